Context: an optimization exercise on an open-source flow, tuned for small area and a short achievable clock period. The choices shown serve that exercise and are no tape-out recipe.
At most, simulation tests tie the RTL to the original design; equivalence was not proved.
The runs stand in the order in which they began. Some may have run side by side, so a run need not build on the results above it, and the first need not be the original design.
The series may have gaps, and a smaller design here may also do less where the tests do not look.
The RTL of runs 2 to 4 was laid out without a check of its function.

===== flow/design.v =====
`timescale 1ns / 1ps
module Lorenz_axi (
    input clk,
    input rst,
    input key_valid,          
    input [7:0] key_in,       
    output reg [7:0] tdata,   
    output reg tvalid,        
    input tready              
);
    reg signed [43:0] x, y, z;
    reg signed [43:0] x_next, y_next, z_next;
    reg signed [43:0] a, b, c;
    localparam signed [43:0] T = 44'sd10486;  
    reg [1:0] key_select;
    always @(posedge clk or posedge rst) begin
        if (rst) begin
            x <= 44'sd1048576;   
            y <= 44'sd2097152;
            z <= 44'sd3145728;
            a <= 44'sd10485760;
            b <= 44'sd29360128;
            c <= 44'sd87381;
            key_select <= 2'b00;
            tvalid <= 0;
        end 
        else begin
            if (key_valid) begin
                a <= 44'sd10485760 + (key_in[7:0] << 12);
                b <= 44'sd29360128 + (key_in[7:0] << 12);
                c <= 44'sd87381 + (key_in[7:0] << 12);
            end
            x_next = x + ((T * (a * (y - x) >> 20)) >> 20);
            y_next = y + ((T * ((b * x >> 20) - (x * z >> 20) - y) >> 20));
            z_next = z + ((T * ((x * y >> 20) - (c * z >> 20)) >> 20));
            x <= x_next;
            y <= y_next;
            z <= z_next;
            case (key_select)
                2'b00: tdata <= x_next[7:0];
                2'b01: tdata <= y_next[7:0];
                2'b10: tdata <= z_next[7:0];
            endcase
            key_select <= key_select + 1;
            tvalid <= 1'b1;   
            if (tready)
                tvalid <= 1'b1;
        end
    end
endmodule
`timescale 1ns / 1ps
module Encryptor_axi (
    input clk,
    input rst,
    input [7:0] pixel_in,      
    input pixel_valid,         
    input [7:0] tdata,         
    input tvalid,              
    output reg tready,         
    output reg [7:0] pixel_out,  
    output reg done
);
    reg [31:0] count;
    always @(posedge clk or posedge rst) begin
        if (rst) begin
            count <= 0;
            done <= 0;
            pixel_out <= 0;
            tready <= 1'b1;   
        end 
        else if (pixel_valid && tvalid) begin
            pixel_out <= pixel_in ^ tdata;  
            count <= count + 1;
            if (count == (512*512*3)) 
                done <= 1;
        end
    end
endmodule
`timescale 1ns / 1ps
module Lorenz_Encryptor_Top (
    input wire clk,
    input wire rst,
    input wire [7:0]  s_axis_key_tdata,    
    input wire        s_axis_key_tvalid,   
    output wire       s_axis_key_tready,   
    output wire [7:0] m_axis_key_tdata,    
    output wire       m_axis_key_tvalid,   
    input wire        m_axis_key_tready,   
    input wire [7:0]  s_axis_pixel_tdata,   
    input wire        s_axis_pixel_tvalid,  
    output wire       s_axis_pixel_tready,  
    output wire [7:0] m_axis_pixel_tdata,   
    output wire       m_axis_pixel_tvalid,  
    input wire        m_axis_pixel_tready,  
    output wire done
);
    wire [7:0] key_data_out;
    wire key_valid_out;
    wire key_ready_in;
    Lorenz_axi lorenz_inst (
        .clk(clk),
        .rst(rst),
        .key_valid(s_axis_key_tvalid),    
        .key_in(s_axis_key_tdata),        
        .tdata(key_data_out),             
        .tvalid(key_valid_out),           
        .tready(key_ready_in)             
    );
    Encryptor_axi encryptor_inst (
        .clk(clk),
        .rst(rst),
        .pixel_in(s_axis_pixel_tdata),    
        .pixel_valid(s_axis_pixel_tvalid),
        .tdata(key_data_out),             
        .tvalid(key_valid_out),           
        .tready(key_ready_in),            
        .pixel_out(m_axis_pixel_tdata),   
        .done(done)
    );
    assign s_axis_key_tready  = key_ready_in;   
    assign m_axis_key_tdata   = key_data_out;   
    assign m_axis_key_tvalid  = key_valid_out;  
    assign s_axis_pixel_tready = m_axis_pixel_tready;   
    assign m_axis_pixel_tvalid = s_axis_pixel_tvalid;   
endmodule

===== flow/run.sh =====
#!/bin/bash
# synth_recipe.tcl (not shown) runs the flow's synth.tcl, then flattens the netlist and writes it again
# the make line also repeats each setting of config.mk as NAME=value (left out here)
make -C /OpenROAD-flow-scripts/flow DESIGN_CONFIG=/design/flow/config.mk WORK_HOME=/design/flow/orfs CLKGATE_MAP_FILE= SYNTH_SCRIPT=/design/flow/synth_recipe.tcl finish

===== flow/config.mk =====
export PLATFORM = sky130hd
export DESIGN_NAME = Lorenz_Encryptor_Top
export DESIGN_NICKNAME = Lorenz_Encryptor_Top
export VERILOG_FILES = /design/flow/design.v
export SDC_FILE = /design/flow/constraint.sdc
export NUM_CORES = 4
export LEC_CHECK = 0
export CAP_MARGIN = 20
export CORE_MARGIN = 2
export CORE_UTILIZATION = 40
export SLEW_MARGIN = 20

===== flow/constraint.sdc =====
create_clock -name core_clock -period 22.0 [get_ports {clk}]
set_input_delay 4.4000 -clock core_clock [delete_from_list [all_inputs] [get_ports {clk}]]
set_output_delay 4.4000 -clock core_clock [all_outputs]
set_load 0.01 [all_outputs]

==> qor.csv, run 1 <==
stage;metric;value;unit
worst_hold_path;hold_path_class;register to register;
job;max-cap-violations;0;
critical_path;reg2reg_depth;79;
layout;num-nets-final;18800;
layout;synthToLayoutAreaGrowth;5.39;%
timing;drv_slew;0;
timing;relSlewSlack;0.199;
timing;finalHoldViolCount;0;
cts;cts_buffers;27;
detailed_routing;wirelength;396;mm
placement;pre_cts_slack;0.886;ns
timing;rsz0062_at_grt;no;
synth;synth.distinct_cells;93;
detailed_routing;routedWlPerCell;21.5;µm
timing;fin_ws;0.947;ns
critical_path;setup.worst_path.end_class;register;
global_routing;grt_pass1_vias;98900;
placement;io_buffer_count;38;
timing;fmax;47.5;MHz
synth;yosysSeqAreaShare;0.0393;
synth;yosysTopAreaCellShare;0.445;
detailed_routing;detail_route.drc_violations;0;
placement;dp_hpwl;326;mm
detailed_routing;drt_iter0_drc;6841;
synth;async_flop_share;0.960;
cts;hold_buffers;0;
layout;layout_commonest_cell;inv_1;
floorplanning;dieArea;328000;µm²
timing;finalSetupViolations;0;
layout;layout_common_cells;inv_1, fa_1, ha_1;
layout;fill_cells;31600;
detailed_routing;first_pass_iters;9;
synth;synth-edff-count;8;
critical_path;reg2reg_to;lorenz_inst.y[38]$_DFF_PP0_;
synth;synth_ff_type;dfrtp_1;
floorplanning;die_y;573;µm
synth;ys_seq_elements;201;
cts;cts_buffer_depth;3;
global_routing;grt_pass1_wl;613;mm
critical_path;setup.worst_path.class;register to register;
layout;drive_gt1_frac;0.0319;
synth;synth_area_leader_cell;fa_1;
timing;finClkSkew;0.0857;ns
timing;tightest_slew;1.19;ns
critical_path;crit_fanout;15;
critical_path;cp.required;22.63;ns
detailed_routing;num_vias;93200;
cts;clk_pin_slew;0.07;ns
detailed_routing;via_per_inst;5.06;
global_routing;antenna_found_initial;29;
global_routing;gr-total-overflow;0;
global_routing;grt_usage;0.250;
worst_hold_path;holdPathStages;1;
floorplanning;design.portCount;43;
timing;finalCritPeriodShare;0.957;
critical_path;r2r_setup_slack;0.95;ns
detailed_routing;ant_nets;0;
cts;clock-root-buffer;clkbuf_16;
critical_path;r2r-start;lorenz_inst.x[1]$_DFF_PP0_;
cts;cts_tree;done;
critical_path;worstPathArrival;21.68;ns
cts;clkSinkCount;201;
synth;netlist_area;129000;µm²
run_status;status;no timing/DRC/antenna violations;
floorplanning;num_rows;208;
timing;totalNegativeSetupSlack;0;ns
placement;place_congestion;0.979;
floorplanning;initial_core_util;0.402;
synth;synthTopCellsByArea;fa_1, ha_1, inv_1, nand2_1, xnor2_1;
global_routing;grt_max_degree;85;
critical_path;critPathSlowestCell;dfrtp_2;
cts;clk_latency;0.71;ns
worst_hold_path;hold_start;encryptor_inst.count[31]$_DFFE_PP0P_;
worst_hold_path;hold_end;encryptor_inst.count[31]$_DFFE_PP0P_;
floorplanning;die_w;573;µm
timing;period_minus_slack;21.05;ns
critical_path;cpPeakStageDelay;1.04;ns
synth;ys_warn_count;2;
cts;cts_max_level;1;
synth;synth.avg_cell_area;9.07;µm²
layout;final_core_util;0.424;
critical_path;critPathLaunchType;register;
critical_path;cpMostUsedCell;fa_1;
floorplanning;core_area;321000;µm²
synth;synthCells;14300;
## metrics by stage
step | cells | instance area [µm²] | hold WS (ns)
6_report | 18400 | 136000 | 0.472
5_1_grt | 18400 | 136000 | 0.493
2_1_floorplan | 14300 | 129000 | 0.443
4_1_cts | 18400 | 136000 | 0.475
3_5_place_dp | 18300 | 135000 | 0.462
3_3_place_gp | 18300 | 135000 | 0.459
## how the worst max path moves through the flow
stage / start / end / slack (ns)
global route: lorenz_inst.x[8]$_DFF_PP0_ / lorenz_inst.y[38]$_DFF_PP0_ / 0.003
global placement: lorenz_inst.x[8]$_DFF_PP0_ / lorenz_inst.y[32]$_DFF_PP0_ / 0.97
CTS: lorenz_inst.x[1]$_DFF_PP0_ / lorenz_inst.y[38]$_DFF_PP0_ / 0.92
finish: lorenz_inst.x[1]$_DFF_PP0_ / lorenz_inst.y[38]$_DFF_PP0_ / 0.95
floorplan: lorenz_inst.x[18]$_DFF_PP0_ / lorenz_inst.y[38]$_DFF_PP0_ / 3.38
detailed placement: lorenz_inst.z[3]$_DFF_PP0_ / lorenz_inst.y[32]$_DFF_PP0_ / 0.89
## cells in the mapped netlist (8+ instances only)
library cell / instances
o21ai_0: 146
nand2_1: 1412
nor3_1: 71
nand4_1: 36
nand2b_1: 38
a21o_1: 133
a21boi_0: 13
buf_1: 25
or3_1: 22
and3_1: 42
o21bai_1: 46
dfrtp_1: 186
nor4_1: 22
and2_1: 715
ha_1: 1847
nor2_1: 940
or2_2: 12
inv_1: 3782
a31oi_1: 23
nor2b_1: 65
xor2_1: 163
a21oi_1: 242
o211ai_1: 15
clkinv_1: 33
mux2_2: 9
xnor2_1: 533
clkbuf_1: 489
o21a_1: 63
nand3_1: 67
a211oi_1: 15
o21ai_1: 9
and4_1: 9
edfxtp_1: 8
fa_1: 2871
## critical path, delay by kind of cell, from the launching register on
kind	cells	cell delay (ns)
AOI/OAI and AO/OA	27	5.52
xor gates and xnor gates	4	1.40
adders and majority gates	19	8.27
buffers and inverters	10	0.98
DFF	1	1.04
and+or+nand+nor	19	3.68
## sequential cells by signal, indices dropped and copies added (netlist names)
register and cells:
lorenz_inst.x 44, lorenz_inst.y 44, lorenz_inst.z 44, encryptor_inst.count 32
lorenz_inst.c 9, encryptor_inst.pixel_out 8, lorenz_inst.b 8, lorenz_inst.tdata 8
lorenz_inst.key_select 2, encryptor_inst.done 1, lorenz_inst.tvalid 1
## logic make-up after synthesis
logic type	synth area share
AND/OR/NAND/NOR	0.122
buffers and inverters	0.126
multiplexers	0.00102
flip-flops	0.0393
AO/OA/AOI/OAI	0.0407
other	0.0000290
XOR/XNOR	0.0479
adder cells (fa/ha/maj)	0.623
## repair_timing
item / 4_1_cts / 5_1_grt
setup endpoints to repair: 0 / 15
resized for setup: 0 / 8
setup buffers: 0 / 2
## routing by layer
| layer | part of all wire | up-vias | routed length (µm) | global-route usage |
|---|---|---|---|---|
| li1 | - | 41500 | - | - |
| met1 | 0.42 | 47600 | 165000 | 0.339 |
| met2 | 0.44 | 3463 | 174000 | 0.391 |
| met3 | 0.091 | 689 | 36200 | 0.0495 |
| met4 | 0.053 | 24 | 21000 | 0.105 |
| met5 | 0.00041 | - | 164 | 0 |
## area by class of cell
cell class	count	area, µm²	area share
Timing Repair Buffer	312	2490	0.0183
Clock inverter	14	113	0.000826
Sequential cell	201	5160	0.0379
Multi-Input combinational cell	9711	108000	0.792
Tap cell	4305	5390	0.0395
Clock buffer	36	802	0.00589
Antenna cell	14	35.0	0.000257
Inverter	3820	14300	0.105
Power of run 1 is not shown: the default activity estimate is doubtful for this run.
==> run 2: too many edits to list; what changed since run 1 <==
flow/design.v: 125 -> 14741 lines; modules unchanged: 1
  Lorenz_axi: edited, 49 -> 14666 lines, shown in part
  Encryptor_axi: edited, 27 -> 28 lines
  code outside the modules changed too, not shown
==> module Lorenz_axi, changes in run 2, first 99 of 14697 lines <==
@@ -1,37 +1,14655 @@
 module Lorenz_axi (
     input clk,
     input rst,
-    input key_valid,          
-    input [7:0] key_in,       
-    output reg [7:0] tdata,   
-    output reg tvalid,        
-    input tready              
+    input key_valid,
+    input [7:0] key_in,
+    output reg [7:0] tdata,
+    output reg tvalid,
+    input tready
 );
-    reg signed [43:0] x, y, z;
-    reg signed [43:0] x_next, y_next, z_next;
-    reg signed [43:0] a, b, c;
-    localparam signed [43:0] T = 44'sd10486;  
+    reg [43:0] x, y, z;
+    reg [7:0] k;
     reg [1:0] key_select;
+    wire [43:0] x_next, y_next, z_next;
+    wire [8:0] kc = {1'b0, k} + 9'd21;
+    wire [31:0] d;
+    wire n1;
+    wire n2;
+    wire n3;
+    wire n4;
+    wire n5;
+    wire n6;
+    wire n7;
+    wire n8;
+    wire n9;
+    wire n10;
+    wire n11;
+    wire n12;
+    wire n13;
+    wire n14;
+    wire n15;
+    wire n16;
+    wire n17;
+    wire n18;
+    wire n19;
+    wire n20;
+    wire n21;
+    wire n22;
+    wire n23;
+    wire n24;
+    wire n25;
+    wire n26;
+    wire n27;
+    wire n28;
+    wire n29;
+    wire n30;
+    wire n31;
+    wire n32;
+    wire n33;
+    wire n34;
+    wire n35;
+    wire n36;
+    wire n37;
+    wire n38;
+    wire n39;
+    wire n40;
+    wire n41;
+    wire n42;
+    wire n43;
+    wire n44;
+    wire n45;
+    wire n46;
+    wire n47;
+    wire n48;
+    wire n49;
+    wire n50;
+    wire n51;
+    wire n52;
+    wire n53;
+    wire n54;
+    wire n55;
+    wire n56;
+    wire n57;
+    wire n58;
+    wire n59;
+    wire n60;
+    wire n61;
+    wire n62;
+    wire n63;
+    wire n64;
+    wire n65;
+    wire n66;
+    wire n67;
+    wire n68;
+    wire n69;
+    wire n70;
+    wire n71;
+    wire n72;
+    wire n73;
+    wire n74;
==> module Encryptor_axi as of run 2 <==
module Encryptor_axi (
    input clk,
    input rst,
    input [7:0] pixel_in,
    input pixel_valid,
    input [7:0] tdata,
    input tvalid,
    output reg tready,
    output reg [7:0] pixel_out,
    output reg done
);
    reg [19:0] count;
    wire fire = pixel_valid & tvalid;
    always @(posedge clk or posedge rst) begin
        if (rst) begin
            count <= 20'd0;
            done <= 1'b0;
            pixel_out <= 8'd0;
            tready <= 1'b1;
        end else if (fire) begin
            pixel_out <= pixel_in ^ tdata;
            if (!done)
                count <= count + 20'd1;
            if (count[19] & count[18])
                done <= 1'b1;
        end
    end
endmodule
--- a/flow/config.mk
+++ b/flow/config.mk
@@ -5,7 +5,8 @@
 export SDC_FILE = /design/flow/constraint.sdc
 export NUM_CORES = 4
 export LEC_CHECK = 0
+export ABC_AREA = 1
 export CAP_MARGIN = 20
 export CORE_MARGIN = 2
-export CORE_UTILIZATION = 40
+export CORE_UTILIZATION = 60
 export SLEW_MARGIN = 20
==> run 2 against run 1 <==
Final cell count shrank 19%. Global-route usage is 24 points higher. Area after synthesis decreased by 19%. Hold slack gained 0.025 ns. Fmax increased by 37%. Register-to-register slack better by 5.6 ns. Design area shrank 20%. Setup slack better by 5.6 ns.
==> qor.csv, run 2 <==
stage;metric;value;unit
run_status;status;no timing/DRC/antenna violations;
floorplanning;num_rows;153;
placement;io_buffer_count;38;
critical_path;crit_fanout;36;
critical_path;setup.worst_path.class;register to register;
synth;synth.distinct_cells;69;
synth;synth.avg_cell_area;8.18;µm²
detailed_routing;num_vias;95000;
timing;period_minus_slack;15.42;ns
critical_path;critPathTopFamily;adder cells;
global_routing;antenna_found_initial;21;
global_routing;grt_max_degree;66;
layout;layout_commonest_cell;inv_1;
detailed_routing;via_per_inst;6.39;
critical_path;startpoint;lorenz_inst.x[7]$_DFF_PP0_;
detailed_routing;detail_route.drc_violations;0;
synth;yosysSeqAreaShare;0.0434;
critical_path;cp.required;22.53;ns
synth;synthTopCellsByCount;inv_1, fa_1, nand2_1, xor2_1, o22ai_1;
cts;cts_buffers;17;
worst_hold_path;hold_path_class;register to register;
critical_path;worstPathArrival;15.95;ns
detailed_routing;first_pass_iters;14;
timing;tightest_slew;1.17;ns
floorplanning;die_y;422;µm
synth;yosysTopAreaCellShare;0.409;
layout;final_cells;14900;
timing;relSlewSlack;0.200;
timing;finalSetupViolations;0;
cts;cts_buffer_depth;2;
synth;ys_warn_count;2;
timing;finalHoldViolCount;0;
critical_path;cpMostUsedCell;fa_1;
global_routing;gr-total-overflow;0;
synth;synth-edff-count;8;
synth;synth_area_leader_cell;fa_1;
cts;postCtsSetupBuffers;0;
cts;clkSinkCount;180;
global_routing;grt_pass1_wl;638;mm
cts;clk_latency;0.63;ns
timing;rsz0062_at_grt;no;
floorplanning;design.portCount;43;
cts;cts_max_level;4;
timing;drv_slew;0;
synth;synthTopCellsByArea;fa_1, inv_1, xor2_1, ha_1, o22ai_1;
placement;place_congestion;1.10;
synth;synth_ff_type;dfrtp_1;
layout;final_core_util;0.624;
cts;clock-root-buffer;clkbuf_16;
job;max-cap-violations;0;
critical_path;critPathSlowestCell;nand2_1;
synth;ys_seq_elements;180;
detailed_routing;routedWlPerCell;29.4;µm
worst_hold_path;hold_start;lorenz_inst.key_select[0]$_DFF_PP0_;
timing;totalNegativeSetupSlack;0;ns
layout;layout_common_cells;inv_1, fa_1, nand2_1;
detailed_routing;ant_nets;0;
detailed_routing;drt_iter0_drc;13800;
synth;netlist_area;105000;µm²
global_routing;grt_usage;0.491;
timing;finalCritPeriodShare;0.701;
floorplanning;core_area;174000;µm²
layout;drive_gt1_frac;0.0365;
critical_path;critPathLaunchType;register;
layout;fin_area;108000;µm²
layout;reg_top3;lorenz_inst.x: 44 flops, lorenz_inst.y: 44 flops, lorenz_inst.z: 44 flops;
critical_path;r2r-start;lorenz_inst.x[7]$_DFF_PP0_;
placement;dp_hpwl;333;mm
cts;hold_buffers;0;
layout;synthToLayoutAreaGrowth;3.37;%
synth;async_flop_share;0.956;
critical_path;cpPeakStageDelay;0.85;ns
critical_path;crit_buf_inv;12;
cts;cts_resized;0;
cts;clk_pin_slew;0.10;ns
placement;placedInstanceArea;108000;µm²
placement;dp_cells;14800;
timing;finClkSkew;0.0341;ns
detailed_routing;wirelength;437;mm
floorplanning;initial_core_util;0.604;
floorplanning;dieArea;178000;µm²
synth;synth_most_common_cell;inv_1;
layout;num-nets-final;15400;
synth;synthCells;12800;
timing;fmax;64.9;MHz
floorplanning;die_w;422;µm
global_routing;grt_pass1_vias;97900;
critical_path;setup.worst_path.end_class;register;
cts;cts_tree;done;
run 2: cell count changes after synthesis, sizes merged, moves of 80 or more:
cell,before,now
inv,3787,3190
a21oi,245,427
fa,2871,2142
ha,1847,686
xnor2,535,127
nor2,941,711
a21o,135,20
o22ai,5,965
nand2,1412,1616
and2,718,17
buf,34,214
xor2,164,1223
clkbuf,489,409
nand3,67,228
run 2: per-layer routing:
layer / share of wire / vias to the layer above / global-route usage
li1: - / 38300 / -
met1: 0.35 / 46600 / 0.606
met2: 0.40 / 7657 / 0.680
met3: 0.17 / 2329 / 0.245
met4: 0.085 / 38 / 0.305
met5: 0.0023 / - / 0.0371
run 2: kinds of logic after synthesis:
group,share of synthesized area
buf+inv,0.139
fa+ha+maj,0.491
simple gates,0.107
compound gates,0.106
xor+xnor,0.113
flops,0.0434
other cells,0.0000358
mux,0.0000955
run 2: worst register-to-register path: cells and delay by family (launching register included):
family | cells | cell delay [ns]
fa+ha+maj | 14 | 6.07
flops | 1 | 0.45
simple gates | 10 | 2.40
compound gates | 7 | 1.80
buf+inv | 12 | 3.34
xor+xnor | 6 | 1.26
run 2: path summary, 6_finish.rpt:
path	slack, ns	cells after the start	end
setup / recovery	6.58	49	lorenz_inst.z[40]$_DFFE_PP0P_
hold / removal	0.50	1	lorenz_inst.key_select[0]$_DFF_PP0_
setup reg to reg	6.58	49	lorenz_inst.z[40]$_DFFE_PP0P_
hold reg to reg	0.50	1	lorenz_inst.key_select[0]$_DFF_PP0_
max in group asynchronous	16.29	3	lorenz_inst.k[0]$_DFFE_PP0P_
min in group asynchronous	4.28	2	lorenz_inst.key_select[1]$_DFF_PP0_
run 2: stage by stage:
step / setup WS [ns] / hold slack, ns
3_3_place_gp: 7.29 / 0.469
6_report: 6.58 / 0.498
3_5_place_dp: 7.28 / 0.476
4_1_cts: 7.21 / 0.489
2_1_floorplan: 10.27 / 0.448
5_1_grt: 5.96 / 0.519
run 2: layout make-up:
type	instances	area (µm²)
repair buffers	294	2330
clock buffers	18	429
clock inverters	14	156
flip-flops and latches	180	4570
diodes	11	27.5
well taps	2325	2910
inverters	3219	12100
multi-input cells	8794	85800
fillers	15500	65300
Power of run 2 is not shown: the default activity estimate is doubtful for this run.
==> inputs of run 3 (changes only) <==
--- a/flow/config.mk
+++ b/flow/config.mk
@@ -8,5 +8,5 @@
 export ABC_AREA = 1
 export CAP_MARGIN = 20
 export CORE_MARGIN = 2
-export CORE_UTILIZATION = 60
+export CORE_UTILIZATION = 40
 export SLEW_MARGIN = 20
==> run 3 against run 2 <==
Sequential share of layout area is essentially flat. Still clean. Hold slack lost 0.010 ns. Fmax grew 0.91%. Die area grew 49%. Utilization shrank 20 points. Setup slack gained 0.14 ns.
==> qor.csv, run 3 <==
stage;metric;value;unit
cts;clk_latency;0.58;ns
floorplanning;num_rows;187;
placement;place_congestion;1.00;
placement;io_buffer_count;38;
layout;synthToLayoutAreaGrowth;4.34;%
critical_path;setup.worst_path.class;register to register;
critical_path;worstPathArrival;15.77;ns
synth;synthTopCellsByCount;inv_1, fa_1, nand2_1, xor2_1, o22ai_1;
synth;synth_most_common_cell;inv_1;
worst_hold_path;hold_path_class;register to register;
detailed_routing;wl_met3;50.5;mm
detailed_routing;m1WireLength;156;mm
timing;period_minus_slack;15.28;ns
run_status;status;no timing/DRC/antenna violations;
global_routing;antenna_found_initial;17;
cts;clk_pin_slew;0.08;ns
cts;clock-root-buffer;clkbuf_16;
floorplanning;core_area;260000;µm²
critical_path;cpPeakStageDelay;0.80;ns
layout;num-nets-final;15300;
cts;cts_buffer_depth;2;
layout;drive_gt1_frac;0.0322;
timing;totalNegativeSetupSlack;0;ns
synth;yosysSeqAreaShare;0.0434;
critical_path;critPathTopFamily;adder cells;
global_routing;grt_pass1_wl;599;mm
floorplanning;dieArea;266000;µm²
critical_path;crit_buf_inv;13;
synth;synth.avg_cell_area;8.18;µm²
cts;postCtsSetupBuffers;0;
timing;relSlewSlack;0.239;
timing;finalCritPeriodShare;0.694;
detailed_routing;drt_iter0_drc;11300;
detailed_routing;first_pass_iters;10;
critical_path;cpMostUsedCell;nand2_1;
timing;tightest_slew;1.14;ns
cts;cts_buffers;17;
detailed_routing;top_layer;met5;
cts;cts_resized;0;
critical_path;r2r-start;lorenz_inst.k[2]$_DFFE_PP0P_;
critical_path;reg2reg_depth;57;
synth;synthTopCellsByArea;fa_1, inv_1, xor2_1, ha_1, o22ai_1;
cts;hold_buffers;0;
timing;finalSetupViolations;0;
floorplanning;design.portCount;43;
layout;reg_top3;lorenz_inst.x: 44 flops, lorenz_inst.y: 44 flops, lorenz_inst.z: 44 flops;
synth;yosysTopAreaCellShare;0.409;
timing;fmax;65.5;MHz
detailed_routing;ant_nets;0;
global_routing;gr-total-overflow;0;
placement;dp_hpwl;299;mm
cts;clkSinkCount;180;
detailed_routing;routedWlPerCell;25.3;µm
timing;finalHoldViolCount;0;
synth;ys_seq_elements;180;
synth;ys_warn_count;2;
timing;rsz0062_at_grt;no;
worst_hold_path;holdPathStages;2;
synth;async_flop_share;0.956;
critical_path;critPathLaunchType;register;
critical_path;startpoint;lorenz_inst.k[2]$_DFFE_PP0P_;
synth;synthCells;12800;
synth;synth.distinct_cells;69;
synth;synth_ff_type;dfrtp_1;
timing;finClkSkew;0.0357;ns
detailed_routing;dr_wl_met2;170;mm
timing;fin_hold_ws;0.488;ns
critical_path;crit_fanout;40;
floorplanning;die_y;516;µm
detailed_routing;wirelength;404;mm
worst_hold_path;hold_start;encryptor_inst.pixel_out[6]$_DFFE_PP0P_;
global_routing;grt_usage;0.304;
critical_path;cp.required;22.49;ns
detailed_routing;detail_route.drc_violations;0;
floorplanning;initial_core_util;0.403;
layout;layout_common_cells;inv_1, fa_1, nand2_1;
synth;synth-edff-count;8;
floorplanning;die_w;516;µm
global_routing;grt_pass1_vias;91500;
cts;cts_max_level;4;
critical_path;critPathSlowestCell;nand2_1;
critical_path;crit_cells;57;
timing;drv_slew;0;
global_routing;grt_max_degree;85;
detailed_routing;num_vias;90100;
job;max-cap-violations;0;
critical_path;setup.worst_path.end_class;register;
cts;cts_tree;done;
detailed_routing;via_per_inst;5.64;
layout;layout_commonest_cell;inv_1;
synth;netlist_area;105000;µm²
critical_path;r2r_setup_slack;6.72;ns
synth;synth_area_leader_cell;fa_1;
[run 3: cell counts after synthesis]
Identical to the previous run, type by type.
[run 3: kinds of logic (layout without fill, tap and decap cells)]
logic type               count (synthesis)  count (layout)  synth area share
multiplexers                             1               1         0.0000955
adder cells (fa/ha/maj)               2828            2828             0.491
AND/OR/NAND/NOR                       2764            2764             0.107
XOR/XNOR                              1350            1350             0.113
buffers and inverters                 3842            3485             0.139
flip-flops                             180             180            0.0434
other                                    1              14         0.0000358
AO/OA/AOI/OAI                         1849            1849             0.106
[run 3: stage by stage]
step	instances	setup WS (ns)	utilization	area, µm²
2_1_floorplan	12800	10.27	-	105000
3_5_place_dp	15900	7.07	0.418	109000
5_1_grt	16000	5.84	0.420	109000
3_3_place_gp	15900	7.09	0.418	109000
4_1_cts	16000	7.02	0.420	109000
6_report	16000	6.72	0.420	109000
[run 3: final timing paths]
path / endpoint
worst max-delay path: lorenz_inst.z[27]$_DFFE_PP0P_
worst min-delay path: encryptor_inst.pixel_out[6]$_DFFE_PP0P_
worst max register to register: lorenz_inst.z[27]$_DFFE_PP0P_
worst min register to register: encryptor_inst.pixel_out[6]$_DFFE_PP0P_
max in group asynchronous: lorenz_inst.x[15]$_DFF_PP0_
min in group asynchronous: encryptor_inst.pixel_out[2]$_DFFE_PP0P_
[run 3: metal layers]
layer | track usage | vias to the layer above
met5 | 0.0157 | -
met4 | 0.154 | 26
met3 | 0.0945 | 1516
met2 | 0.454 | 5886
met1 | 0.396 | 44400
li1 | - | 38200
[run 3: cell type report]
type | instances | area, µm²
inverters | 3219 | 12100
diodes | 12 | 30.0
flip-flops and latches | 180 | 4580
clock inverters | 14 | 160
well taps | 3496 | 4370
clock buffers | 18 | 439
fillers | 26700 | 151000
multi-input cells | 8794 | 85800
repair buffers | 234 | 1850
[run 3: tightest hold or removal path: cells and delay by family (launching register included)]
family	cells	cell delay (ns)
flip-flops	1	0.35
AO/OA/AOI/OAI	1	0.06
AND/OR/NAND/NOR	1	0.05
Power of run 3 is not shown: the default activity estimate is doubtful for this run.
--- run 4: outline of the changes from run 3 ---
flow/design.v: 14741 -> 17654 lines; modules unchanged: 2
  Lorenz_axi: edited, 14666 -> 17571 lines, shown in part
  lz_fa: new, 4 lines
  lz_ha: new, 4 lines
==> module Lorenz_axi as of run 4, first 120 of 17571 lines <==
module Lorenz_axi (
    input clk,
    input rst,
    input key_valid,
    input [7:0] key_in,
    output reg [7:0] tdata,
    output reg tvalid,
    input tready
);
    reg [43:0] x, y, z;
    reg [7:0] k;
    reg [1:0] key_select;
    wire [43:0] x_next, y_next, z_next;
    wire [8:0] kc = {1'b0, k} + 9'd21;
    wire n1;
    wire n2;
    wire n3;
    wire n4;
    wire n5;
    wire n6;
    wire n7;
    wire n8;
    wire n9;
    wire n10;
    wire n11;
    wire n12;
    wire n13;
    wire n14;
    wire n15;
    wire n16;
    wire n17;
    wire n18;
    wire n19;
    wire n20;
    wire n21;
    wire n22;
    wire n23;
    wire n24;
    wire n25;
    wire n26;
    wire n27;
    wire n28;
    wire n29;
    wire n30;
    wire n31;
    wire n32;
    wire n33;
    wire n34;
    wire n35;
    wire n36;
    wire n37;
    wire n38;
    wire n39;
    wire n40;
    wire n41;
    wire n42;
    wire n43;
    wire n44;
    wire n45;
    wire n46;
    wire n47;
    wire n48;
    wire n49;
    wire n50;
    wire n51;
    wire n52;
    wire n53;
    wire n54;
    wire n55;
    wire n56;
    wire n57;
    wire n58;
    wire n59;
    wire n60;
    wire n61;
    wire n62;
    wire n63;
    wire n64;
    wire n65;
    wire n66;
    wire n67;
    wire n68;
    wire n69;
    wire n70;
    wire n71;
    wire n72;
    wire n73;
    wire n74;
    wire n75;
    wire n76;
    wire n77;
    wire n78;
    wire n79;
    wire n80;
    wire n81;
    wire n82;
    wire n83;
    wire n84;
    wire n85;
    wire n86;
    wire n87;
    wire n88;
    wire n89;
    wire n90;
    wire n91;
    wire n92;
    wire n93;
    wire n94;
    wire n95;
    wire n96;
    wire n97;
    wire n98;
    wire n99;
    wire n100;
    wire n101;
    wire n102;
    wire n103;
    wire n104;
    wire n105;
    wire n106;
==> module lz_fa as of run 4 <==
module lz_fa (input a, input b, input c, output s, output co);
    assign s = a ^ b ^ c;
    assign co = (a & b) | (a & c) | (b & c);
endmodule
==> module lz_ha as of run 4 <==
module lz_ha (input a, input b, output s, output co);
    assign s = a ^ b;
    assign co = a & b;
endmodule
removed: flow/run.sh
==> flow/flow/run.sh (new file) <==
#!/bin/bash
# The standard layout (standard synthesis included), with the timing
# repair steps aiming at a setup slack of SETUP_SLACK_MARGIN ns instead of 0.
# The make output goes to flow_standard.log; each step's own log is under orfs/logs.
set -uo pipefail
bash standard.sh SETUP_SLACK_MARGIN=8 TNS_END_PERCENT=10 finish > flow_standard.log 2>&1
==> flow/standard.sh (new file) <==
#!/bin/bash
# synth_recipe.tcl (not shown) runs the flow's synth.tcl, then flattens the netlist and writes it again
# the make line also repeats each setting of config.mk as NAME=value (left out here)
make -C /OpenROAD-flow-scripts/flow DESIGN_CONFIG=/design/flow/config.mk WORK_HOME=/design/flow/orfs CLKGATE_MAP_FILE= SYNTH_SCRIPT=/design/flow/synth_recipe.tcl "${@:-finish}"
--- a/flow/config.mk
+++ b/flow/config.mk
@@ -10,3 +10,5 @@
 export CORE_MARGIN = 2
 export CORE_UTILIZATION = 40
 export SLEW_MARGIN = 20
+export SYNTH_HIERARCHICAL = 1
+export SYNTH_MINIMUM_KEEP_SIZE = 0
==> run 4 against run 3 <==
Final cell count shrank 29%. Routed wire length fell by 18%. Clock skew about the same. Die area is 16% lower. Count of clock-buffer cells in the layout fell by 1. Sequential share of layout area increased by 0.77 points. Area after synthesis decreased by 16%. Design area is 15% lower. Critical path depth decreased by 15. Register-to-register slack better by 1.6 ns.
==> qor.csv, run 4 <==
stage;metric;value;unit
run_status;status;no timing/DRC/antenna violations;
synth;synth.avg_cell_area;10.1;µm²
cts;cts_tree;done;
detailed_routing;wirelength;332;mm
synth;synth_most_common_cell;fa_1;
critical_path;critPathSlowestCell;dfrtp_4;
timing;period_minus_slack;13.65;ns
layout;drive_gt1_frac;0.0516;
worst_hold_path;hold_path_class;register to register;
floorplanning;num_rows;172;
placement;io_buffer_count;38;
synth;ys_seq_elements;180;
timing;totalNegativeSetupSlack;0;ns
floorplanning;dieArea;225000;µm²
placement;place_congestion;0.963;
timing;fmax;73.2;MHz
placement;dp_hpwl;233;mm
synth;ys_warn_count;8;
synth;yosysTopAreaCellShare;0.469;
layout;fin_area;93200;µm²
detailed_routing;ant_nets;0;
layout;synthToLayoutAreaGrowth;5.39;%
floorplanning;design.portCount;43;
critical_path;setup.worst_path.class;register to register;
job;max-cap-violations;0;
detailed_routing;num_vias;71200;
critical_path;cpPeakStageDelay;0.78;ns
synth;synthTopCellsByCount;fa_1, xor2_1, o22ai_1, inv_1, nand2_1;
placement;placedInstanceArea;91600;µm²
cts;clk_pin_slew;0.10;ns
critical_path;crit_fanout;37;
timing;drv_slew;0;
detailed_routing;detail_route.drc_violations;0;
global_routing;antenna_found_initial;6;
layout;fill_cells;20800;
critical_path;cpMostUsedCell;fa_1;
layout;reg_top3;lorenz_inst.x: 44 flops, lorenz_inst.y: 44 flops, lorenz_inst.z: 44 flops;
cts;clk_latency;0.62;ns
critical_path;cp.required;22.53;ns
global_routing;gr-total-overflow;0;
global_routing;grt_pass1_vias;76100;
global_routing;grt_usage;0.295;
detailed_routing;drt_iter0_drc;9449;
synth;synth_area_leader_cell;fa_1;
critical_path;critPathLaunchType;register;
timing;rsz0062_at_grt;no;
critical_path;worstPathArrival;14.18;ns
layout;layout_commonest_cell;fa_1;
detailed_routing;routedWlPerCell;29.4;µm
floorplanning;die_w;474;µm
synth;yosysSeqAreaShare;0.0514;
layout;num-nets-final;11100;
floorplanning;die_y;474;µm
floorplanning;initial_core_util;0.402;
detailed_routing;via_per_inst;6.30;
timing;finalCritPeriodShare;0.621;
cts;cts_max_level;4;
timing;relSlewSlack;0.184;
detailed_routing;first_pass_iters;9;
timing;finClkSkew;0.0354;ns
synth;async_flop_share;0.956;
synth;netlist_area;88400;µm²
global_routing;grt_max_degree;73;
global_routing;grt_pass1_wl;492;mm
layout;seqCellArea;4610;µm²
cts;clkSinkCount;180;
critical_path;crit_buf_inv;5;
timing;tightest_slew;1.22;ns
synth;synthTopCellsByArea;fa_1, xor2_1, o22ai_1, ha_1, dfrtp_1;
synth;synth.distinct_cells;60;
timing;finalHoldViolCount;0;
layout;multi_input_area;78900;µm²
cts;cts_buffer_depth;2;
synth;synth-edff-count;8;
timing;finalSetupViolations;0;
synth;synth_ff_type;dfrtp_1;
critical_path;critPathTopFamily;adder cells;
layout;layout_common_cells;fa_1, xor2_1, o22ai_1;
cts;hold_buffers;0;
floorplanning;core_area;220000;µm²
cts;clock-root-buffer;clkbuf_16;
cts;cts_buffers;17;
critical_path;setup.worst_path.end_class;register;
synth;synthCells;8723;
[run 4: worst paths after layout]
check,to,cells after the start,startpoint,slack (ns)
hold / removal,lorenz_inst.y[42]$_DFF_PP0_,2,lorenz_inst.y[42]$_DFF_PP0_,0.48
max in group asynchronous,lorenz_inst.x[27]$_DFF_PP0_,3,rst,16.37
hold reg to reg,lorenz_inst.y[42]$_DFF_PP0_,2,lorenz_inst.y[42]$_DFF_PP0_,0.48
setup reg to reg,lorenz_inst.z[25]$_DFF_PP0_,42,lorenz_inst.x[5]$_DFF_PP0_,8.35
setup / recovery,lorenz_inst.z[25]$_DFF_PP0_,42,lorenz_inst.x[5]$_DFF_PP0_,8.35
min in group asynchronous,lorenz_inst.x[6]$_DFF_PP0_,2,rst,4.28
[run 4: cell type report]
type / count / area share
diodes: 3 / 0.0000806
clock buffers: 17 / 0.00457
repair buffers: 246 / 0.0251
repair inverters: 2 / 0.000107
inverters: 787 / 0.0323
flip-flops and latches: 180 / 0.0495
multi-input cells: 7089 / 0.846
clock inverters: 15 / 0.00222
well taps: 2958 / 0.0397
[run 4: Yosys stat by module (local to each module, per instance)]
module	cells	copies in the design	flops+latches	cell area, µm²
Lorenz_axi	6366	1	151	44700
Encryptor_axi	182	1	29	1490
lz_fa	1	1997	0	20.0
Lorenz_Encryptor_Top	2	1	0	15.0
lz_ha	1	176	0	12.5
[run 4: per-stage QoR]
stage,worst slack (ns),hold WS [ns],utilization,std cells
floorplan,10.31,0.441,-,8723
global placement,6.77,0.459,0.417,11200
detailed placement,6.68,0.463,0.417,11200
CTS,7.94,0.486,0.421,11300
global route,7.95,0.517,0.424,11300
finish,8.35,0.485,0.424,11300
[run 4: cell families (layout without fill, tap and decap cells)]
family / count (synthesis) / after routing / synth area share
simple gates: 1181 / 1183 / 0.0585
buf+inv: 1458 / 1067 / 0.0628
compound gates: 1694 / 1696 / 0.118
mux: 11 / 11 / 0.00126
xor+xnor: 1468 / 1468 / 0.145
other cells: 2 / 5 / 0.0000849
fa+ha+maj: 2729 / 2729 / 0.562
flops: 180 / 180 / 0.0514
[run 4: layer usage]
layer	track usage	vias up	routed length [µm]
met3	0.100	1463	43400
met4	0.176	9	26100
met1	0.379	36200	124000
li1	-	28200	-
met2	0.427	5316	138000
met5	0.00584	-	156
[run 4: repair_timing]
action	4_1_cts	5_1_grt
buffers inserted	8	30
resized for setup	25	86
pin swaps	3	4
cloned	2	4
setup endpoints to repair	57	62
[run 4: worst min-delay path, stage by stage, from the launching register on]
cell and delay [ns]:
dfrtp_1 0.35, nand2_1 0.05, nand2_1 0.05
Power of run 4 is left out: the tool's default activity adds up to more than one toggle a clock period on the data nets, which glitch-free logic cannot reach.
--- run 5: outline of the changes from run 4 ---
flow/design.v: 17654 -> 17586 lines; modules unchanged: 4
  Lorenz_axi: edited, 17571 -> 17503 lines, shown in part
==> module Lorenz_axi, changes in run 5, first 98 of 14961 lines <==
@@ -11,7 +11,7 @@
     reg [7:0] k;
     reg [1:0] key_select;
     wire [43:0] x_next, y_next, z_next;
-    wire [8:0] kc = {1'b0, k} + 9'd21;
+    reg [8:0] kc;          
     wire n1;
     wire n2;
     wire n3;
@@ -1693,6 +1693,9 @@
     wire n1679;
     wire n1680;
     wire n1681;
+    reg [21:0] bone, btwo;
+    wire [21:0] bone_next, btwo_next;
+    wire [44:0] xe = {x_next, 1'b0};
     wire n1682;
     wire n1683;
     wire n1684;
@@ -1855,50 +1858,50 @@
     wire n1841;
     wire n1842;
     wire n1843;
-    wire n1844;
-    wire n1845;
-    wire n1846;
-    wire n1847;
-    wire n1848;
-    wire n1849;
-    wire n1850;
-    wire n1851;
-    wire n1852;
-    wire n1853;
-    wire n1854;
-    wire n1855;
-    wire n1856;
-    wire n1857;
-    wire n1858;
-    wire n1859;
-    wire n1860;
-    wire n1861;
-    wire n1862;
-    wire n1863;
-    wire n1864;
-    wire n1865;
-    wire n1866;
-    wire n1867;
-    wire n1868;
-    wire n1869;
-    wire n1870;
-    wire n1871;
-    wire n1872;
-    wire n1873;
-    wire n1874;
-    wire n1875;
-    wire n1876;
-    wire n1877;
-    wire n1878;
-    wire n1879;
+    wire s1844;
+    wire c1845;
+    wire s1846;
+    wire c1847;
+    wire s1848;
+    wire c1849;
+    wire s1850;
+    wire c1851;
+    wire s1852;
+    wire c1853;
+    wire s1854;
+    wire c1855;
+    wire s1856;
+    wire c1857;
+    wire s1858;
+    wire c1859;
+    wire s1860;
+    wire c1861;
+    wire s1862;
+    wire c1863;
+    wire s1864;
+    wire c1865;
+    wire s1866;
+    wire c1867;
+    wire s1868;
+    wire c1869;
+    wire s1870;
+    wire c1871;
+    wire s1872;
+    wire c1873;
+    wire s1874;
+    wire c1875;
+    wire s1876;
+    wire c1877;
+    wire s1878;
+    wire c1879;
     wire n1880;
     wire n1881;
-    wire n1882;
==> flow/flow/run.sh (replaced) <==
#!/bin/bash
# The standard layout (standard synthesis included), with the timing
# repair steps aiming at a setup slack of SETUP_SLACK_MARGIN ns instead of 0.
# The make output goes to flow_standard.log; each step's own log is under orfs/logs.
set -uo pipefail
bash standard.sh SETUP_SLACK_MARGIN=11 TNS_END_PERCENT=10 finish > flow_standard.log 2>&1
==> run 5 against run 4 <==
Design area rose by 9.4%. Hold slack got worse by 0.014 ns. Utilization rose by 3.4 points. Global-route usage rose by 0.87 points.
==> qor.csv, run 5 <==
stage;metric;value;unit
layout;reg_top3;lorenz_inst.y: 44 flops, lorenz_inst.z: 44 flops, lorenz_inst.x: 43 flops;
global_routing;gr-total-overflow;0;
cts;clk_pin_slew;0.06;ns
critical_path;crit_fanout;5;
layout;layout_common_cells;fa_1, xor2_1, o22ai_1;
cts;cts_tree;done;
critical_path;cpMostUsedCell;fa_1;
synth;async_flop_share;0.966;
floorplanning;initial_core_util;0.403;
timing;finalCritPeriodShare;0.521;
global_routing;grt_pass1_vias;78400;
timing;drv_slew;0;
placement;dp_hpwl;239;mm
timing;totalNegativeSetupSlack;0;ns
timing;tightest_slew;1.08;ns
synth;yosysTopAreaCellShare;0.463;
synth;synthTopCellsByArea;fa_1, xor2_1, o22ai_1, ha_1, dfrtp_1;
floorplanning;dieArea;228000;µm²
synth;ys_seq_elements;232;
layout;synthToLayoutAreaGrowth;13.6;%
synth;synth_ff_type;dfrtp_1;
critical_path;reg2reg_depth;44;
timing;relSlewSlack;0.280;
placement;place_congestion;0.974;
floorplanning;die_y;478;µm
critical_path;cp.required;22.54;ns
placement;io_buffer_count;38;
detailed_routing;routedWlPerCell;29.8;µm
cts;cts_buffer_depth;3;
critical_path;crit_cells;44;
detailed_routing;num_vias;73700;
detailed_routing;via_per_inst;6.26;
detailed_routing;drt_iter0_drc;9493;
cts;clkSinkCount;232;
detailed_routing;detail_route.drc_violations;0;
critical_path;critPathSlowestCell;fa_2;
global_routing;grt_usage;0.303;
critical_path;critPathLaunchType;register;
cts;hold_buffers;0;
cts;clock-root-buffer;clkbuf_16;
cts;cts_buffers;35;
global_routing;antenna_found_initial;11;
detailed_routing;first_pass_iters;8;
timing;period_minus_slack;11.47;ns
synth;synth.distinct_cells;57;
critical_path;cpPeakStageDelay;0.64;ns
timing;fmax;87.2;MHz
timing;fin_hold_ws;0.471;ns
synth;netlist_area;89700;µm²
synth;yosysSeqAreaShare;0.0653;
detailed_routing;ant_nets;0;
worst_hold_path;holdPathStages;2;
layout;layout_commonest_cell;fa_1;
critical_path;crit_buf_inv;7;
synth;synth_area_leader_cell;fa_1;
synth;ys_warn_count;8;
critical_path;setup.worst_path.class;register to register;
critical_path;critPathTopFamily;adder cells;
timing;finalHoldViolCount;0;
global_routing;grt_pass1_wl;517;mm
layout;num-nets-final;11500;
synth;synth.avg_cell_area;10.2;µm²
floorplanning;num_rows;173;
synth;synthCells;8803;
floorplanning;core_area;223000;µm²
timing;finalSetupViolations;0;
floorplanning;design.portCount;43;
run_status;status;no timing/DRC/antenna violations;
detailed_routing;wirelength;351;mm
layout;drive_gt1_frac;0.145;
synth;synth-edff-count;8;
synth;synth_most_common_cell;fa_1;
cts;cts_max_level;2;
cts;clk_latency;0.66;ns
critical_path;worstPathArrival;12.01;ns
critical_path;setup.worst_path.end_class;register;
synth;synthTopCellsByCount;fa_1, xor2_1, o22ai_1, inv_1, nand2_1;
job;max-cap-violations;0;
timing;finClkSkew;0.0580;ns
worst_hold_path;hold_path_class;register to register;
global_routing;grt_max_degree;122;
floorplanning;die_w;478;µm
timing;rsz0062_at_grt;yes;
[run 5: final timing paths]
check	from	endpoint	slack, ns
setup / recovery	lorenz_inst.z[18]$_DFF_PP0_	lorenz_inst.z[26]$_DFF_PP0_	10.53
setup reg to reg	lorenz_inst.z[18]$_DFF_PP0_	lorenz_inst.z[26]$_DFF_PP0_	10.53
hold reg to reg	lorenz_inst.y[43]$_DFF_PP0_	lorenz_inst.y[43]$_DFF_PP0_	0.47
min in group asynchronous	rst	lorenz_inst.tvalid$_DFF_PP0_	4.36
max in group asynchronous	rst	lorenz_inst.y[30]$_DFF_PP0_	16.41
hold / removal	lorenz_inst.y[43]$_DFF_PP0_	lorenz_inst.y[43]$_DFF_PP0_	0.47
[run 5: final cells by class]
cell class	instances	area [µm²]
Sequential cell	232	6030
Timing Repair inverter	2	15.0
Clock buffer	49	1020
Clock inverter	15	279
Tap cell	2975	3720
Antenna cell	6	15.0
Inverter	842	3530
Multi-Input combinational cell	7084	80800
Fill cell	20600	121000
Timing Repair Buffer	552	6520
[run 5: routing by layer]
| metal | share of wire | global-route usage | up-vias |
|---|---|---|---|
| li1 | - | - | 29200 |
| met4 | 0.078 | 0.183 | 12 |
| met3 | 0.13 | 0.109 | 1632 |
| met5 | 0.0013 | 0.000840 | - |
| met2 | 0.42 | 0.446 | 5398 |
| met1 | 0.36 | 0.381 | 37500 |
[run 5: what timing repair did]
action	in CTS	in global routing
setup endpoints to repair	183	167
resized for setup	811	238
setup buffers	192	111
pin swaps	137	137
cloned	26	8
[run 5: worst register-to-register path: cells and delay by family, from the launching register on]
kind | cells | cell delay [ns]
adder cells (fa/ha/maj) | 17 | 7.61
AO/OA/AOI/OAI | 6 | 0.94
AND/OR/NAND/NOR | 14 | 1.38
flip-flops | 1 | 0.52
buffers and inverters | 7 | 0.90
[run 5: kinds of logic after synthesis]
kind of cell             share of synthesized area
flip-flops                                  0.0653
buffers and inverters                       0.0630
adder cells (fa/ha/maj)                      0.551
multiplexers                               0.00135
XOR/XNOR                                     0.144
other                                    0.0000837
AO/OA/AOI/OAI                                0.118
AND/OR/NAND/NOR                             0.0562
[run 5: Yosys stat by module, one instance, submodules excluded]
module,copies in the design,flops+latches,cells inside
Lorenz_axi,1,203,6446
Encryptor_axi,1,29,182
lz_fa,1997,0,1
Lorenz_Encryptor_Top,1,0,2
lz_ha,176,0,1
[run 5: stage by stage]
| stage | std cells | area (µm²) | setup slack [ns] | util |
|---|---|---|---|---|
| after floorplan | 8803 | 89700 | 11.02 | - |
| after CTS | 11600 | 99900 | 10.57 | 0.449 |
| after global routing | 11800 | 102000 | 10.31 | 0.458 |
| final | 11800 | 102000 | 10.53 | 0.458 |
| after global placement | 11400 | 92900 | 8.40 | 0.417 |
| after detailed placement | 11400 | 92900 | 8.25 | 0.417 |
Power of run 5 is left out for the same reason.
==> inputs of run 6 (changes only) <==
==> flow/flow/run.sh (replaced) <==
#!/bin/bash
# The standard layout (standard synthesis included), with the timing
# repair steps aiming at a setup slack of SETUP_SLACK_MARGIN ns instead of 0.
# The make output goes to flow_standard.log; each step's own log is under orfs/logs.
set -uo pipefail
bash standard.sh SETUP_SLACK_MARGIN=12 TNS_END_PERCENT=10 finish > flow_standard.log 2>&1
==> run 6 against run 5 <==
Still clean on timing, DRC and antenna. Non-clock buffer count is 18 lower. Die area stayed put. Fmax is 1.0% lower. Routed wire length is 2.8% higher. Count of clock-buffer cells in the layout is 6 lower. Register-to-register slack worse by 0.12 ns. Utilization is 0.24 points higher. Hold slack better by 0.013 ns. Critical path type unchanged. Critical endpoint is now lorenz_inst.y[25]$_DFF_PP0_. Highest routed layer unchanged.
==> qor.csv, run 6 <==
stage;metric;value;unit
cts;cts_max_level;2;
synth;async_flop_share;0.966;
global_routing;grt_max_degree;83;
cts;clk_latency;0.66;ns
layout;layout_common_cells;fa_1, xor2_1, o22ai_1;
synth;synth_ff_type;dfrtp_1;
critical_path;worstPathArrival;12.10;ns
synth;synthTopCellsByCount;fa_1, xor2_1, o22ai_1, inv_1, nand2_1;
synth;synth.distinct_cells;57;
layout;fill_cells;20400;
layout;layout_commonest_cell;fa_1;
job;max-cap-violations;0;
critical_path;cpPeakStageDelay;0.71;ns
timing;tightest_slew;1.00;ns
global_routing;grt_pass1_wl;532;mm
synth;synthCells;8803;
critical_path;setup.worst_path.end_class;register;
run_status;status;no timing/DRC/antenna violations;
synth;ys_warn_count;8;
synth;synth-edff-count;8;
timing;fmax;86.3;MHz
floorplanning;initial_core_util;0.403;
floorplanning;core_area;223000;µm²
synth;ys_seq_elements;232;
floorplanning;die_w;478;µm
timing;totalNegativeSetupSlack;0;ns
cts;clock-root-buffer;clkbuf_16;
synth;synth.avg_cell_area;10.2;µm²
synth;synthTopCellsByArea;fa_1, xor2_1, o22ai_1, ha_1, dfrtp_1;
timing;drv_slew;0;
synth;synth_area_leader_cell;fa_1;
layout;synthToLayoutAreaGrowth;14.2;%
critical_path;setup.worst_path.class;register to register;
timing;finClkSkew;0.0423;ns
placement;io_buffer_count;38;
cts;cts_buffers;34;
cts;cts_tree;done;
detailed_routing;first_pass_iters;9;
layout;reg_top3;lorenz_inst.y: 44 flops, lorenz_inst.z: 44 flops, lorenz_inst.x: 43 flops;
timing;relSlewSlack;0.330;
cts;cts_buffer_depth;3;
timing;finalCritPeriodShare;0.527;
detailed_routing;wirelength;361;mm
layout;drive_gt1_frac;0.150;
critical_path;crit_fanout;37;
cts;clk_pin_slew;0.06;ns
critical_path;critPathLaunchType;register;
synth;netlist_area;89700;µm²
detailed_routing;detail_route.drc_violations;0;
detailed_routing;ant_nets;0;
timing;rsz0062_at_grt;yes;
timing;period_minus_slack;11.59;ns
synth;yosysSeqAreaShare;0.0653;
global_routing;grt_pass1_vias;79400;
placement;dp_hpwl;239;mm
floorplanning;die_y;478;µm
global_routing;antenna_found_initial;10;
timing;fin_ws;10.41;ns
detailed_routing;via_per_inst;6.33;
synth;yosysTopAreaCellShare;0.463;
floorplanning;design.portCount;43;
critical_path;critPathSlowestCell;o211ai_1;
timing;finalHoldViolCount;0;
placement;place_congestion;0.966;
detailed_routing;num_vias;74400;
synth;synth_most_common_cell;fa_1;
detailed_routing;routedWlPerCell;30.7;µm
critical_path;cpMostUsedCell;fa_1;
cts;clkSinkCount;232;
floorplanning;num_rows;173;
layout;num-nets-final;11500;
global_routing;grt_usage;0.314;
critical_path;cp.required;22.51;ns
timing;finalSetupViolations;0;
placement;pre_cts_slack;8.26;ns
global_routing;gr-total-overflow;0;
worst_hold_path;hold_path_class;register to register;
detailed_routing;drt_iter0_drc;8964;
floorplanning;dieArea;228000;µm²
[run 6: cell families (layout without fill, tap and decap cells)]
family / after synthesis / after routing / synth area share
AOI/OAI and AO/OA: 1725 / 1726 / 0.118
xor gates and xnor gates: 1478 / 1478 / 0.144
adders and majority gates: 2709 / 2709 / 0.551
buffers and inverters: 1494 / 1444 / 0.0630
DFF: 232 / 232 / 0.0653
muxes: 12 / 12 / 0.00135
other: 2 / 20 / 0.0000837
and+or+nand+nor: 1151 / 1159 / 0.0562
[run 6: what timing repair did]
| action | in CTS | in global routing |
|---|---|---|
| pin swaps | 156 | 82 |
| cloned | 45 | 3 |
| hold buffers | 0 | 0 |
| endpoints found under the setup margin | 183 | 183 |
| resized for setup | 820 | 156 |
| setup buffers | 256 | 43 |
[run 6: metal layers]
metal  track usage  share of wire
met4         0.186          0.076
met2         0.457           0.42
met1         0.393           0.36
met3         0.126           0.14
met5             0        0.00058
[run 6: cell type report]
class	count	area [µm²]	area share
repair inverters	7	62.6	0.000610
flip-flops and latches	232	6040	0.0590
inverters	842	3610	0.0352
clock inverters	18	269	0.00263
repair buffers	534	6620	0.0646
multi-input cells	7086	81200	0.792
diodes	18	45.0	0.000440
clock buffers	43	935	0.00912
well taps	2975	3720	0.0363
[run 6: metrics by stage]
step / area [µm²] / cells / util / hold slack [ns]
final: 102000 / 11800 / 0.461 / 0.484
after global routing: 102000 / 11700 / 0.460 / 0.506
after CTS: 101000 / 11700 / 0.455 / 0.482
after detailed placement: 93200 / 11300 / 0.419 / 0.468
after global placement: 93200 / 11300 / 0.419 / 0.460
after floorplan: 90300 / 8803 / - / 0.441
[run 6: per-module statistics from Yosys (local to each module, per instance)]
module / flip-flops and latches / copies in the design / area [µm²]
lz_ha: 0 / 176 / 12.5
lz_fa: 0 / 1997 / 20.0
Lorenz_Encryptor_Top: 0 / 1 / 15.0
Encryptor_axi: 29 / 1 / 1490
Lorenz_axi: 203 / 1 / 46000
[run 6: path summary, 6_finish.rpt]
check                                            start                             endpoint  slack [ns]  cells after the start
max reg2reg                 lorenz_inst.z[0]$_DFF_PP0_          lorenz_inst.y[25]$_DFF_PP0_       10.41                     33
max in group asynchronous                          rst          lorenz_inst.y[30]$_DFF_PP0_       15.45                      4
min in group asynchronous                          rst  lorenz_inst.key_select[0]$_DFF_PP0_        4.36                      2
min                        lorenz_inst.y[43]$_DFF_PP0_          lorenz_inst.y[43]$_DFF_PP0_        0.48                      2
min reg2reg                lorenz_inst.y[43]$_DFF_PP0_          lorenz_inst.y[43]$_DFF_PP0_        0.48                      2
max                         lorenz_inst.z[0]$_DFF_PP0_          lorenz_inst.y[25]$_DFF_PP0_       10.41                     33
[run 6: critical path, delay by kind of cell (launching register included)]
family | cells | cell delay, ns
AO/OA/AOI/OAI | 4 | 1.32
XOR/XNOR | 2 | 0.35
buffers and inverters | 6 | 1.08
adder cells (fa/ha/maj) | 17 | 7.50
AND/OR/NAND/NOR | 4 | 0.67
flip-flops | 1 | 0.47
Power of run 6 is left out for the same reason.
==> inputs of run 7 (changes only) <==
==> flow/flow/run.sh (replaced) <==
#!/bin/bash
# The standard layout (standard synthesis included), with the timing
# repair steps aiming at a setup slack of SETUP_SLACK_MARGIN ns instead of 0.
# The make output goes to flow_standard.log; each step's own log is under orfs/logs.
set -uo pipefail
bash standard.sh SETUP_SLACK_MARGIN=10 TNS_END_PERCENT=10 finish > flow_standard.log 2>&1
==> run 7 against run 6 <==
Routed wire length decreased by 5.5%. Clock skew increased by 0.0089 ns. Register-to-register slack got worse by 0.34 ns. Final cell count decreased by 1.1%. Critical path depth increased by 5. Critical path type unchanged. Critical endpoint unchanged. Highest routed layer unchanged.
==> qor.csv, run 7 <==
stage;metric;value;unit
floorplanning;num_rows;173;
timing;finalCritPeriodShare;0.542;
layout;reg_top3;lorenz_inst.y: 44 flops, lorenz_inst.z: 44 flops, lorenz_inst.x: 43 flops;
floorplanning;die_y;478;µm
synth;synthCells;8803;
synth;synth.distinct_cells;57;
synth;synthTopCellsByArea;fa_1, xor2_1, o22ai_1, ha_1, dfrtp_1;
layout;drive_gt1_frac;0.106;
worst_hold_path;holdPathStages;2;
critical_path;cpPeakStageDelay;0.63;ns
layout;num-nets-final;11400;
critical_path;critPathSlowestCell;fa_2;
detailed_routing;ant_nets;0;
floorplanning;design.portCount;43;
layout;layout_common_cells;fa_1, xor2_1, o22ai_1;
cts;cts_tree;done;
detailed_routing;routedWlPerCell;29.3;µm
global_routing;grt_pass1_vias;76600;
timing;finalHoldViolCount;0;
synth;ys_warn_count;8;
global_routing;gr-total-overflow;0;
synth;synth_most_common_cell;fa_1;
placement;dp_hpwl;239;mm
cts;cts_buffers;35;
critical_path;r2r-start;lorenz_inst.bone[9]$_DFF_PP0_;
detailed_routing;wirelength;341;mm
synth;synthTopCellsByCount;fa_1, xor2_1, o22ai_1, inv_1, nand2_1;
placement;io_buffer_count;38;
critical_path;setup.worst_path.class;register to register;
synth;synth.avg_cell_area;10.2;µm²
worst_hold_path;hold_path_class;register to register;
cts;clkSinkCount;232;
timing;finClkSkew;0.0513;ns
cts;clock-root-buffer;clkbuf_16;
synth;yosysTopAreaCellShare;0.463;
synth;ys_seq_elements;232;
synth;async_flop_share;0.966;
cts;clk_pin_slew;0.07;ns
detailed_routing;drt_iter0_drc;9081;
critical_path;crit_buf_inv;4;
synth;yosysSeqAreaShare;0.0653;
global_routing;grt_pass1_wl;501;mm
worst_hold_path;hold_start;lorenz_inst.y[43]$_DFF_PP0_;
timing;drv_slew;0;
critical_path;worstPathArrival;12.44;ns
critical_path;critPathLaunchType;register;
floorplanning;core_area;223000;µm²
floorplanning;die_w;478;µm
placement;place_congestion;0.974;
detailed_routing;num_vias;72400;
detailed_routing;via_per_inst;6.23;
run_status;status;no timing/DRC/antenna violations;
cts;cts_buffer_depth;3;
critical_path;crit_fanout;37;
timing;totalNegativeSetupSlack;0;ns
global_routing;grt_usage;0.293;
critical_path;r2r_setup_slack;10.07;ns
synth;synth_area_leader_cell;fa_1;
layout;layout_commonest_cell;fa_1;
floorplanning;dieArea;228000;µm²
floorplanning;initial_core_util;0.403;
worst_hold_path;hold_end;lorenz_inst.y[43]$_DFF_PP0_;
layout;synthToLayoutAreaGrowth;10.3;%
critical_path;cpMostUsedCell;fa_1;
synth;synth_ff_type;dfrtp_1;
job;max-cap-violations;0;
timing;finalSetupViolations;0;
global_routing;antenna_found_initial;5;
critical_path;reg2reg_to;lorenz_inst.y[25]$_DFF_PP0_;
detailed_routing;first_pass_iters;10;
critical_path;setup.worst_path.end_class;register;
cts;clk_latency;0.66;ns
synth;synth-edff-count;8;
global_routing;grt_max_degree;122;
timing;fmax;83.8;MHz
timing;relSlewSlack;0.266;
synth;netlist_area;89700;µm²
critical_path;critPathTopFamily;adder cells;
cts;cts_max_level;2;
timing;period_minus_slack;11.93;ns
timing;rsz0062_at_grt;yes;
critical_path;cp.required;22.51;ns
critical_path;reg2reg_depth;38;
timing;tightest_slew;1.10;ns
detailed_routing;detail_route.drc_violations;0;
-- run 7: cell count changes in the layout (fill, tap and decap cells not counted), sizes merged --
cell      before  now
clkbuf        44   66
buf          466  373
clkinvlp      45   35
bufinv         6    7
inv          756  768
nand3        145  143
nand2        696  692
clkinv        60   50
bufbuf        29    1
diode         18    3
-- run 7: final cells by class --
class | instances | area [µm²]
inverter | 842 | 3420
timing repair inverter | 3 | 20.0
sequential | 232 | 6030
clock buffer | 49 | 1020
multi-input combinational | 7080 | 79500
fill | 21000 | 124000
timing repair buffer | 429 | 4910
clock inverter | 15 | 279
tap | 2975 | 3720
antenna | 3 | 7.51
-- run 7: modules after synthesis (local to each module, per instance) --
module	flops+latches	times used
lz_fa	0	1997
Encryptor_axi	29	1
lz_ha	0	176
Lorenz_Encryptor_Top	0	1
Lorenz_axi	203	1
-- run 7: stage by stage --
step                area (µm²)  utilization  setup slack [ns]  hold WS, ns  instances
finish                   98900        0.445             10.07        0.469      11600
detailed placement       92900        0.417              8.25        0.459      11400
global placement         92900        0.417              8.40        0.460      11400
CTS                      95800        0.430              9.95        0.471      11500
global route             98900        0.444              9.90        0.488      11600
floorplan                89700            -             11.02        0.441       8803
-- run 7: worst max path at each step --
stage / start / end / slack [ns] / depth (start not counted)
6_report: lorenz_inst.bone[9]$_DFF_PP0_ / lorenz_inst.y[25]$_DFF_PP0_ / 10.07 / 38
4_1_cts: lorenz_inst.z[20]$_DFF_PP1_ / lorenz_inst.y[31]$_DFF_PP0_ / 9.95 / 38
5_1_grt: lorenz_inst.btwo[1]$_DFF_PP0_ / lorenz_inst.y[25]$_DFF_PP0_ / 9.90 / 39
3_5_place_dp: lorenz_inst.x[3]$_DFF_PP0_ / lorenz_inst.btwo[18]$_DFF_PP0_ / 8.25 / 50
3_3_place_gp: lorenz_inst.bone[0]$_DFF_PP0_ / lorenz_inst.y[25]$_DFF_PP0_ / 8.40 / 38
2_1_floorplan: lorenz_inst.z[17]$_DFF_PP0_ / lorenz_inst.z[25]$_DFF_PP0_ / 11.02 / 40
-- run 7: metal layers --
metal | vias to the layer above | track usage | part of all wire
li1 | 28900 | - | -
met1 | 37000 | 0.373 | 0.37
met2 | 5109 | 0.436 | 0.43
met3 | 1394 | 0.0971 | 0.13
met4 | 14 | 0.165 | 0.072
met5 | - | 0.00966 | 0.0024
-- run 7: logic make-up after synthesis --
family          share of synthesized area
buf+inv                            0.0630
fa+ha+maj                           0.551
simple gates                       0.0562
flops                              0.0653
mux                               0.00135
compound gates                      0.118
xor+xnor                            0.144
other cells                     0.0000837
-- run 7: what timing repair did --
action                                  CTS  global route
gates cloned                              3            14
endpoints found under the hold margin     0             0
buffers inserted                         51           143
hold buffers                              0             0
resized for setup                       295           452
pin swaps                                11            55
endpoints found under the setup margin  160           128
-- run 7: worst reg2reg max path, delay by kind of cell (launching register included) --
family / cells / cell delay [ns]
xor gates and xnor gates: 2 / 0.32
and+or+nand+nor: 7 / 1.16
adders and majority gates: 17 / 7.37
AOI/OAI and AO/OA: 8 / 1.48
buffers and inverters: 4 / 1.04
DFF: 1 / 0.44
Power of run 7 is left out for the same reason.
==> inputs of run 8 (changes only) <==
==> flow/flow/run.sh (replaced) <==
#!/bin/bash
# The standard layout (standard synthesis included), with the timing
# repair steps aiming at a setup slack of SETUP_SLACK_MARGIN ns instead of 0.
# The make output goes to flow_standard.log; each step's own log is under orfs/logs.
set -uo pipefail
bash standard.sh SETUP_SLACK_MARGIN=11 TNS_END_PERCENT=0 finish > flow_standard.log 2>&1
==> run 8 against run 7 <==
Setup slack gained 0.35 ns. First-iteration DRC count is 3.1% higher. Die area stayed put. Synthesized cell count did not move. Critical endpoint unchanged. Final cell count up 0.45%. Via count is 0.87% higher. Routed wire length rose by 1.5%. Still clean on timing, DRC and antenna. Utilization up 0.78 points. Design area rose by 1.8%. Global-route usage is 0.66 points higher. Critical path type unchanged. Area after synthesis unchanged.
==> qor.csv, run 8 <==
stage;metric;value;unit
timing;finalCritPeriodShare;0.526;
floorplanning;die_y;478;µm
synth;synthCells;8803;
synth;synth_area_leader_cell;fa_1;
cts;cts_buffers;35;
floorplanning;design.portCount;43;
critical_path;setup.worst_path.class;register to register;
layout;reg_top3;lorenz_inst.y: 44 flops, lorenz_inst.z: 44 flops, lorenz_inst.x: 43 flops;
synth;synth.avg_cell_area;10.2;µm²
synth;ys_warn_count;8;
timing;totalNegativeSetupSlack;0;ns
synth;synthXorXnorAreaFrac;0.144;
synth;synth-compound-area-share;0.118;
synth;synth-edff-count;8;
timing;tightest_slew;1.09;ns
synth;synth.distinct_cells;57;
cts;hold_buffers;0;
global_routing;antenna_found_initial;7;
timing;finalSetupViolations;0;
synth;synth_simple_gate_area_share;0.0562;
critical_path;critPathLaunchType;register;
synth;yosysSeqAreaShare;0.0653;
floorplanning;die_w;478;µm
detailed_routing;drt_iter0_drc;9365;
critical_path;worstPathArrival;12.13;ns
synth;ys_seq_elements;232;
global_routing;grt_max_degree;122;
critical_path;crit_fanout;23;
synth;synthTopCellsByCount;fa_1, xor2_1, o22ai_1, inv_1, nand2_1;
synth;synthTopCellsByArea;fa_1, xor2_1, o22ai_1, ha_1, dfrtp_1;
floorplanning;initial_core_util;0.403;
layout;drive_gt1_frac;0.128;
floorplanning;dieArea;228000;µm²
timing;relSlewSlack;0.272;
detailed_routing;routedWlPerCell;29.6;µm
critical_path;cpMostUsedCell;fa_1;
run_status;status;no timing/DRC/antenna violations;
global_routing;grt_pass1_vias;77700;
detailed_routing;wirelength;346;mm
timing;rsz0062_at_grt;yes;
synth;synth_fa_ha_area_frac;0.551;
cts;cts_buffer_depth;3;
detailed_routing;detail_route.drc_violations;0;
global_routing;gr-total-overflow;0;
synth;synth_top_family_by_area;adder cells;
synth;synth_ff_type;dfrtp_1;
layout;layout_common_cells;fa_1, xor2_1, o22ai_1;
timing;drv_slew;0;
global_routing;grt_pass1_wl;511;mm
timing;finClkSkew;0.0487;ns
timing;fmax;86.4;MHz
synth;yosysTopAreaCellShare;0.463;
critical_path;setup.worst_path.end_class;register;
critical_path;cpPeakStageDelay;0.59;ns
detailed_routing;num_vias;73000;
placement;dp_hpwl;239;mm
critical_path;cp.required;22.56;ns
worst_hold_path;hold_path_class;register to register;
layout;num-nets-final;11400;
detailed_routing;first_pass_iters;8;
global_routing;grt_usage;0.299;
timing;period_minus_slack;11.58;ns
placement;place_congestion;0.974;
floorplanning;num_rows;173;
floorplanning;core_area;223000;µm²
synth;synth.area.mux_share;0.00135;
cts;clk_latency;0.65;ns
critical_path;critPathSlowestCell;fa_2;
cts;clkSinkCount;232;
detailed_routing;ant_nets;0;
synth;async_flop_share;0.966;
layout;layout_commonest_cell;fa_1;
cts;clk_pin_slew;0.06;ns
placement;io_buffer_count;38;
detailed_routing;via_per_inst;6.25;
job;max-cap-violations;0;
synth;netlist_area;89700;µm²
layout;synthToLayoutAreaGrowth;12.2;%
cts;cts_tree;done;
synth;synth_most_common_cell;fa_1;
cts;cts_max_level;2;
timing;finalHoldViolCount;0;
cts;clock-root-buffer;clkbuf_16;
[run 8: cell counts after synthesis]
Identical to the previous run, type by type.
[run 8: final timing paths]
kind	startpoint	to	slack, ns	depth (start not counted)
setup reg to reg	lorenz_inst.x[25]$_DFF_PP0_	lorenz_inst.y[25]$_DFF_PP0_	10.42	38
hold reg to reg	lorenz_inst.y[43]$_DFF_PP0_	lorenz_inst.y[43]$_DFF_PP0_	0.47	2
min in group asynchronous	rst	lorenz_inst.btwo[3]$_DFF_PP0_	4.36	2
hold / removal	lorenz_inst.y[43]$_DFF_PP0_	lorenz_inst.y[43]$_DFF_PP0_	0.47	2
setup / recovery	lorenz_inst.x[25]$_DFF_PP0_	lorenz_inst.y[25]$_DFF_PP0_	10.42	38
max in group asynchronous	rst	lorenz_inst.y[30]$_DFF_PP0_	16.42	3
[run 8: critical path, delay by kind of cell, from the launching register on]
kind,cells,cell delay [ns]
buffers and inverters,7,1.50
and+or+nand+nor,10,1.29
AOI/OAI and AO/OA,1,0.16
adders and majority gates,18,7.42
xor gates and xnor gates,2,0.65
DFF,1,0.39
[run 8: kinds of logic (layout without fill, tap and decap cells)]
| group | Yosys count | in the layout |
|---|---|---|
| AOI/OAI and AO/OA | 1725 | 1726 |
| xor gates and xnor gates | 1478 | 1478 |
| adders and majority gates | 2709 | 2709 |
| buffers and inverters | 1494 | 1387 |
| DFF | 232 | 232 |
| muxes | 12 | 12 |
| other | 2 | 5 |
| and+or+nand+nor | 1151 | 1156 |
[run 8: area by class of cell]
class / count / area, µm²
antenna: 3 / 7.51
clock buffer: 49 / 1020
clock inverter: 15 / 279
fill: 20700 / 122000
inverter: 842 / 3460
multi-input combinational: 7083 / 80400
sequential: 232 / 6030
tap: 2975 / 3720
timing repair buffer: 479 / 5720
timing repair inverter: 2 / 15.0
[run 8: what timing repair did]
action,CTS,global route
gates resized for setup,677,253
setup buffers,146,90
setup endpoints to repair,183,170
cloned,15,12
pin swaps,86,108
[run 8: metal layers]
metal	up-vias	track usage	routed length, µm
li1	29000	-	-
met1	37200	0.379	126000
met2	5380	0.442	148000
met3	1466	0.104	44700
met4	18	0.176	25800
met5	-	0.00441	1110
[run 8: per-module statistics from Yosys, one instance, submodules excluded]
| module | cell area [µm²] | times used | flip-flops and latches |
|---|---|---|---|
| Encryptor_axi | 1490 | 1 | 29 |
| Lorenz_Encryptor_Top | 15.0 | 1 | 0 |
| Lorenz_axi | 46000 | 1 | 203 |
| lz_fa | 20.0 | 1997 | 0 |
| lz_ha | 12.5 | 176 | 0 |
[run 8: through the flow]
step / setup WS, ns / area (µm²) / hold slack [ns] / cells / utilization
after floorplan: 11.02 / 89700 / 0.441 / 8803 / -
after global placement: 8.40 / 92900 / 0.460 / 11400 / 0.417
after detailed placement: 8.25 / 92900 / 0.459 / 11400 / 0.417
after CTS: 10.57 / 98600 / 0.471 / 11600 / 0.443
after global routing: 10.21 / 101000 / 0.488 / 11700 / 0.452
final: 10.42 / 101000 / 0.468 / 11700 / 0.452
Power of run 8 is left out for the same reason.
==> inputs of run 9 (changes only) <==
==> flow/flow/run.sh (replaced) <==
#!/bin/bash
# The standard layout (standard synthesis included), with the timing
# repair steps aiming at a setup slack of SETUP_SLACK_MARGIN ns instead of 0.
# The make output goes to flow_standard.log; each step's own log is under orfs/logs.
set -uo pipefail
bash standard.sh SETUP_SLACK_MARGIN=11 TNS_END_PERCENT=10 SKIP_INCREMENTAL_REPAIR=1 finish > flow_standard.log 2>&1
==> run 9 against run 8 <==
Still clean on timing, DRC and antenna. Count of clock-buffer cells in the layout stayed put. Global-route usage grew 0.38 points. Synthesized cell count unchanged. Utilization fell by 0.32 points. Clock skew up 0.0085 ns. Routed wire length up 0.32%. Fmax is 1.1% lower. Non-clock buffer count shrank 43. Die area unchanged. Critical endpoint unchanged. Largest cell class unchanged. Highest routed layer unchanged.
==> qor.csv, run 9 <==
stage;metric;value;unit
run_status;status;no timing/DRC/antenna violations;
timing;fmax;85.4;MHz
global_routing;grt_max_degree;122;
critical_path;crit_end;lorenz_inst.y[25]$_DFF_PP0_;
timing;tightest_slew;1.10;ns
timing;finalHoldViolCount;0;
cts;clk_latency;0.65;ns
timing;drv_slew;0;
synth;synth_most_common_cell;fa_1;
layout;layout_commonest_cell;fa_1;
synth;synthTopCellsByCount;fa_1, xor2_1, o22ai_1, inv_1, nand2_1;
global_routing;grt_pass1_wl;517;mm
cts;postCtsSetupBuffers;192;
floorplanning;core_area;223000;µm²
cts;cts_buffer_depth;3;
synth;ys_seq_elements;232;
synth;synth.avg_cell_area;10.2;µm²
synth;synthCells;8803;
detailed_routing;wirelength;347;mm
detailed_routing;first_pass_iters;9;
detailed_routing;detail_route.drc_violations;0;
synth;yosysSeqAreaShare;0.0653;
layout;layout_common_cells;fa_1, xor2_1, o22ai_1;
detailed_routing;drt_iter0_drc;9364;
critical_path;r2r-start;lorenz_inst.x[31]$_DFF_PP0_;
synth;synth.distinct_cells;57;
global_routing;grt_use_met2;0.446;
critical_path;startpoint;lorenz_inst.x[31]$_DFF_PP0_;
layout;reg_top3;lorenz_inst.y: 44 flops, lorenz_inst.z: 44 flops, lorenz_inst.x: 43 flops;
layout;synthToLayoutAreaGrowth;11.4;%
critical_path;critPathLaunchType;register;
critical_path;critPathTopFamily;adder cells;
critical_path;critPathSlowestCell;xor2_1;
global_routing;grt_usage;0.303;
layout;final_core_util;0.449;
cts;hold_buffers;0;
cts;cts_tree;done;
critical_path;worstPathArrival;12.26;ns
synth;synth_ff_type;dfrtp_1;
job;max-cap-violations;0;
floorplanning;die_y;478;µm
global_routing;antenna_found_initial;12;
layout;drive_gt1_frac;0.117;
cts;clock-root-buffer;clkbuf_16;
critical_path;r2r_setup_slack;10.29;ns
critical_path;cp.required;22.55;ns
synth;netlist_area;89700;µm²
critical_path;reg2reg_to;lorenz_inst.y[25]$_DFF_PP0_;
floorplanning;die_w;478;µm
synth;synth-edff-count;8;
synth;yosysTopAreaCellShare;0.463;
synth;ys_warn_count;8;
detailed_routing;ant_nets;0;
worst_hold_path;hold_path_class;register to register;
timing;period_minus_slack;11.71;ns
cts;cts_resized;811;
global_routing;top_usage_layer;met2;
synth;synthTopCellsByArea;fa_1, xor2_1, o22ai_1, ha_1, dfrtp_1;
cts;clk_pin_slew;0.05;ns
synth;synth_area_leader_cell;fa_1;
global_routing;use_met1;0.381;
synth;async_flop_share;0.966;
global_routing;use_met3;0.109;
critical_path;cpPeakStageDelay;0.93;ns
placement;dp_hpwl;239;mm
placement;place_congestion;0.974;
detailed_routing;via_per_inst;6.27;
critical_path;crit_cells;34;
timing;relSlewSlack;0.267;
critical_path;crit_buf_inv;6;
timing;finalSetupViolations;0;
timing;fin_hold_ws;0.469;ns
cts;cts_buffers;35;
global_routing;grt_pass1_vias;78400;
critical_path;reg2reg_depth;34;
cts;cts_max_level;2;
detailed_routing;num_vias;73000;
critical_path;crit_fanout;28;
floorplanning;initial_core_util;0.403;
critical_path;setup.worst_path.class;register to register;
critical_path;cpMostUsedCell;fa_1;
timing;finalCritPeriodShare;0.532;
timing;totalNegativeSetupSlack;0;ns
floorplanning;design.portCount;43;
placement;io_buffer_count;38;
floorplanning;dieArea;228000;µm²
timing;finClkSkew;0.0572;ns
layout;num-nets-final;11400;
cts;clkSinkCount;232;
detailed_routing;routedWlPerCell;29.8;µm
critical_path;setup.worst_path.end_class;register;
floorplanning;num_rows;173;
global_routing;gr-total-overflow;0;
## run 9: through the flow
stage                     setup slack [ns]  cells  cell area [µm²]
after floorplan                      11.02   8803            89700
after global placement                8.40  11400            92900
after detailed placement              8.25  11400            92900
after CTS                            10.57  11600            99900
after global routing                  9.95  11600            99900
final                                10.29  11600            99900
## run 9: worst min path at each step
stage                                         start  slack [ns]                                    to  cells past startpoint
2_1_floorplan  encryptor_inst.count[19]$_DFFE_PP0P_        0.44  encryptor_inst.count[19]$_DFFE_PP0P_                      2
3_3_place_gp   encryptor_inst.count[19]$_DFFE_PP0P_        0.46  encryptor_inst.count[19]$_DFFE_PP0P_                      2
3_5_place_dp            lorenz_inst.y[43]$_DFF_PP0_        0.46           lorenz_inst.y[43]$_DFF_PP0_                      2
4_1_cts                 lorenz_inst.y[43]$_DFF_PP0_        0.47           lorenz_inst.y[43]$_DFF_PP0_                      2
5_1_grt                 lorenz_inst.y[43]$_DFF_PP0_        0.49           lorenz_inst.y[43]$_DFF_PP0_                      2
6_report                lorenz_inst.y[43]$_DFF_PP0_        0.47           lorenz_inst.y[43]$_DFF_PP0_                      2
## run 9: per-module statistics from Yosys (local to each module, per instance)
module,copies in the design,cells,flops+latches
Lorenz_Encryptor_Top,1,2,0
Lorenz_axi,1,6446,203
lz_ha,176,1,0
Encryptor_axi,1,182,29
lz_fa,1997,1,0
## run 9: layer usage
metal | vias up | share of wire
li1 | 28900 | -
met1 | 37200 | 0.36
met2 | 5331 | 0.43
met3 | 1563 | 0.13
met4 | 10 | 0.077
met5 | - | 0.00033
## run 9: worst min-delay path: stages, from the launching register on
cell,delay [ns]
dfrtp_1,0.34
nand2_1,0.05
nand2_1,0.04
## run 9: logic make-up (layout without fill, tap and decap cells)
| family | Yosys count | in the layout | share of synthesized area |
|---|---|---|---|
| compound gates | 1725 | 1726 | 0.118 |
| xor+xnor | 1478 | 1478 | 0.144 |
| other cells | 2 | 10 | 0.0000837 |
| buf+inv | 1494 | 1344 | 0.0630 |
| mux | 12 | 12 | 0.00135 |
| fa+ha+maj | 2709 | 2709 | 0.551 |
| simple gates | 1151 | 1154 | 0.0562 |
| flops | 232 | 232 | 0.0653 |
## run 9: final cells by class
type                            count  area [µm²]
Fill cell                       20800      123000
Multi-Input combinational cell   7081       80100
Sequential cell                   232        6020
Timing Repair Buffer              436        5350
Tap cell                         2975        3720
Inverter                          842        3440
Clock buffer                       49        1020
Clock inverter                     15         279
Antenna cell                        8        20.0
Timing Repair inverter              2        15.0
Power of run 9 is left out for the same reason.
==> inputs of run 10 (changes only) <==
==> flow/flow/run.sh (replaced) <==
#!/bin/bash
# The standard layout (standard synthesis included), with the timing
# repair steps aiming at a setup slack of SETUP_SLACK_MARGIN ns instead of 0.
# The make output goes to flow_standard.log; each step's own log is under orfs/logs.
set -uo pipefail
bash standard.sh SETUP_SLACK_MARGIN=10.5 TNS_END_PERCENT=0 finish > flow_standard.log 2>&1
==> run 10 against run 9 <==
Fmax increased by 1.6%. Area after synthesis did not move. Design area grew 1.7%. Non-clock buffer count increased by 98. Sequential share of layout area down 0.084 points. Register-to-register slack gained 0.19 ns. Via count increased by 0.42%. Critical path depth down 2. Utilization rose by 0.78 points. Critical endpoint unchanged.
==> qor.csv, run 10 <==
stage;metric;value;unit
layout;fin_area;102000;µm²
synth;netlist_area;89700;µm²
timing;finClkSkew;0.0487;ns
critical_path;cp.required;22.52;ns
timing;finalHoldViolCount;0;
synth;synth-edff-count;8;
placement;dp_hpwl;239;mm
synth;synth_area_leader_cell;fa_1;
cts;cts_max_level;2;
critical_path;setup.worst_path.end_class;register;
cts;hold_buffers;0;
synth;ys_seq_elements;232;
placement;io_buffer_count;38;
cts;cts_buffer_depth;3;
timing;relSlewSlack;0.284;
layout;layout_commonest_cell;fa_1;
placement;dp_cells;11400;
critical_path;cpMostUsedCell;fa_1;
layout;num-nets-final;11500;
layout;fill_cells;20600;
synth;synthCells;8803;
synth;synthTopCellsByArea;fa_1, xor2_1, o22ai_1, ha_1, dfrtp_1;
layout;multi_input_area;80700;µm²
timing;rsz0062_at_grt;yes;
cts;clk_pin_slew;0.07;ns
cts;clk_latency;0.67;ns
global_routing;grt_pass1_wl;509;mm
global_routing;grt_pass1_vias;77500;
synth;synth_most_common_cell;fa_1;
placement;place_congestion;0.974;
floorplanning;num_rows;173;
floorplanning;dieArea;228000;µm²
run_status;status;no timing/DRC/antenna violations;
floorplanning;die_y;478;µm
job;max-cap-violations;0;
timing;tightest_slew;1.07;ns
layout;drive_gt1_frac;0.140;
timing;fmax;86.8;MHz
critical_path;setup.worst_path.class;register to register;
detailed_routing;routedWlPerCell;29.9;µm
critical_path;worstPathArrival;12.04;ns
layout;seqCellArea;6040;µm²
detailed_routing;first_pass_iters;8;
detailed_routing;drt_iter0_drc;9337;
layout;layout_common_cells;fa_1, xor2_1, o22ai_1;
detailed_routing;ant_nets;0;
synth;synthTopCellsByCount;fa_1, xor2_1, o22ai_1, inv_1, nand2_1;
synth;synth_ff_type;dfrtp_1;
critical_path;critPathLaunchType;register;
worst_hold_path;hold_path_class;register to register;
detailed_routing;wirelength;351;mm
global_routing;grt_max_degree;122;
cts;clock-root-buffer;clkbuf_16;
critical_path;crit_fanout;28;
placement;placedInstanceArea;92900;µm²
timing;finalCritPeriodShare;0.524;
critical_path;r2r_setup_slack;10.48;ns
global_routing;grt_usage;0.299;
synth;synth.distinct_cells;57;
layout;final_core_util;0.457;
floorplanning;initial_core_util;0.403;
detailed_routing;via_per_inst;6.25;
layout;synthToLayoutAreaGrowth;13.3;%
synth;synth.avg_cell_area;10.2;µm²
cts;cts_tree;done;
synth;async_flop_share;0.966;
synth;yosysSeqAreaShare;0.0653;
detailed_routing;num_vias;73300;
timing;period_minus_slack;11.52;ns
timing;finalSetupViolations;0;
cts;cts_buffers;35;
synth;yosysTopAreaCellShare;0.463;
floorplanning;design.portCount;43;
timing;totalNegativeSetupSlack;0;ns
global_routing;antenna_found_initial;8;
global_routing;gr-total-overflow;0;
cts;clkSinkCount;232;
floorplanning;die_w;478;µm
critical_path;cpPeakStageDelay;0.76;ns
critical_path;critPathSlowestCell;o211ai_1;
timing;drv_slew;0;
detailed_routing;detail_route.drc_violations;0;
layout;reg_top3;lorenz_inst.y: 44 flops, lorenz_inst.z: 44 flops, lorenz_inst.x: 43 flops;
layout;final_cells;11700;
floorplanning;core_area;223000;µm²
synth;ys_warn_count;8;
==> run 10: changes by cell type in the layout (fill, tap and decap cells not counted), moves of 9 or more <==
| cell | before | now |
|---|---|---|
| buf_4 | 223 | 302 |
| fa_1 | 1992 | 1961 |
| fa_2 | 81 | 112 |
| clkbuf_16 | 36 | 55 |
| ha_1 | 587 | 569 |
| ha_4 | 45 | 57 |
| inv_1 | 691 | 679 |
| bufbuf_16 | 19 | 8 |
| o22ai_1 | 1308 | 1297 |
| clkinvlp_4 | 29 | 39 |
| buf_12 | 66 | 75 |
==> run 10: routing by layer <==
layer | routed length [µm] | track usage | up-vias
met5 | 621 | 0.00210 | -
met4 | 26800 | 0.174 | 12
met3 | 47600 | 0.107 | 1557
met2 | 149000 | 0.440 | 5395
met1 | 127000 | 0.377 | 37300
li1 | - | - | 29100
==> run 10: what timing repair did <==
action | CTS | global route
pin swaps | 66 | 159
resized for setup | 613 | 406
endpoints found under the hold margin | 0 | 0
setup endpoints to repair | 177 | 148
setup buffers | 134 | 148
gates cloned | 13 | 22
==> run 10: final timing paths <==
check | startpoint | endpoint | depth (start not counted)
worst max-delay path | lorenz_inst.bone[2]$_DFF_PP0_ | lorenz_inst.y[25]$_DFF_PP0_ | 32
worst min register to register | lorenz_inst.y[43]$_DFF_PP0_ | lorenz_inst.y[43]$_DFF_PP0_ | 2
min in group asynchronous | rst | lorenz_inst.btwo[3]$_DFF_PP0_ | 2
max in group asynchronous | rst | lorenz_inst.y[30]$_DFF_PP0_ | 3
worst max register to register | lorenz_inst.bone[2]$_DFF_PP0_ | lorenz_inst.y[25]$_DFF_PP0_ | 32
worst min-delay path | lorenz_inst.y[43]$_DFF_PP0_ | lorenz_inst.y[43]$_DFF_PP0_ | 2
==> run 10: Yosys stat by module (local to each module, per instance) <==
module	area (µm²)	flip-flops and latches
lz_fa	20.0	0
Lorenz_axi	46000	203
Lorenz_Encryptor_Top	15.0	0
lz_ha	12.5	0
Encryptor_axi	1490	29
==> run 10: through the flow <==
stage	setup slack, ns	hold slack [ns]
2_1_floorplan	11.02	0.441
3_3_place_gp	8.40	0.460
3_5_place_dp	8.25	0.459
4_1_cts	10.46	0.471
5_1_grt	10.28	0.488
6_report	10.48	0.470
==> run 10: cells by family after synthesis <==
group | share of synthesized area
xor gates and xnor gates | 0.144
AOI/OAI and AO/OA | 0.118
other | 0.0000837
DFF | 0.0653
muxes | 0.00135
buffers and inverters | 0.0630
and+or+nand+nor | 0.0562
adders and majority gates | 0.551
==> run 10: layout make-up <==
type / count / area share
Multi-Input combinational cell: 7082 / 0.794
Timing Repair Buffer: 534 / 0.0627
Sequential cell: 232 / 0.0594
Tap cell: 2975 / 0.0366
Inverter: 842 / 0.0344
Clock buffer: 49 / 0.0100
Clock inverter: 15 / 0.00274
Timing Repair inverter: 2 / 0.000148
Antenna cell: 6 / 0.000148
==> run 10: worst max-delay path: cells and delay by family, from the launching register on <==
kind,cells,cell delay [ns]
simple gates,4,0.49
compound gates,4,1.23
xor+xnor,2,0.31
buf+inv,5,1.08
flops,1,0.49
fa+ha+maj,17,7.73
Power of run 10 is left out for the same reason.
==> inputs of run 11 (changes only) <==
==> flow/flow/run.sh (replaced) <==
#!/bin/bash
# The standard layout (standard synthesis included), with the timing
# repair steps aiming at a setup slack of SETUP_SLACK_MARGIN ns instead of 0.
# The make output goes to flow_standard.log; each step's own log is under orfs/logs.
set -uo pipefail
bash standard.sh SETUP_SLACK_MARGIN=11.5 TNS_END_PERCENT=0 finish > flow_standard.log 2>&1
==> run 11 against run 10 <==
Sequential cell count did not move. Design area shrank 1.0%. Sequential share of layout area grew 0.074 points. Highest routed layer unchanged.
==> qor.csv, run 11 <==
stage;metric;value;unit
run_status;status;no timing/DRC/antenna violations;
cts;cts_buffer_depth;3;
timing;finalCritPeriodShare;0.528;
floorplanning;dieArea;228000;µm²
cts;cts_max_level;2;
critical_path;cpPeakStageDelay;0.68;ns
global_routing;antenna_found_initial;10;
critical_path;setup.worst_path.class;register to register;
critical_path;crit_buf_inv;5;
synth;yosysSeqAreaShare;0.0653;
critical_path;setup.worst_path.end_class;register;
critical_path;critPathLaunchType;register;
synth;netlist_area;89700;µm²
synth;synth_most_common_cell;fa_1;
layout;synthToLayoutAreaGrowth;12.2;%
timing;rsz0062_at_grt;yes;
synth;synth.avg_cell_area;10.2;µm²
critical_path;cp.required;22.48;ns
cts;clk_pin_slew;0.05;ns
floorplanning;die_y;478;µm
synth;ys_warn_count;8;
cts;clkSinkCount;232;
layout;layout_commonest_cell;fa_1;
placement;dp_hpwl;240;mm
global_routing;grt_pass1_vias;78700;
critical_path;critPathTopFamily;adder cells;
timing;relSlewSlack;0.266;
placement;place_congestion;0.990;
layout;drive_gt1_frac;0.128;
critical_path;cpMostUsedCell;fa_1;
cts;clk_latency;0.64;ns
timing;drv_slew;0;
critical_path;critPathSlowestCell;dfrtp_4;
timing;fmax;86.1;MHz
floorplanning;num_rows;173;
critical_path;worstPathArrival;12.10;ns
detailed_routing;via_per_inst;6.32;
synth;async_flop_share;0.966;
timing;finalSetupViolations;0;
timing;finalHoldViolCount;0;
detailed_routing;routedWlPerCell;30.5;µm
synth;synthTopCellsByArea;fa_1, xor2_1, o22ai_1, ha_1, dfrtp_1;
global_routing;gr-total-overflow;0;
detailed_routing;first_pass_iters;9;
worst_hold_path;hold_path_class;register to register;
timing;tightest_slew;1.10;ns
worst_hold_path;hold_end;lorenz_inst.y[43]$_DFF_PP0_;
worst_hold_path;holdPathStages;2;
critical_path;r2r-start;lorenz_inst.x[27]$_DFF_PP0_;
placement;io_buffer_count;38;
worst_hold_path;hold_start;lorenz_inst.y[43]$_DFF_PP0_;
critical_path;crit_fanout;12;
floorplanning;die_w;478;µm
synth;synth-edff-count;8;
synth;yosysTopAreaCellShare;0.463;
critical_path;reg2reg_to;lorenz_inst.y[25]$_DFF_PP0_;
detailed_routing;num_vias;73900;
synth;ys_seq_elements;232;
cts;cts_tree;done;
job;max-cap-violations;0;
timing;period_minus_slack;11.62;ns
detailed_routing;wirelength;357;mm
critical_path;reg2reg_depth;36;
layout;layout_common_cells;fa_1, xor2_1, o22ai_1;
layout;num-nets-final;11400;
floorplanning;design.portCount;43;
global_routing;grt_usage;0.310;
global_routing;grt_pass1_wl;526;mm
cts;cts_buffers;35;
detailed_routing;ant_nets;0;
critical_path;r2r_setup_slack;10.38;ns
layout;reg_top3;lorenz_inst.y: 44 flops, lorenz_inst.z: 44 flops, lorenz_inst.x: 43 flops;
cts;hold_buffers;0;
timing;finClkSkew;0.0459;ns
synth;synthCells;8803;
timing;totalNegativeSetupSlack;0;ns
synth;synth_ff_type;dfrtp_1;
synth;synth_area_leader_cell;fa_1;
cts;clock-root-buffer;clkbuf_16;
floorplanning;initial_core_util;0.403;
detailed_routing;drt_iter0_drc;9588;
global_routing;grt_max_degree;79;
floorplanning;core_area;223000;µm²
detailed_routing;detail_route.drc_violations;0;
synth;synthTopCellsByCount;fa_1, xor2_1, o22ai_1, inv_1, nand2_1;
synth;synth.distinct_cells;57;
==> run 11: cell counts after synthesis <==
No cell type changed its count.
==> run 11: Yosys stat by module (local to each module, per instance) <==
module                times used  area (µm²)
Encryptor_axi                  1        1490
Lorenz_Encryptor_Top           1        15.0
lz_ha                        176        12.5
lz_fa                       1997        20.0
Lorenz_axi                     1       46000
==> run 11: how the worst max path moves through the flow <==
stage	startpoint	end	slack, ns	depth (start not counted)
floorplan	lorenz_inst.z[21]$_DFF_PP1_	lorenz_inst.z[25]$_DFF_PP0_	11.38	40
global placement	lorenz_inst.k[7]$_DFFE_PP0P_	lorenz_inst.y[25]$_DFF_PP0_	8.18	38
detailed placement	lorenz_inst.k[7]$_DFFE_PP0P_	lorenz_inst.y[25]$_DFF_PP0_	8.06	38
CTS	lorenz_inst.z[18]$_DFF_PP0_	lorenz_inst.z[25]$_DFF_PP0_	10.50	38
global route	lorenz_inst.x[21]$_DFF_PP0_	lorenz_inst.btwo[18]$_DFF_PP0_	10.11	40
finish	lorenz_inst.x[27]$_DFF_PP0_	lorenz_inst.y[25]$_DFF_PP0_	10.38	36
==> run 11: area by class of cell <==
class	count	area [µm²]
diodes	3	7.51
well taps	2975	3720
fillers	20800	122000
inverters	842	3540
multi-input cells	7083	80200
repair inverters	7	60.1
repair buffers	494	5940
clock inverters	19	215
flip-flops and latches	232	6050
clock buffers	43	967
==> run 11: metal layers <==
metal,up-vias,track usage,share of wire
met5,-,0.00609,0.00074
met4,12,0.190,0.080
met3,1643,0.102,0.13
met2,5587,0.454,0.42
met1,37600,0.395,0.36
li1,29100,-,-
==> run 11: stage by stage <==
step / area, µm² / cells / utilization / hold WS [ns] / setup WS [ns]
after floorplan: 89900 / 8803 / - / 0.441 / 11.38
after global placement: 92900 / 11300 / 0.417 / 0.462 / 8.18
after detailed placement: 92900 / 11300 / 0.417 / 0.461 / 8.06
after CTS: 99200 / 11600 / 0.446 / 0.474 / 10.50
after global routing: 101000 / 11700 / 0.452 / 0.512 / 10.11
final: 101000 / 11700 / 0.452 / 0.473 / 10.38
==> run 11: cell families (layout without fill, tap and decap cells) <==
kind of cell / Yosys count / after routing / share of synthesized area
other: 2 / 5 / 0.0000837
DFF: 232 / 232 / 0.0653
xor gates and xnor gates: 1478 / 1478 / 0.144
buffers and inverters: 1494 / 1405 / 0.0630
and+or+nand+nor: 1151 / 1154 / 0.0562
adders and majority gates: 2709 / 2709 / 0.551
muxes: 12 / 12 / 0.00135
AOI/OAI and AO/OA: 1725 / 1728 / 0.118
==> run 11: worst reg2reg max path: cells and delay by family, from the launching register on <==
family	cells	cell delay (ns)
adder cells (fa/ha/maj)	19	7.97
AO/OA/AOI/OAI	6	0.94
XOR/XNOR	2	0.76
flip-flops	1	0.68
buffers and inverters	5	0.66
AND/OR/NAND/NOR	4	0.50
==> run 11: repair_timing <==
action,4_1_cts,5_1_grt
buffers inserted,202,58
gates cloned,33,7
setup endpoints to repair,183,181
resized for setup,610,202
pin swaps,69,63
Power of run 11 is left out for the same reason.
==> inputs of run 12 (changes only) <==
--- a/flow/config.mk
+++ b/flow/config.mk
@@ -8,7 +8,7 @@
 export ABC_AREA = 1
 export CAP_MARGIN = 20
 export CORE_MARGIN = 2
-export CORE_UTILIZATION = 40
+export CORE_UTILIZATION = 50
 export SLEW_MARGIN = 20
 export SYNTH_HIERARCHICAL = 1
 export SYNTH_MINIMUM_KEEP_SIZE = 0
==> run 12 against run 11 <==
Global-route usage is 7.6 points higher. Largest cell class unchanged. Clock skew increased by 0.048 ns. Critical path type unchanged. Final cell count fell by 5.4%. Critical path depth did not move.
==> qor.csv, run 12 <==
stage;metric;value;unit
run_status;status;no timing/DRC/antenna violations;
critical_path;critPathTopFamily;adder cells;
placement;dp_hpwl;235;mm
timing;relSlewSlack;0.231;
layout;drive_gt1_frac;0.120;
synth;ys_seq_elements;232;
synth;synthCells;8803;
global_routing;antenna_found_initial;10;
layout;layout_common_cells;fa_1, xor2_1, o22ai_1;
global_routing;gr-total-overflow;0;
cts;cts_buffer_depth;3;
cts;cts_max_level;2;
synth;synth-edff-count;8;
floorplanning;design.portCount;43;
critical_path;setup.worst_path.end_class;register;
worst_hold_path;hold_path_class;register to register;
critical_path;crit_cells;36;
timing;fmax;85.7;MHz
floorplanning;initial_core_util;0.503;
layout;final_core_util;0.559;
cts;clkSinkCount;232;
global_routing;grt_pass1_wl;516;mm
placement;place_congestion;0.988;
floorplanning;dieArea;183000;µm²
placement;placedInstanceArea;92100;µm²
synth;synthTopCellsByCount;fa_1, xor2_1, o22ai_1, inv_1, nand2_1;
cts;clk_latency;0.72;ns
global_routing;grt_pass1_vias;77800;
layout;reg_top3;lorenz_inst.y: 44 flops, lorenz_inst.z: 44 flops, lorenz_inst.x: 43 flops;
detailed_routing;drt_iter0_drc;9754;
synth;synthTopCellsByArea;fa_1, xor2_1, o22ai_1, ha_1, dfrtp_1;
global_routing;grt_usage;0.386;
timing;finalSetupViolations;0;
synth;async_flop_share;0.966;
detailed_routing;via_per_inst;6.68;
critical_path;cp.required;22.52;ns
detailed_routing;routedWlPerCell;32.1;µm
synth;netlist_area;89700;µm²
critical_path;crit_buf_inv;8;
critical_path;crit_end;lorenz_inst.y[25]$_DFF_PP0_;
synth;yosysTopAreaCellShare;0.463;
layout;num-nets-final;11400;
timing;finalCritPeriodShare;0.530;
critical_path;critPathSlowestCell;fa_2;
synth;synth_area_leader_cell;fa_1;
timing;finClkSkew;0.0938;ns
critical_path;reg2reg_to;lorenz_inst.y[25]$_DFF_PP0_;
cts;cts_buffers;36;
layout;fin_area;99800;µm²
floorplanning;core_area;178000;µm²
detailed_routing;ant_nets;0;
timing;rsz0062_at_grt;yes;
detailed_routing;wirelength;356;mm
critical_path;r2r_setup_slack;10.33;ns
placement;io_buffer_count;38;
synth;synth.avg_cell_area;10.2;µm²
detailed_routing;detail_route.drc_violations;0;
critical_path;startpoint;lorenz_inst.z[17]$_DFF_PP0_;
detailed_routing;num_vias;73900;
detailed_routing;first_pass_iters;12;
job;max-cap-violations;0;
timing;drv_slew;0;
critical_path;cpMostUsedCell;fa_1;
critical_path;critPathLaunchType;register;
synth;yosysSeqAreaShare;0.0653;
synth;ys_warn_count;8;
layout;layout_commonest_cell;fa_1;
critical_path;worstPathArrival;12.19;ns
cts;clock-root-buffer;clkbuf_16;
critical_path;setup.worst_path.class;register to register;
synth;synth.distinct_cells;57;
floorplanning;num_rows;155;
floorplanning;die_w;428;µm
timing;period_minus_slack;11.67;ns
timing;tightest_slew;1.15;ns
critical_path;reg2reg_depth;36;
timing;totalNegativeSetupSlack;0;ns
floorplanning;die_y;428;µm
synth;synth_ff_type;dfrtp_1;
critical_path;cpPeakStageDelay;0.62;ns
critical_path;r2r-start;lorenz_inst.z[17]$_DFF_PP0_;
timing;finalHoldViolCount;0;
layout;synthToLayoutAreaGrowth;11.2;%
critical_path;crit_fanout;37;
synth;synth_most_common_cell;fa_1;
cts;hold_buffers;0;
global_routing;grt_max_degree;117;
cts;clk_pin_slew;0.07;ns
cts;cts_tree;done;
[run 12: routing by layer]
layer,vias to the layer above,part of all wire,GRT usage
li1,29000,-,-
met1,37400,0.36,0.496
met2,5780,0.41,0.549
met3,1737,0.15,0.153
met4,26,0.078,0.224
met5,-,0.0020,0.0227
[run 12: kinds of logic after synthesis]
group	synth area share
AND/OR/NAND/NOR	0.0562
buffers and inverters	0.0630
other	0.0000837
adder cells (fa/ha/maj)	0.551
multiplexers	0.00135
AO/OA/AOI/OAI	0.118
flip-flops	0.0653
XOR/XNOR	0.144
[run 12: stage by stage]
| stage | setup slack, ns | hold slack [ns] | instances |
|---|---|---|---|
| 2_1_floorplan | 11.38 | 0.441 | 8803 |
| 3_5_place_dp | 8.53 | 0.467 | 10700 |
| 5_1_grt | 10.15 | 0.507 | 11100 |
| 3_3_place_gp | 8.62 | 0.459 | 10700 |
| 4_1_cts | 10.60 | 0.480 | 11000 |
| 6_report | 10.33 | 0.475 | 11100 |
[run 12: tightest hold or removal path: cells and delay by family, from the launching register on]
kind,cells,cell delay (ns)
DFF,1,0.34
and+or+nand+nor,2,0.10
[run 12: final cells by class]
cell class / count / area (µm²)
repair buffers: 473 / 6030
repair inverters: 6 / 53.8
inverters: 842 / 3600
clock inverters: 21 / 251
multi-input cells: 7081 / 79800
diodes: 13 / 32.5
well taps: 2355 / 2950
fillers: 15300 / 78700
clock buffers: 45 / 1010
flip-flops and latches: 232 / 6050
[run 12: how the worst min path moves through the flow]
stage	start	endpoint	cells past startpoint
after global routing	lorenz_inst.y[42]$_DFF_PP0_	lorenz_inst.y[42]$_DFF_PP0_	2
after detailed placement	lorenz_inst.y[43]$_DFF_PP0_	lorenz_inst.y[43]$_DFF_PP0_	2
after floorplan	encryptor_inst.count[19]$_DFFE_PP0P_	encryptor_inst.count[19]$_DFFE_PP0P_	2
after CTS	lorenz_inst.y[43]$_DFF_PP0_	lorenz_inst.y[43]$_DFF_PP0_	2
after global placement	lorenz_inst.y[42]$_DFF_PP0_	lorenz_inst.y[42]$_DFF_PP0_	2
final	lorenz_inst.y[42]$_DFF_PP0_	lorenz_inst.y[42]$_DFF_PP0_	2
[run 12: what timing repair did]
item | CTS | global route
cloned | 29 | 16
setup endpoints to repair | 183 | 181
buffers inserted | 158 | 73
pin swaps | 55 | 66
resized for setup | 655 | 148
[run 12: modules after synthesis (local to each module, per instance)]
module / cell area [µm²] / cells inside / times used
Lorenz_Encryptor_Top: 15.0 / 2 / 1
lz_ha: 12.5 / 1 / 176
lz_fa: 20.0 / 1 / 1997
Lorenz_axi: 46000 / 6446 / 1
Encryptor_axi: 1490 / 182 / 1
Power of run 12 is left out for the same reason.
--- run 13: outline of the changes from run 12 ---
flow/design.v: 17586 -> 17527 lines; modules unchanged: 4
  Lorenz_axi: edited, 17503 -> 17444 lines, shown in part
==> module Lorenz_axi, changes in run 13, first 105 of 4441 lines <==
@@ -8456,100 +8456,100 @@
     wire n8439;
     wire n8440;
     wire n8441;
-    wire n8442;
-    wire n8443;
+    wire s8442;
+    wire c8443;
     wire n8444;
     wire n8445;
-    wire n8446;
-    wire n8447;
-    wire n8448;
-    wire n8449;
-    wire n8450;
-    wire n8451;
-    wire n8452;
-    wire n8453;
-    wire n8454;
-    wire n8455;
-    wire n8456;
-    wire n8457;
-    wire n8458;
-    wire n8459;
-    wire n8460;
-    wire n8461;
-    wire n8462;
-    wire n8463;
-    wire n8464;
-    wire n8465;
-    wire n8466;
-    wire n8467;
-    wire n8468;
-    wire n8469;
-    wire n8470;
-    wire n8471;
-    wire n8472;
-    wire n8473;
-    wire n8474;
-    wire n8475;
-    wire n8476;
-    wire n8477;
-    wire n8478;
-    wire n8479;
-    wire n8480;
-    wire n8481;
-    wire n8482;
-    wire n8483;
-    wire n8484;
-    wire n8485;
-    wire n8486;
-    wire n8487;
-    wire n8488;
-    wire n8489;
-    wire n8490;
-    wire n8491;
-    wire n8492;
-    wire n8493;
-    wire n8494;
-    wire n8495;
-    wire n8496;
-    wire n8497;
-    wire n8498;
-    wire n8499;
-    wire n8500;
-    wire n8501;
-    wire n8502;
-    wire n8503;
-    wire n8504;
-    wire n8505;
-    wire n8506;
-    wire n8507;
-    wire n8508;
-    wire n8509;
-    wire n8510;
-    wire n8511;
-    wire n8512;
-    wire n8513;
-    wire n8514;
-    wire n8515;
-    wire n8516;
-    wire n8517;
-    wire n8518;
-    wire n8519;
-    wire n8520;
-    wire n8521;
-    wire n8522;
-    wire n8523;
-    wire n8524;
-    wire n8525;
-    wire n8526;
-    wire n8527;
-    wire n8528;
-    wire n8529;
-    wire n8530;
-    wire n8531;
-    wire n8532;
-    wire n8533;
-    wire n8534;
-    wire n8535;
+    wire s8446;
+    wire c8447;
+    wire s8448;
+    wire c8449;
+    wire s8450;
--- a/flow/config.mk
+++ b/flow/config.mk
@@ -8,7 +8,7 @@
 export ABC_AREA = 1
 export CAP_MARGIN = 20
 export CORE_MARGIN = 2
-export CORE_UTILIZATION = 50
+export CORE_UTILIZATION = 40
 export SLEW_MARGIN = 20
 export SYNTH_HIERARCHICAL = 1
 export SYNTH_MINIMUM_KEEP_SIZE = 0
==> run 13 against run 12 <==
Sequential cell count unchanged. Design area up 2.3%. Synthesized cell count rose by 0.36%. Hold slack got worse by 0.0053 ns. Clock skew is 0.045 ns lower. Non-clock buffer count is 20 higher. Count of clock-buffer cells in the layout fell by 4. First-iteration DRC count up 12%. Setup slack gained 0.34 ns. Utilization fell by 10 points. Critical endpoint is now lorenz_inst.z[25]$_DFF_PP0_. Largest cell class unchanged. Highest routed layer unchanged.
==> qor.csv, run 13 <==
stage;metric;value;unit
run_status;status;no timing/DRC/antenna violations;
timing;finalSetupViolations;0;
layout;reg_top3;lorenz_inst.y: 44 flops, lorenz_inst.z: 44 flops, lorenz_inst.x: 43 flops;
floorplanning;initial_core_util;0.402;
cts;clock-root-buffer;clkbuf_16;
detailed_routing;num_vias;74900;
floorplanning;core_area;224000;µm²
layout;fill_cells;20500;
global_routing;antenna_found_initial;15;
global_routing;gr-total-overflow;0;
detailed_routing;routedWlPerCell;30.4;µm
layout;layout_commonest_cell;fa_1;
critical_path;startpoint;lorenz_inst.y[20]$_DFF_PP0_;
timing;fmax;88.3;MHz
critical_path;critPathSlowestCell;fa_1;
critical_path;worstPathArrival;11.84;ns
critical_path;reg2reg_depth;33;
critical_path;crit_cells;33;
floorplanning;die_y;479;µm
synth;synth_area_leader_cell;fa_1;
timing;finalHoldViolCount;0;
critical_path;crit_fanout;25;
placement;io_buffer_count;38;
placement;place_congestion;0.943;
timing;period_minus_slack;11.33;ns
global_routing;grt_pass1_vias;78500;
critical_path;crit_end;lorenz_inst.z[25]$_DFF_PP0_;
layout;final_core_util;0.455;
critical_path;r2r-start;lorenz_inst.y[20]$_DFF_PP0_;
timing;rsz0062_at_grt;yes;
timing;finClkSkew;0.0492;ns
global_routing;grt_usage;0.305;
synth;synth.distinct_cells;61;
cts;clk_pin_slew;0.07;ns
critical_path;critPathTopFamily;adder cells;
cts;cts_tree;done;
timing;drv_slew;0;
cts;clkSinkCount;232;
synth;synth-edff-count;8;
detailed_routing;detail_route.drc_violations;0;
job;max-cap-violations;0;
floorplanning;dieArea;229000;µm²
detailed_routing;ant_nets;0;
synth;yosysTopAreaCellShare;0.466;
synth;async_flop_share;0.966;
floorplanning;die_w;479;µm
synth;synthTopCellsByCount;fa_1, xor2_1, o22ai_1, inv_1, nand2_1;
layout;num-nets-final;11500;
cts;clk_latency;0.66;ns
synth;ys_seq_elements;232;
critical_path;setup.worst_path.class;register to register;
detailed_routing;via_per_inst;6.37;
layout;drive_gt1_frac;0.121;
floorplanning;design.portCount;43;
critical_path;setup.worst_path.end_class;register;
detailed_routing;first_pass_iters;10;
detailed_routing;drt_iter0_drc;10900;
synth;synth_most_common_cell;fa_1;
cts;hold_buffers;0;
critical_path;reg2reg_to;lorenz_inst.z[25]$_DFF_PP0_;
layout;synthToLayoutAreaGrowth;13.1;%
synth;synth_ff_type;dfrtp_1;
timing;finalCritPeriodShare;0.515;
critical_path;r2r_setup_slack;10.67;ns
cts;cts_buffer_depth;3;
critical_path;crit_buf_inv;4;
synth;netlist_area;90200;µm²
worst_hold_path;hold_path_class;register to register;
cts;cts_max_level;2;
placement;dp_hpwl;238;mm
critical_path;critPathLaunchType;register;
timing;relSlewSlack;0.250;
global_routing;grt_max_degree;82;
critical_path;cpPeakStageDelay;0.62;ns
synth;synth.avg_cell_area;10.2;µm²
synth;yosysSeqAreaShare;0.0649;
global_routing;grt_pass1_wl;519;mm
critical_path;cpMostUsedCell;fa_1;
timing;totalNegativeSetupSlack;0;ns
cts;cts_buffers;35;
synth;synthCells;8835;
critical_path;cp.required;22.51;ns
timing;tightest_slew;1.12;ns
layout;layout_common_cells;fa_1, xor2_1, o22ai_1;
synth;ys_warn_count;8;
floorplanning;num_rows;174;
detailed_routing;wirelength;358;mm
synth;synthTopCellsByArea;fa_1, xor2_1, o22ai_1, ha_1, dfrtp_1;
run 13: cell types whose count changed after synthesis, moves of 7 or more:
cell | before | now
a211oi_1 | 12 | 5
inv_1 | 757 | 790
nand3_1 | 142 | 135
nor2_1 | 161 | 148
fa_1 | 2073 | 2099
xnor2_1 | 70 | 60
buf_1 | 151 | 143
and2_1 | 9 | 16
buf_2 | 4 | 14
run 13: cell families (layout without fill, tap and decap cells):
group / after synthesis / after routing / synth area share
and+or+nand+nor: 1132 / 1133 / 0.0551
buffers and inverters: 1531 / 1443 / 0.0643
DFF: 232 / 232 / 0.0649
adders and majority gates: 2741 / 2741 / 0.555
muxes: 12 / 12 / 0.00135
other: 2 / 25 / 0.0000832
AOI/OAI and AO/OA: 1720 / 1720 / 0.117
xor gates and xnor gates: 1465 / 1465 / 0.142
run 13: modules after synthesis (local to each module, per instance):
module	flip-flops and latches	cells inside	area, µm²	copies in the design
Encryptor_axi	29	182	1490	1
Lorenz_Encryptor_Top	0	2	15.0	1
Lorenz_axi	203	6445	45800	1
lz_fa	0	1	20.0	2035
lz_ha	0	1	12.5	171
run 13: stage by stage:
step,area [µm²],hold WS [ns],setup slack (ns),instances
floorplan,90400,0.441,11.44,8835
global placement,93400,0.460,8.33,11400
detailed placement,93400,0.459,8.20,11400
CTS,99200,0.472,10.66,11600
global route,102000,0.504,10.40,11700
finish,102000,0.470,10.67,11800
run 13: worst reg2reg max path, delay by kind of cell (launching register included):
family	cells	cell delay [ns]
AND/OR/NAND/NOR	8	1.29
AO/OA/AOI/OAI	1	0.23
buffers and inverters	4	0.79
XOR/XNOR	2	0.35
flip-flops	1	0.54
adder cells (fa/ha/maj)	18	8.01
run 13: routing by layer:
metal / track usage / share of wire
met2: 0.440 / 0.41
met5: 0.00808 / 0.00096
met4: 0.166 / 0.084
met1: 0.394 / 0.37
met3: 0.113 / 0.14
run 13: timing repair:
item / in CTS / in global routing
endpoints found under the setup margin: 183 / 179
setup buffers: 114 / 107
gates cloned: 37 / 25
pin swaps: 57 / 91
gates resized for setup: 601 / 306
run 13: layout make-up:
type	instances	area, µm²	share of cell area
antenna	23	57.6	0.000564
clock buffer	41	928	0.00910
clock inverter	23	443	0.00434
inverter	878	3680	0.0361
multi-input combinational	7073	80300	0.787
sequential	232	6060	0.0594
tap	2992	3740	0.0367
timing repair buffer	493	6720	0.0658
timing repair inverter	8	67.6	0.000662
run 13: worst min path at each step:
stage | startpoint | depth (start not counted) | end | slack, ns
2_1_floorplan | encryptor_inst.count[19]$_DFFE_PP0P_ | 2 | encryptor_inst.count[19]$_DFFE_PP0P_ | 0.44
5_1_grt | lorenz_inst.y[43]$_DFF_PP0_ | 2 | lorenz_inst.y[43]$_DFF_PP0_ | 0.50
6_report | lorenz_inst.y[43]$_DFF_PP0_ | 2 | lorenz_inst.y[43]$_DFF_PP0_ | 0.47
3_5_place_dp | lorenz_inst.y[42]$_DFF_PP0_ | 2 | lorenz_inst.y[42]$_DFF_PP0_ | 0.46
4_1_cts | lorenz_inst.y[42]$_DFF_PP0_ | 2 | lorenz_inst.y[42]$_DFF_PP0_ | 0.47
3_3_place_gp | lorenz_inst.y[42]$_DFF_PP0_ | 2 | lorenz_inst.y[42]$_DFF_PP0_ | 0.46
Power of run 13 is left out for the same reason.
==> inputs of run 14 (changes only) <==
==> flow/design.v: back to that of run 5 <==
--- a/flow/config.mk
+++ b/flow/config.mk
@@ -8,7 +8,7 @@
 export ABC_AREA = 1
 export CAP_MARGIN = 20
 export CORE_MARGIN = 2
-export CORE_UTILIZATION = 40
+export CORE_UTILIZATION = 33
 export SLEW_MARGIN = 20
 export SYNTH_HIERARCHICAL = 1
 export SYNTH_MINIMUM_KEEP_SIZE = 0
==> run 14 against run 13 <==
Still clean on timing, DRC and antenna. Hold slack better by 0.0024 ns. Critical path depth stayed put. Die area up 20%. Largest cell class unchanged.
==> qor.csv, run 14 <==
stage;metric;value;unit
synth;synth_simple_gate_area_share;0.0562;
critical_path;r2r_setup_slack;10.35;ns
floorplanning;dieArea;276000;µm²
detailed_routing;num_vias;73800;
synth;synth.distinct_cells;57;
timing;relSlewSlack;0.311;
global_routing;grt_pass1_wl;514;mm
timing;tightest_slew;1.03;ns
critical_path;critPathLaunchType;register;
critical_path;crit_fanout;37;
critical_path;cp.required;22.53;ns
synth;netlist_area;89700;µm²
synth;ys_warn_count;8;
global_routing;antenna_found_initial;11;
floorplanning;core_area;271000;µm²
critical_path;reg2reg_to;lorenz_inst.y[25]$_DFF_PP0_;
synth;synthXorXnorAreaFrac;0.144;
cts;cts_tree;done;
critical_path;r2r-start;lorenz_inst.x[3]$_DFF_PP0_;
worst_hold_path;hold_end;lorenz_inst.y[43]$_DFF_PP0_;
layout;synthToLayoutAreaGrowth;13.5;%
critical_path;crit_buf_inv;6;
worst_hold_path;hold_path_class;register to register;
cts;cts_buffer_depth;3;
detailed_routing;drt_iter0_drc;10100;
critical_path;critPathTopFamily;adder cells;
cts;clkSinkCount;232;
critical_path;setup.worst_path.class;register to register;
layout;num-nets-final;11400;
timing;totalNegativeSetupSlack;0;ns
floorplanning;num_rows;191;
synth;async_flop_share;0.966;
synth;synthCells;8803;
timing;drv_slew;0;
timing;finClkSkew;0.0511;ns
critical_path;cpMostUsedCell;fa_1;
synth;synth-compound-area-share;0.118;
placement;dp_hpwl;238;mm
timing;finalHoldViolCount;0;
layout;layout_common_cells;fa_1, xor2_1, o22ai_1;
cts;cts_max_level;2;
layout;layout_commonest_cell;fa_1;
global_routing;gr-total-overflow;0;
floorplanning;die_y;525;µm
synth;synth_ff_type;dfrtp_1;
global_routing;grt_usage;0.247;
synth;synth_area_leader_cell;fa_1;
timing;finalSetupViolations;0;
detailed_routing;detail_route.drc_violations;0;
detailed_routing;via_per_inst;6.00;
synth;synth_most_common_cell;fa_1;
detailed_routing;first_pass_iters;10;
detailed_routing;routedWlPerCell;28.8;µm
timing;fmax;85.9;MHz
worst_hold_path;holdPathStages;2;
synth;synth.area.mux_share;0.00135;
placement;dp_cells;11900;
cts;clk_pin_slew;0.06;ns
placement;io_buffer_count;38;
worst_hold_path;hold_start;lorenz_inst.y[43]$_DFF_PP0_;
detailed_routing;ant_nets;0;
timing;rsz0062_at_grt;yes;
synth;yosysTopAreaCellShare;0.463;
synth;synth_fa_ha_area_frac;0.551;
cts;clock-root-buffer;clkbuf_16;
floorplanning;die_w;525;µm
critical_path;setup.worst_path.end_class;register;
timing;finalCritPeriodShare;0.529;
synth;synth_top_family_by_area;adder cells;
cts;cts_buffers;37;
layout;drive_gt1_frac;0.129;
placement;place_congestion;0.968;
run_status;status;no timing/DRC/antenna violations;
synth;yosysSeqAreaShare;0.0653;
critical_path;worstPathArrival;12.18;ns
layout;final_cells;12300;
synth;synthTopCellsByCount;fa_1, xor2_1, o22ai_1, inv_1, nand2_1;
synth;synthTopCellsByArea;fa_1, xor2_1, o22ai_1, ha_1, dfrtp_1;
global_routing;grt_max_degree;83;
critical_path;reg2reg_depth;33;
synth;ys_seq_elements;232;
floorplanning;initial_core_util;0.332;
critical_path;critPathSlowestCell;o211ai_1;
timing;fin_hold_ws;0.472;ns
synth;synth-edff-count;8;
floorplanning;design.portCount;43;
detailed_routing;wirelength;354;mm
layout;reg_top3;lorenz_inst.y: 44 flops, lorenz_inst.z: 44 flops, lorenz_inst.x: 43 flops;
critical_path;cpPeakStageDelay;0.72;ns
cts;hold_buffers;0;
global_routing;grt_pass1_vias;78600;
job;max-cap-violations;0;
cts;clk_latency;0.68;ns
timing;period_minus_slack;11.65;ns
synth;synth.avg_cell_area;10.2;µm²
[run 14: timing repair]
item | CTS | global route
setup endpoints to repair | 183 | 183
pin swaps | 40 | 129
gates resized for setup | 485 | 447
buffers inserted | 101 | 153
cloned | 12 | 24
[run 14: per-module statistics from Yosys, one instance, submodules excluded]
| module | cell area (µm²) | cells inside |
|---|---|---|
| lz_fa | 20.0 | 1 |
| Lorenz_axi | 46000 | 6446 |
| lz_ha | 12.5 | 1 |
| Lorenz_Encryptor_Top | 15.0 | 2 |
| Encryptor_axi | 1490 | 182 |
[run 14: worst min-delay path: cells and delay by family, from the launching register on]
family | cells | cell delay (ns)
AND/OR/NAND/NOR | 2 | 0.11
flip-flops | 1 | 0.34
[run 14: logic make-up after synthesis]
kind of cell,Yosys count
xor+xnor,1478
flops,232
fa+ha+maj,2709
mux,12
other cells,2
compound gates,1725
simple gates,1151
buf+inv,1494
[run 14: how the worst max path moves through the flow]
stage                                  from                             end  slack (ns)  cells past startpoint
6_report         lorenz_inst.x[3]$_DFF_PP0_     lorenz_inst.y[25]$_DFF_PP0_       10.35                     33
2_1_floorplan   lorenz_inst.z[21]$_DFF_PP1_     lorenz_inst.z[25]$_DFF_PP0_       11.38                     40
4_1_cts         lorenz_inst.z[17]$_DFF_PP0_     lorenz_inst.z[25]$_DFF_PP0_       10.29                     39
3_3_place_gp   lorenz_inst.k[5]$_DFFE_PP0P_     lorenz_inst.y[25]$_DFF_PP0_        8.55                     42
5_1_grt         lorenz_inst.z[19]$_DFF_PP0_  lorenz_inst.tdata[5]$_DFFE_PP_       10.12                     40
3_5_place_dp   lorenz_inst.k[5]$_DFFE_PP0P_     lorenz_inst.y[25]$_DFF_PP0_        8.50                     42
[run 14: area by class of cell]
class	instances	area [µm²]
Timing Repair inverter	1	7.51
Timing Repair Buffer	495	6240
Antenna cell	11	27.5
Sequential cell	232	6080
Fill cell	26300	169000
Clock buffer	45	1020
Clock inverter	22	240
Multi-Input combinational cell	7078	80200
Inverter	842	3470
Tap cell	3570	4470
[run 14: layer usage]
layer  vias to the layer above  track usage  routed length [µm]
met5                         -      0.00537                 805
met4                        18        0.148               28800
met3                      1642       0.0773               44900
met2                      5468        0.377              153000
met1                     37600        0.306              126000
li1                      29000            -                   -
[run 14: metrics by stage]
stage,utilization,worst slack (ns),area [µm²]
floorplan,-,11.38,89900
global placement,0.346,8.55,93600
detailed placement,0.346,8.50,93600
CTS,0.362,10.29,97900
global route,0.376,10.12,102000
finish,0.376,10.35,102000
Power of run 14 is left out for the same reason.

[port drivers added, routing unchanged]
The flow's constraints put no driver on any port. The routed layouts listed below were extracted and timed again, unchanged, in two steps. Step 1 sets driving cells, clkbuf_16 on the clock port and buf_2 on the other inputs (assumed; they add their load-dependent delay and slew). Step 2 also shifts input and output timing later by t, the mid clock arrival at the registers, as if the neighbouring blocks saw the same clock. Slacks: ideal ports / drivers / drivers and shift; pairs: ideal ports / drivers.
run	t (ns)	setup slack, ns	worst data-port slew with drivers (ns)
run 1	0.743	0.947 / 0.947 / 0.947	0.07
run 2	0.707	6.585 / 6.585 / 6.585	0.06
run 3	0.653	6.724 / 6.724 / 6.724	0.06
run 4	0.691	8.348 / 8.348 / 8.348	0.06
run 5	0.706	10.531 / 10.531 / 10.531	0.06
run 6	0.734	10.414 / 10.414 / 10.414	0.06
run 7	0.712	10.072 / 10.072 / 10.072	0.06
run 8	0.706	10.420 / 10.420 / 10.420	0.06
run 9	0.703	10.294 / 10.294 / 10.294	0.06
run 10	0.730	10.479 / 10.479 / 10.479	0.06
run 11	0.712	10.384 / 10.384 / 10.384	0.06
run 12	0.762	10.329 / 10.329 / 10.329	0.13
run 13	0.724	10.669 / 10.669 / 10.669	0.06
run 14	0.754	10.353 / 10.353 / 10.353	0.06
After both steps setup and hold are still met in every run listed.
